Source: an optimization exercise on an open RTL-to-GDS flow (aim: small area and a short achievable clock period). Production flows keep margins and buffers that such runs may drop.
Where RTL was checked, it was by simulation tests only, not by an equivalence proof against the original.
The runs stand in the order in which they began. Some may have run side by side, so a run need not build on the results above it, and the first need not be the original design.
The series may have gaps, and a smaller design here may also do less where the tests do not look.
For runs 1, 4 and 6, only the layout was checked, not whether the RTL still works.

==> flow/config.mk <==
export PLATFORM = sky130hd
export DESIGN_NAME = fir_parallel
export DESIGN_NICKNAME = fir_parallel
export VERILOG_FILES = /design/flow/design.v
export SDC_FILE = /design/flow/constraint.sdc
export NUM_CORES = 4
export LEC_CHECK = 0
export CAP_MARGIN = 20
export CORE_MARGIN = 2
export CORE_UTILIZATION = 40
export SLEW_MARGIN = 20
==> flow/constraint.sdc <==
create_clock -name core_clock -period 14.0 [get_ports {i_clock}]
set_input_delay 2.8000 -clock core_clock [delete_from_list [all_inputs] [get_ports {i_clock}]]
set_output_delay 2.8000 -clock core_clock [all_outputs]
set_load 0.01 [all_outputs]
==> flow/design.v <==
module fir_instance #(
  NB_IN = 8,
  NB_COEFFS = 8,
  N_COEFFS = 8,
  NB_OUT = NB_IN + NB_COEFFS + $clog2(N_COEFFS)
)
( 
  input [NB_IN*N_COEFFS -1 : 0] i_data,
  input [NB_COEFFS*N_COEFFS -1 : 0] i_coeffs,
  output signed [NB_OUT-1 : 0] o_data
);
  localparam NB_PROD = NB_IN + NB_COEFFS;
  reg signed [NB_OUT  -1 : 0] data_sum; 
  reg signed [NB_PROD -1 : 0] prod;
  reg signed [NB_IN -1 : 0] i_data_array [N_COEFFS -1 : 0];
  integer j;
  always@(*)
  begin
    data_sum = {NB_OUT {1'b0}};
    for(j=0; j<N_COEFFS; j=j+1)
    begin: data_accum
      i_data_array[j] = $signed(i_data[(j+1)*NB_IN-1 -: NB_IN]);
      prod = i_data_array[j]*$signed(i_coeffs[(j+1)*NB_COEFFS-1 -: NB_COEFFS]);
      data_sum = data_sum + prod;
    end
  end
  assign o_data = data_sum;
endmodule
module fir_parallel #(
  NB_IN = 8,
  NB_COEFFS = 8,
  N_COEFFS = 8,
  PARALLELISM = 2,
  NB_OUT = NB_IN + NB_COEFFS + $clog2(N_COEFFS)
)
( 
  input [NB_IN*PARALLELISM -1 : 0] i_data,
  input [NB_COEFFS*N_COEFFS -1 : 0] i_coeffs,
  input i_clock,
  output [NB_OUT*PARALLELISM -1 : 0] o_data
);
  reg signed [NB_IN -1 : 0] shift_reg [N_COEFFS-1 -1 : 0];
  reg signed [NB_IN -1 : 0] fir_input_full [N_COEFFS-1+PARALLELISM -1 : 0];
  reg signed [NB_IN -1 : 0] data_in_reg [PARALLELISM -1 : 0];
  wire signed [NB_OUT-1 : 0] data_out [PARALLELISM -1 : 0];
  reg signed [NB_OUT-1 : 0] data_out_reg [PARALLELISM -1 : 0];
  integer ii, kk;
  always @(*)
  begin: fir_input_gen
    for(kk = 0; kk < PARALLELISM; kk = kk+1)
    begin: fir_input_loop_p    
      fir_input_full[kk] = data_in_reg[kk];
    end
    for(ii = PARALLELISM; ii < N_COEFFS+PARALLELISM-1; ii = ii+1)
    begin: fir_input_loop
      fir_input_full[ii] = shift_reg[ii-PARALLELISM];
    end
  end
  integer i, ll, mm, pp;
  always @(posedge i_clock)
  begin
    for(pp = 0; pp < PARALLELISM; pp = pp+1)
    begin: Data_in_reg
      data_in_reg[pp] <= i_data[(pp+1)*NB_IN -1 -: NB_IN];
    end
    for(ll = 0; ll < PARALLELISM; ll = ll+1)
    begin: Shift_reg_input
      shift_reg[ll] <= data_in_reg[ll];
    end
    for(i=PARALLELISM; i<N_COEFFS-1; i=i+PARALLELISM)
    begin: shift_reg_for
      for(mm = 0; mm < PARALLELISM; mm = mm+1)
      begin: Shift_reg_input
        if(i+mm < N_COEFFS-1)
        begin
          shift_reg[i+mm] <= shift_reg[i-PARALLELISM+mm];
        end
      end
    end
    for(pp = 0; pp < PARALLELISM; pp = pp+1)
    begin: Data_out_reg
      data_out_reg[pp] <= data_out[pp];
    end
  end
  genvar l,s;
  generate
    wire [NB_IN*N_COEFFS -1 : 0] fir_input[PARALLELISM -1 : 0];
    for(l = 0; l < PARALLELISM; l = l+1)
    begin
      for(s = 0; s < N_COEFFS; s = s+1)
      begin
        assign fir_input[l][(s+1)*NB_IN -1 -: NB_IN] = fir_input_full[N_COEFFS+PARALLELISM-1 -s-l -1];
      end
      fir_instance u_fir(
        .i_data(fir_input[l]),
        .i_coeffs(i_coeffs),
        .o_data(data_out[l])
      );
      assign o_data[(l+1)*NB_OUT -1 -: NB_OUT] = data_out_reg[l]; 
    end
  endgenerate
endmodule
==> flow/run.sh <==
#!/bin/bash
# synth_recipe.tcl (not shown) runs the flow's synth.tcl, then flattens the netlist and writes it again
# the make line also repeats each setting of config.mk as NAME=value (left out here)
make -C /OpenROAD-flow-scripts/flow DESIGN_CONFIG=/design/flow/config.mk WORK_HOME=/design/flow/orfs CLKGATE_MAP_FILE= SYNTH_SCRIPT=/design/flow/synth_recipe.tcl finish
==> flow_metrics.py, run 1 <==
metrics = {
    "status": {
        "run_status": "no timing/DRC/antenna violations",
    },
    "critical_path": {
        "endpoint_kind": "flop",
        "worstSetupStartpoint": "i_coeffs[9]",
        "startpoint_type": "primary input",
        "rrSetupSlack_ns": 2.02,
        "cpMostUsedCell": "fa_1",
        "ff2ff_path_depth": 37,
        "crit_type": "in -> reg",
        "crit_fanout": 6,
        "worstSetupEndpoint": "data_out_reg[0][17]$_DFF_P_",
        "cp_slowest_cell": "fa_1",
        "cp.required_ns": 14.32,
        "r2r_end": "data_out_reg[0][17]$_DFF_P_",
        "slowest_delay_ns": 0.58,
        "arrival_ns": 13.95,
        "r2r_start": "shift_reg[5][2]$_DFF_P_",
    },
    "min_path": {
        "min_path_type": "reg -> reg",
    },
    "synth": {
        "synthDominantCellAreaShare_pct": 57.0,
        "ys_ff_latch": 110,
        "synth_most_common_cell": "inv_1",
        "netlist_area_um2": 46900,
        "synth_area_leaders": "fa_1 (57%), inv_1 (12%), ha_1 (9.7%)",
        "yosys_warnings": 11,
        "synth_edf_count": 0,
        "synth_area_per_cell_um2": 9.89,
        "yosysUniqueCellTypes": 51,
        "async_reset_ff_share_pct": 0,
        "ys.flop_type": "dfxtp_1",
        "synthCells": 4742,
        "synth_top_area_cell": "fa_1",
        "ys_seq_area_share_pct": 4.70,
        "synth.cells.most_frequent": "inv_1 (1467), fa_1 (1336), nand2_1 (457)",
    },
    "drt": {
        "vias": 31077,
        "ant_nets": 0,
        "routed_wl_mm": 129,
        "drc": 0,
        "drt_first_pass_iters": 7,
        "wire_per_inst_um": 19.6,
        "viasPerCell": 4.74,
        "drtIter0Drc": 1762,
    },
    "sta": {
        "min_period_over_period_pct": 97.4,
        "timing.fmax_mhz": 73.4,
        "fin_setup_tns_ns": 0,
        "worst_pin_slew_ns": 1.20,
        "slew_headroom_pct": 20.0,
        "slew_viol_final": 0,
        "setup_violations": 0,
        "hold_viol": 0,
        "skew_ns": 0.0239,
        "setup_ws_ns": 0.368,
        "period_needed_ns": 13.63,
    },
    "layout": {
        "multi_input_comb_area_um2": 39100,
        "drive_above_1_share_pct": 7.33,
        "register_area_um2": 2200,
        "final_cells": 6561,
        "utilization_pct": 45.1,
        "largest_register_ffs": 56,
        "fillers": 11068,
        "synthToLayoutAreaGrowth_pct": 11.8,
        "nNetsFinal": 6810,
    },
    "floorplanning": {
        "dieHeight_um": 346,
        "num_io_pins": 119,
        "rows": 125,
        "coreArea_um2": 116000,
        "die_w_um": 346,
        "die_area_um2": 120000,
        "start_util_pct": 40.4,
    },
    "run": {
        "max_cap_violations": 0,
    },
    "global_route": {
        "grt_pass1_wl_mm": 205,
        "grt_pass1_vias": 35089,
        "grt_max_degree": 18,
        "antenna_found_initial": 12,
        "grt-ovfl-total": 0,
        "grt_use_total_pct": 22.8,
    },
    "cts": {
        "clk_latency_ns": 0.44,
        "clk_pin_slew_ns": 0.10,
        "clockBufferDepth": 2,
        "htreeDepth": 3,
        "clockRootBuffer": "clkbuf_16",
        "clock-sinks": 110,
        "cts_tree": "yes",
        "cts_hold_buf": 0,
        "cts_buffers": 9,
    },
    "placement": {
        "gp_congestion": 0.878,
        "placedCellCount": 6534,
        "dp_hpwl_mm": 107,
        "io_buffer_count": 118,
        "pre_cts_slack_ns": -0.608,
    },
}
[worst max-delay path: cells and delay by family]
kind                     cells  cell delay (ns)
AND/OR/NAND/NOR              4             0.97
XOR/XNOR                     1             0.18
adder cells (fa/ha/maj)     16             7.49
buffers and inverters       12             1.26
AO/OA/AOI/OAI                6             1.28
[routing by layer]
metal  global-route usage (%)  part of all wire (%)  vias to the layer above
met5                        0                 0.030                        -
met1                     30.8                    42                    16230
li1                         -                     -                    13821
met4                     6.06                   2.9                        6
met3                     5.05                   7.5                      135
met2                     37.1                    48                      885
[layout by cell type, fill, tap and decap left out, types with 3 or more instances in the layout]
cell type,Yosys,routed
o21ai_0,26,18
dlymetal6s2s_1,0,11
nor3_1,7,6
fa_2,0,7
fa_1,1336,1329
nor2_1,53,50
a21o_1,16,16
nand4_1,5,5
nand3_1,4,4
o21a_1,10,10
a211oi_1,4,3
a21oi_1,34,23
inv_2,0,7
nor2b_1,44,44
buf_12,0,6
buf_6,0,8
diode_2,0,4
nand2b_1,73,73
a21oi_2,1,10
ha_4,0,7
inv_1,1467,1459
clkbuf_16,0,9
buf_4,0,266
ha_1,365,357
xnor2_2,0,3
o21ai_1,0,4
clkinvlp_4,0,3
xnor2_1,90,85
dfxtp_1,110,109
and2_1,454,452
clkdlybuf4s50_1,0,104
xor2_1,18,17
nand2_1,457,455
o21ai_2,0,3
[worst min path at each step]
stage | from | slack (ns) | cells past startpoint | endpoint
after floorplan | data_in_reg[0][4]$_DFF_P_ | 0.33 | 0 | shift_reg[0][4]$_DFF_P_
after global placement | data_in_reg[0][7]$_DFF_P_ | 0.54 | 0 | shift_reg[0][7]$_DFF_P_
after detailed placement | data_in_reg[0][7]$_DFF_P_ | 0.54 | 0 | shift_reg[0][7]$_DFF_P_
after CTS | data_in_reg[0][7]$_DFF_P_ | 0.55 | 0 | shift_reg[0][7]$_DFF_P_
after global routing | data_in_reg[0][7]$_DFF_P_ | 0.57 | 0 | shift_reg[0][7]$_DFF_P_
final | data_in_reg[0][7]$_DFF_P_ | 0.56 | 0 | shift_reg[0][7]$_DFF_P_
[cell families (layout without fill, tap and decap cells)]
logic type	count (synthesis)	count (layout)	synth area share [%]
AO/OA/AOI/OAI	118	118	1.64
XOR/XNOR	108	108	2.02
adder cells (fa/ha/maj)	1701	1701	66.8
buffers and inverters	1592	1883	12.7
flip-flops	110	110	4.70
other	0	4	0
AND/OR/NAND/NOR	1113	1113	12.1
[layout make-up]
type	instances	share of cell area [%]
inverter	1467	10.5
clock buffer	12	0.470
sequential	110	4.20
timing repair inverter	1	0.0143
clock inverter	4	0.0573
tap	1524	3.64
multi-input combinational	3040	74.6
timing repair buffer	399	6.51
antenna	4	0.0191
[metrics by stage]
stage	hold WS [ns]	cell area, um^2
finish	0.559	52400
global route	0.566	52400
CTS	0.552	51900
detailed placement	0.539	51600
global placement	0.540	51600
floorplan	0.329	46900
[what timing repair did]
item                                    CTS  global route
pin swaps                                 0            57
setup buffers                             0             5
cloned                                    0             2
gates resized for setup                   8           104
endpoints found under the setup margin    5            13
Power of run 1 is not shown: default switching activity piles up to over one toggle a cycle in this logic, so the estimate is an artifact.
## Run 2: large edit since run 1, in outline
flow/design.v: 102 -> 2449 lines; modules unchanged: 0
  fir_fa: new, 10 lines
  fir_ha: new, 9 lines
  fir_hac: new, 9 lines
  fir_lut: new, 12 lines
  fir_parallel: edited, 74 -> 2409 lines, shown in part
  removed: fir_instance
==> module fir_fa as of run 2 <==
module fir_fa (
  input a,
  input b,
  input c,
  output s,
  output co
);
  assign s = a ^ b ^ c;
  assign co = (a & b) | (a & c) | (b & c);
endmodule
==> module fir_ha as of run 2 <==
module fir_ha (
  input a,
  input b,
  output s,
  output co
);
  assign s = a ^ b;
  assign co = a & b;
endmodule
==> module fir_hac as of run 2 <==
module fir_hac (
  input a,
  input b,
  output s,
  output co
);
  assign s = ~(a ^ b);
  assign co = a | b;
endmodule
==> module fir_lut as of run 2 <==
module fir_lut (
  input s1,
  input s2,
  input s3n,
  input a,
  input b,
  input abn,
  output yn
);
  wire t = ~(s3n | abn);
  assign yn = ~((s1 & a) | (s2 & b) | t);
endmodule
==> module fir_parallel, changes in run 2, first 57 of 2481 lines <==
@@ -1,74 +1,2409 @@
-module fir_parallel #(
-  NB_IN = 8,
-  NB_COEFFS = 8,
-  N_COEFFS = 8,
-  PARALLELISM = 2,
-  NB_OUT = NB_IN + NB_COEFFS + $clog2(N_COEFFS)
-)
-( 
-  input [NB_IN*PARALLELISM -1 : 0] i_data,
-  input [NB_COEFFS*N_COEFFS -1 : 0] i_coeffs,
+module fir_parallel (
+  input [15:0] i_data,
+  input [63:0] i_coeffs,
   input i_clock,
-  output [NB_OUT*PARALLELISM -1 : 0] o_data
+  output [37:0] o_data
 );
-  reg signed [NB_IN -1 : 0] shift_reg [N_COEFFS-1 -1 : 0];
-  reg signed [NB_IN -1 : 0] fir_input_full [N_COEFFS-1+PARALLELISM -1 : 0];
-  reg signed [NB_IN -1 : 0] data_in_reg [PARALLELISM -1 : 0];
-  wire signed [NB_OUT-1 : 0] data_out [PARALLELISM -1 : 0];
-  reg signed [NB_OUT-1 : 0] data_out_reg [PARALLELISM -1 : 0];
-  integer ii, kk;
-  always @(*)
-  begin: fir_input_gen
-    for(kk = 0; kk < PARALLELISM; kk = kk+1)
-    begin: fir_input_loop_p    
-      fir_input_full[kk] = data_in_reg[kk];
-    end
-    for(ii = PARALLELISM; ii < N_COEFFS+PARALLELISM-1; ii = ii+1)
-    begin: fir_input_loop
-      fir_input_full[ii] = shift_reg[ii-PARALLELISM];
-    end
-  end
-  integer i, ll, mm, pp;
-  always @(posedge i_clock)
-  begin
-    for(pp = 0; pp < PARALLELISM; pp = pp+1)
-    begin: Data_in_reg
-      data_in_reg[pp] <= i_data[(pp+1)*NB_IN -1 -: NB_IN];
-    end
-    for(ll = 0; ll < PARALLELISM; ll = ll+1)
-    begin: Shift_reg_input
-      shift_reg[ll] <= data_in_reg[ll];
-    end
-    for(i=PARALLELISM; i<N_COEFFS-1; i=i+PARALLELISM)
-    begin: shift_reg_for
-      for(mm = 0; mm < PARALLELISM; mm = mm+1)
-      begin: Shift_reg_input
-        if(i+mm < N_COEFFS-1)
-        begin
-          shift_reg[i+mm] <= shift_reg[i-PARALLELISM+mm];
-        end
-      end
-    end
-    for(pp = 0; pp < PARALLELISM; pp = pp+1)
--- a/flow/config.mk
+++ b/flow/config.mk
@@ -10,2 +10,4 @@
 export CORE_UTILIZATION = 40
 export SLEW_MARGIN = 20
+export SYNTH_HIERARCHICAL = 1
+export SYNTH_MINIMUM_KEEP_SIZE = 0
==> run 2 against run 1 <==
  * Via count is 18% lower
  * Global-route usage up 5.5 points
  * Area after synthesis is 29% lower
  * Die area shrank 28%
  * First-iteration DRC count is 42% higher
  * Non-clock buffer count is 170 lower
  * Synthesized cell count fell by 42%
  * Cell area fell by 26%
  * Flip-flop and latch count increased by 252
  * Routed wire length down 5.6%
==> flow_metrics.py, run 2 <==
metrics = {
    "global_route": {
        "antenna_found_initial": 6,
        "grt_use_total_pct": 28.3,
        "grt_pass1_wl_mm": 181,
        "grt_max_degree": 34,
        "grt-ovfl-total": 0,
        "grt_pass1_vias": 27362,
    },
    "cts": {
        "cts_buffers": 48,
        "cts_hold_buf": 0,
        "htreeDepth": 2,
        "clock-sinks": 362,
        "clk_pin_slew_ns": 0.07,
        "cts_tree": "yes",
        "clk_latency_ns": 0.63,
        "postCtsResizedCells": 0,
        "clockRootBuffer": "clkbuf_16",
        "post_cts_buffers": 0,
        "clockBufferDepth": 3,
    },
    "layout": {
        "most-common-layout-cells": "nor2_1 (582), a221oi_2 (576), fa_1 (526), dfxtp_1 (340), inv_1 (205)",
        "final_common_cell": "nor2_1",
        "finalInstanceArea_um2": 38900,
        "final_cells": 4136,
        "nNetsFinal": 3774,
        "antenna_cells": 0,
        "drive_above_1_share_pct": 28.3,
        "synthToLayoutAreaGrowth_pct": 16.2,
    },
    "synth": {
        "ys_seq_area_share_pct": 21.7,
        "netlist_area_um2": 33500,
        "synth_top_area_cell": "fa_1",
        "synthDominantCellAreaShare_pct": 31.5,
        "yosysUniqueCellTypes": 31,
        "ys.flop_type": "dfxtp_1",
        "synth_area_leaders": "fa_1 (31%), a221oi_2 (26%), dfxtp_1 (22%)",
        "async_reset_ff_share_pct": 0,
        "ys_ff_latch": 362,
        "synth_area_per_cell_um2": 12.3,
        "synth_edf_count": 0,
        "synth_most_common_cell": "nor2_1",
        "synth.cells.most_frequent": "nor2_1 (582), a221oi_2 (576), fa_1 (526)",
        "synthCells": 2731,
        "yosys_warnings": 7,
    },
    "drt": {
        "drc": 0,
        "wl_met3_mm": 9.59,
        "vias": 25620,
        "drtIter0Drc": 2506,
        "ant_nets": 0,
        "viasPerCell": 6.19,
        "routed_wl_mm": 122,
        "met1_length_mm": 47.9,
        "drt_first_pass_iters": 6,
        "wire_per_inst_um": 29.4,
        "dr.max_layer_used": "met5",
        "dr_wl_met2_mm": 58.3,
    },
    "floorplanning": {
        "die_w_um": 293,
        "die_area_um2": 86000,
        "num_io_pins": 119,
        "coreArea_um2": 83300,
        "start_util_pct": 40.2,
        "dieHeight_um": 293,
        "rows": 106,
    },
    "critical_path": {
        "crit_fanout": 6,
        "endpoint_kind": "output pin",
        "worstSetupStartpoint": "q0_0_s0[4]$_DFF_P_",
        "cp.required_ns": 11.20,
        "r2r_start": "s2[4]$_DFF_P_",
        "crit_type": "reg -> out",
        "startpoint_type": "flop",
        "arrival_ns": 2.81,
    },
    "sta": {
        "worst_pin_slew_ns": 1.21,
        "fin_setup_tns_ns": 0,
        "grt_setup_unrepaired": "false",
        "setup_violations": 0,
        "timing.fmax_mhz": 178,
        "period_needed_ns": 5.61,
        "setup_ws_ns": 8.39,
        "slew_headroom_pct": 19.5,
        "slew_viol_final": 0,
        "skew_ns": 0.0400,
        "min_period_over_period_pct": 40.1,
        "hold_viol": 0,
    },
    "min_path": {
        "min_path_type": "reg -> reg",
        "hp-start": "s0[2]$_DFF_P_",
    },
    "placement": {
        "placedCellCount": 4047,
        "dp_hpwl_mm": 83.8,
        "gp_congestion": 0.919,
        "pre_cts_slack_ns": 8.71,
        "io_buffer_count": 118,
        "placed_area_um2": 37100,
    },
    "status": {
        "run_status": "no timing/DRC/antenna violations",
    },
    "run": {
        "max_cap_violations": 0,
    },
}
==> run 2: per-stage QoR <==
step | hold slack [ns] | util, %
finish | 0.415 | 46.7
global route | 0.430 | 46.7
CTS | 0.413 | 46.7
detailed placement | 0.411 | 44.6
global placement | 0.407 | 44.6
floorplan | 0.360 | -
==> run 2: per-layer routing <==
layer / vias up / global-route usage, %
met3: 418 / 5.40
li1: 10769 / -
met5: - / 0
met1: 13016 / 35.2
met2: 1411 / 47.7
met4: 6 / 12.6
==> run 2: cells by family after synthesis <==
group           synth area share [%]
compound gates                  27.7
xor+xnor                        1.58
simple gates                    8.82
flops                           21.7
fa+ha+maj                       37.1
other cells                   0.0112
mux                            0.875
buf+inv                         2.30
==> run 2: layout make-up <==
type                       count  area, um^2
fill                        7501       44400
multi-input combinational   2171       25700
sequential                   362        7270
timing repair buffer         229        2010
tap                         1080        1350
clock buffer                  60        1340
inverter                     205         769
clock inverter                29         405
==> run 2: Yosys stat by module, one instance, submodules excluded <==
module	area (um^2)	flops+latches
fir_parallel	11300	362
fir_fa	20.0	0
fir_ha	12.5	0
fir_lut	18.8	0
==> run 2: worst max-delay path, stage by stage, from the launching register on <==
cell and delay, ns:
dfxtp_1 0.37, a21o_1 0.30, a21o_1 0.27, a21oi_2 0.37
mux2_2 0.39, clkdlybuf4s50_1 0.48
==> run 2: path summary, 6_finish.rpt <==
check	to	slack [ns]	cells past startpoint
setup reg to reg	q0_2_s1[4]$_DFF_P_	8.67	15
hold reg to reg	s2[2]$_DFF_P_	0.42	0
setup / recovery	o_data[18]	8.39	5
hold / removal	s2[2]$_DFF_P_	0.42	0
Power of run 2 is not shown: the default activity estimate is doubtful for this run.
==> run 3: too many edits to list; what changed since run 2 <==
flow/design.v: 2449 -> 2063 lines; modules unchanged: 3
  fir_add19: new, 7 lines
  fir_pfx19: new, 46 lines
  fir_lutn: new, 13 lines
  fir_lutp: new, 13 lines
  fir_aoi22: new, 9 lines
  fir_parallel: edited, 2409 -> 1947 lines, shown in part
  removed: fir_lut
==> module fir_add19 as of run 3 <==
module fir_add19 (
  input [18:0] a,
  input [18:0] b,
  output [18:0] s
);
  assign s = a + b;
endmodule
==> module fir_pfx19 as of run 3 <==
module fir_pfx19 (
  input [18:0] p,
  input [18:0] g,
  output [18:0] s
);
  wire [18:0] g1, p1, g2, p2, g3, p3, g4, p4, g5;
  genvar i;
  generate
    for (i = 0; i < 19; i = i + 1) begin : lv
      if (i % 2 == 1) begin : a1
        assign g1[i] = g[i] | (p[i] & g[i - 1]);
        assign p1[i] = p[i] & p[i - 1];
      end else begin : b1
        assign g1[i] = g[i];
        assign p1[i] = p[i];
      end
      if (i % 4 >= 2) begin : a2
        assign g2[i] = g1[i] | (p1[i] & g1[i - i % 4 + 1]);
        assign p2[i] = p1[i] & p1[i - i % 4 + 1];
      end else begin : b2
        assign g2[i] = g1[i];
        assign p2[i] = p1[i];
      end
      if (i % 8 >= 4) begin : a3
        assign g3[i] = g2[i] | (p2[i] & g2[i - i % 8 + 3]);
        assign p3[i] = p2[i] & p2[i - i % 8 + 3];
      end else begin : b3
        assign g3[i] = g2[i];
        assign p3[i] = p2[i];
      end
      if (i % 16 >= 8) begin : a4
        assign g4[i] = g3[i] | (p3[i] & g3[i - i % 16 + 7]);
        assign p4[i] = p3[i] & p3[i - i % 16 + 7];
      end else begin : b4
        assign g4[i] = g3[i];
        assign p4[i] = p3[i];
      end
      if (i >= 16) begin : a5
        assign g5[i] = g4[i] | (p4[i] & g4[15]);
      end else begin : b5
        assign g5[i] = g4[i];
      end
    end
  endgenerate
  assign s = p ^ {g5[17:0], 1'b0};
endmodule
==> module fir_lutn as of run 3 <==
module fir_lutn (
  input s1,
  input s2,
  input s3,
  input a,
  input b,
  input ab,
  output y
);
  wire n1;
  fir_aoi22 u_n1 (.a1(s1), .a2(a), .b1(s2), .b2(b), .y(n1));
  assign y = n1 & ~(s3 & ab);
endmodule
==> module fir_lutp as of run 3 <==
module fir_lutp (
  input s1,
  input s2,
  input s3,
  input a,
  input b,
  input ab,
  output y
);
  wire n1;
  fir_aoi22 u_n1 (.a1(s1), .a2(a), .b1(s2), .b2(b), .y(n1));
  assign y = ~n1 | (s3 & ab);
endmodule
==> module fir_aoi22 as of run 3 <==
module fir_aoi22 (
  input a1,
  input a2,
  input b1,
  input b2,
  output y
);
  assign y = ~((a1 & a2) | (b1 & b2));
endmodule
==> module fir_parallel, changes in run 3, first 50 of 4270 lines <==
@@ -10,4 +10,8 @@
   reg [7:0] s3;
   reg [7:0] s4;
+  reg [7:0] s5;
+  reg [7:0] s6;
+  reg [7:0] s7;
+  reg [7:0] s8;
   reg [7:0] cr0;
   reg [7:0] cr1;
@@ -18,8 +22,8 @@
   reg [7:0] cr6;
   reg [7:0] cr7;
-  reg [8:0] csn0;
-  reg [8:0] csn1;
-  reg [8:0] csn2;
-  reg [8:0] csn3;
+  reg [8:0] cs0;
+  reg [8:0] cs1;
+  reg [8:0] cs2;
+  reg [8:0] cs3;
   always @(posedge i_clock) begin
     s0 <= i_data[7:0];
@@ -28,4 +32,8 @@
     s3 <= s1;
     s4 <= s2;
+    s5 <= s3;
+    s6 <= s4;
+    s7 <= s5;
+    s8 <= s6;
     cr0 <= i_coeffs[7:0];
     cr1 <= i_coeffs[15:8];
@@ -36,2374 +44,1904 @@
     cr6 <= i_coeffs[55:48];
     cr7 <= i_coeffs[63:56];
-    csn0 <= ~({cr7[7], cr7} + {cr6[7], cr6});
-    csn1 <= ~({cr5[7], cr5} + {cr4[7], cr4});
-    csn2 <= ~({cr3[7], cr3} + {cr2[7], cr2});
-    csn3 <= ~({cr1[7], cr1} + {cr0[7], cr0});
+    cs0 <= {cr7[7], cr7} + {cr6[7], cr6};
+    cs1 <= {cr5[7], cr5} + {cr4[7], cr4};
+    cs2 <= {cr3[7], cr3} + {cr2[7], cr2};
+    cs3 <= {cr1[7], cr1} + {cr0[7], cr0};
   end
   wire dt1_0_s0_s1_0_1 = s0[0] & ~s1[0];
   wire dt1_0_s0_s1_0_2 = ~s0[0] & s1[0];
-  wire dt1_0_s0_s1_0_3n = ~(s0[0] & s1[0]);
-  wire [8:0] t1_0_g0_b0_n;
-  fir_lut u_t1_0_g0_b0_0 (.s1(dt1_0_s0_s1_0_1), .s2(dt1_0_s0_s1_0_2), .s3n(dt1_0_s0_s1_0_3n), .a(cr7[0]), .b(cr6[0]), .abn(csn0[0]), .yn(t1_0_g0_b0_n[0]));
-  fir_lut u_t1_0_g0_b0_1 (.s1(dt1_0_s0_s1_0_1), .s2(dt1_0_s0_s1_0_2), .s3n(dt1_0_s0_s1_0_3n), .a(cr7[1]), .b(cr6[1]), .abn(csn0[1]), .yn(t1_0_g0_b0_n[1]));
-  fir_lut u_t1_0_g0_b0_2 (.s1(dt1_0_s0_s1_0_1), .s2(dt1_0_s0_s1_0_2), .s3n(dt1_0_s0_s1_0_3n), .a(cr7[2]), .b(cr6[2]), .abn(csn0[2]), .yn(t1_0_g0_b0_n[2]));
removed: flow/run.sh
==> flow/flow/run.sh (new file) <==
#!/bin/bash
# Layout flow: the standard ORFS flow (standard.sh, unchanged synthesis),
# with these changes after synthesis:
#  - after floorplan, every combinational cell gets the smallest drive
#    strength of its family (flow/downsize.tcl);
#  - timing repair aims at a setup slack of SETUP_MARGIN ns instead of 0, so the
#    resizer speeds up the paths that set the achieved period;
#  - the port buffers are plain buf_1 cells instead of the delay cell that
#    buffer_ports picks by default (repair may upsize them).
# Each step's full output goes to its own log file in this folder.
set -euo pipefail
SETUP_MARGIN=8.5
HERE=$(pwd)
bash standard.sh synth > log_1_synth.txt 2>&1
bash standard.sh \
  "POST_FLOORPLAN_TCL=${HERE}/flow/downsize.tcl" \
  "SETUP_SLACK_MARGIN=${SETUP_MARGIN}" \
  "BUFFER_PORTS_ARGS=-buffer_cell sky130_fd_sc_hd__buf_1" \
  finish > log_2_layout.txt 2>&1
==> flow/flow/downsize.tcl (new file) <==
# Run after floorplan: give every combinational cell the smallest-area drive
# strength of its family (synthesis sizes each small module for speed against a
# default load); the later timing repair upsizes the cells on critical paths.
set block [ord::get_db_block]
set db [ord::get_db]
set swapped 0
foreach inst [$block getInsts] {
  set cur [$inst getMaster]
  set name [$cur getName]
  if {![regexp {^sky130_fd_sc_hd__([a-z0-9]+)_(\d+)$} $name -> fam sz]} { continue }
  if {[string match "df*" $fam] || [string match "*clk*" $fam] || [string match "*dly*" $fam]
      || $fam eq "conb" || [string match "tap*" $fam] || [string match "fill*" $fam]
      || [string match "decap*" $fam]} { continue }
  set best ""
  set barea 0
  foreach s {1 0 2 4} {
    set m [$db findMaster "sky130_fd_sc_hd__${fam}_$s"]
    if {$m eq "NULL" || $m eq ""} { continue }
    set a [expr {[$m getWidth] * [$m getHeight]}]
    if {$best eq "" || $a < $barea} {
      set best $m
      set barea $a
    }
  }
  if {$best ne "" && [$best getName] ne $name} {
    if {[$inst swapMaster $best]} { incr swapped }
  }
}
puts "downsize: swapped $swapped instances to their smallest drive strength"
==> flow/standard.sh (new file) <==
#!/bin/bash
# synth_recipe.tcl (not shown) runs the flow's synth.tcl, then flattens the netlist and writes it again
# the make line also repeats each setting of config.mk as NAME=value (left out here)
make -C /OpenROAD-flow-scripts/flow DESIGN_CONFIG=/design/flow/config.mk WORK_HOME=/design/flow/orfs CLKGATE_MAP_FILE= SYNTH_SCRIPT=/design/flow/synth_recipe.tcl "${@:-finish}"
--- a/flow/config.mk
+++ b/flow/config.mk
@@ -9,4 +9,7 @@
 export CORE_MARGIN = 2
 export CORE_UTILIZATION = 40
+export CTS_BUF_LIST = sky130_fd_sc_hd__clkbuf_16
+export CTS_CLUSTER_DIAMETER = 100
+export CTS_CLUSTER_SIZE = 30
 export SLEW_MARGIN = 20
 export SYNTH_HIERARCHICAL = 1
==> run 3 against run 2 <==
  * Final cell count is 8.1% lower
  * First-iteration DRC count is 31% higher
  * Non-clock buffer count fell by 8
  * Global-route usage increased by 0.082 points
  * Critical path depth up 8
  * Fmax is 3.7% higher
  * Area after synthesis is 2.5% lower
  * Register-to-register slack lost 0.08 ns
==> flow_metrics.py, run 3 <==
metrics = {
    "synth": {
        "synth_most_common_cell": "a22oi_2",
        "synthDominantCellAreaShare_pct": 32.2,
        "synth_area_per_cell_um2": 13.2,
        "yosys_warnings": 7,
        "netlist_area_um2": 32600,
        "synth.cells.most_frequent": "a22oi_2 (576), fa_1 (524), a21boi_2 (456)",
        "yosysUniqueCellTypes": 40,
        "synthCells": 2464,
        "ys.flop_type": "dfxtp_1",
        "synth_area_leaders": "fa_1 (32%), a22oi_2 (22%), a21boi_2 (16%)",
        "ys_ff_latch": 234,
        "synth_top_area_cell": "fa_1",
        "ys_seq_area_share_pct": 14.4,
        "async_reset_ff_share_pct": 0,
        "synth_edf_count": 0,
    },
    "sta": {
        "holdWs_ns": 0.412,
        "timing.fmax_mhz": 185,
        "slew_viol_final": 0,
        "fin_setup_tns_ns": 0,
        "skew_ns": 0.0383,
        "period_needed_ns": 5.41,
        "hold_viol": 0,
        "setup_violations": 0,
        "min_period_over_period_pct": 38.7,
        "worst_pin_slew_ns": 0.979,
        "slew_headroom_pct": 34.6,
        "grt_setup_unrepaired": "true",
    },
    "critical_path": {
        "cpMostUsedCell": "fa_1",
        "startpoint_type": "flop",
        "r2r_start": "s5[4]$_DFF_P_",
        "slowest_delay_ns": 0.55,
        "cp.required_ns": 14.45,
        "arrival_ns": 5.86,
        "rrSetupSlack_ns": 8.59,
        "cp_slowest_cell": "fa_1",
        "crit_fanout": 9,
        "crit_type": "reg -> reg",
        "path_buf_inv": 1,
        "ff2ff_path_depth": 13,
        "r2r_end": "rp0[11]$_DFF_P_",
        "crit_family": "adder cells",
        "worstPathCellList": "nor2b_4 -> a22oi_1 -> a21boi_1 -> fa_1 -> fa_1 -> fa_1 -> fa_1 -> fa_1 -> fa_1 -> fa_1 -> fa_1 -> inv_1 -> ha_1",
        "endpoint_kind": "flop",
    },
    "drt": {
        "drc": 0,
        "ant_nets": 0,
        "drtIter0Drc": 3278,
        "drt_first_pass_iters": 6,
        "vias": 24562,
        "routed_wl_mm": 121,
        "viasPerCell": 6.46,
        "wire_per_inst_um": 31.9,
    },
    "layout": {
        "nNetsFinal": 3407,
        "most-common-layout-cells": "a22oi_1 (576), fa_1 (524), a21boi_1 (453), dfxtp_1 (133), a21bo_1 (120)",
        "utilization_pct": 40.2,
        "final_common_cell": "a22oi_1",
        "antenna_cells": 0,
        "drive_above_1_share_pct": 14.4,
        "synthToLayoutAreaGrowth_pct": -0.698,
    },
    "floorplanning": {
        "num_io_pins": 119,
        "die_w_um": 290,
        "start_util_pct": 40.4,
        "dieHeight_um": 290,
        "rows": 104,
        "coreArea_um2": 80700,
        "die_area_um2": 83900,
    },
    "cts": {
        "clock-sinks": 234,
        "htreeDepth": 1,
        "cts_buffers": 19,
        "clockRootBuffer": "clkbuf_16",
        "cts_hold_buf": 0,
        "cts_tree": "yes",
        "clk_pin_slew_ns": 0.11,
        "clockBufferDepth": 3,
        "clk_latency_ns": 0.58,
    },
    "placement": {
        "gp_congestion": 0.965,
        "dp_hpwl_mm": 90.9,
        "io_buffer_count": 118,
    },
    "global_route": {
        "antenna_found_initial": 0,
        "grt-ovfl-total": 0,
        "grt_max_degree": 34,
        "grt_use_total_pct": 28.3,
        "grt_pass1_wl_mm": 173,
        "grt_pass1_vias": 24891,
    },
    "status": {
        "run_status": "no timing/DRC/antenna violations",
    },
    "run": {
        "max_cap_violations": 0,
    },
    "min_path": {
        "holdPathStages": 0,
        "hold_path_end": "s2[1]$_DFF_P_",
        "hp-start": "s0[1]$_DFF_P_",
        "min_path_type": "reg -> reg",
    },
}
run 3: cell count changes in the layout (fill, tap and decap cells not counted), moves of 80 or more:
cell	change
inv_1	-133
a221oi_2	-576
a21bo_1	+120
dfxtp_1	-207
a21boi_1	+453
ha_1	-80
a22oi_1	+576
clkdlybuf4s50_1	-118
nor2_1	-561
buf_1	+110
nor2b_4	+85
run 3: area by class of cell:
cell class	instances	area (um^2)
Sequential cell	234	4840
Fill cell	7829	48300
Inverter	70	263
Timing Repair Buffer	221	1230
Clock buffer	19	475
Multi-Input combinational cell	2184	24100
Tap cell	1060	1330
Clock inverter	14	183
run 3: per-stage QoR:
step                setup WS (ns)  std cells  instance area [um^2]
floorplan                    8.51       2488                 32700
global placement             8.18       3702                 30000
detailed placement           8.14       3702                 30000
CTS                          8.43       3736                 31300
global route                 8.46       3802                 32400
finish                       8.59       3802                 32400
run 3: modules after synthesis (local to each module, per instance):
| module | copies in the design | area, um^2 | flops+latches | cells inside |
|---|---|---|---|---|
| fir_parallel | 1 | 7660 | 234 | 656 |
| fir_pfx19 | 2 | 480 | 0 | 66 |
| fir_fa | 520 | 20.0 | 0 | 1 |
| fir_aoi22 | 576 | 12.5 | 0 | 1 |
| fir_ha | 4 | 12.5 | 0 | 1 |
| fir_lutn | 456 | 11.3 | 0 | 1 |
| fir_lutp | 120 | 10.0 | 0 | 1 |
run 3: kinds of logic after synthesis:
kind of cell | after synthesis | synth area share, %
AO/OA/AOI/OAI | 1254 | 43.8
XOR/XNOR | 48 | 1.29
adder cells (fa/ha/maj) | 596 | 34.9
buffers and inverters | 72 | 0.851
flip-flops | 234 | 14.4
other | 2 | 0.0230
AND/OR/NAND/NOR | 258 | 4.74
run 3: per-layer routing:
layer	wire, um	up-vias	global-route usage (%)	part of all wire (%)
met5	0	-	0	0
met4	10500	0	19.3	8.7
met3	10300	435	4.20	8.5
met2	54400	1746	44.5	45
met1	45900	12516	36.2	38
li1	-	9865	-	-
run 3: repair_timing:
action | in CTS | in global routing
endpoints found under the setup margin | 27 | 26
resized for setup | 186 | 207
pin swaps | 1 | 18
gates cloned | 0 | 2
setup buffers | 1 | 64
run 3: how the worst max path moves through the flow:
| stage | from | end | slack (ns) | cells past startpoint |
|---|---|---|---|---|
| after floorplan | cr6[7]$_DFF_P_ | rp0[11]$_DFF_P_ | 8.51 | 12 |
| after global placement | s3[5]$_DFF_P_ | rp0[11]$_DFF_P_ | 8.18 | 13 |
| after detailed placement | s4[1]$_DFF_P_ | rp1[11]$_DFF_P_ | 8.14 | 13 |
| after CTS | cr2[4]$_DFF_P_ | rp1[11]$_DFF_P_ | 8.43 | 12 |
| after global routing | rg1[0]$_DFF_P_ | o_data[37] | 8.46 | 9 |
| final | s5[4]$_DFF_P_ | rp0[11]$_DFF_P_ | 8.59 | 13 |
Power of run 3 is not shown: the default activity estimate is doubtful for this run.
## Run 4: large edit since run 3, in outline
flow/design.v: 2063 -> 2249 lines; modules unchanged: 8
  fir_parallel: edited, 1947 -> 2133 lines, shown in part
==> module fir_parallel as of run 4, first 54 of 2133 lines <==
module fir_parallel (
  input [15:0] i_data,
  input [63:0] i_coeffs,
  input i_clock,
  output [37:0] o_data
);
  reg [7:0] s0;
  reg [7:0] s1;
  reg [7:0] s2;
  reg [7:0] s3;
  reg [7:0] s4;
  reg [7:0] s5;
  reg [7:0] s6;
  reg [7:0] cr0;
  reg [7:0] cr1;
  reg [7:0] cr2;
  reg [7:0] cr3;
  reg [7:0] cr4;
  reg [7:0] cr5;
  reg [7:0] cr6;
  reg [7:0] cr7;
  reg [8:0] cs0;
  reg [8:0] cs1;
  reg [8:0] cs2;
  reg [8:0] cs3;
  always @(posedge i_clock) begin
    s0 <= i_data[7:0];
    s1 <= i_data[15:8];
    s2 <= s0;
    s3 <= s1;
    s4 <= s2;
    s5 <= s3;
    s6 <= s4;
    cr0 <= i_coeffs[7:0];
    cr1 <= i_coeffs[15:8];
    cr2 <= i_coeffs[23:16];
    cr3 <= i_coeffs[31:24];
    cr4 <= i_coeffs[39:32];
    cr5 <= i_coeffs[47:40];
    cr6 <= i_coeffs[55:48];
    cr7 <= i_coeffs[63:56];
    cs0 <= {cr7[7], cr7} + {cr6[7], cr6};
    cs1 <= {cr5[7], cr5} + {cr4[7], cr4};
    cs2 <= {cr3[7], cr3} + {cr2[7], cr2};
    cs3 <= {cr1[7], cr1} + {cr0[7], cr0};
  end
  wire dt1_0_s0_s1_0_1 = s0[0] & ~s1[0];
  wire dt1_0_s0_s1_0_2 = ~s0[0] & s1[0];
  wire dt1_0_s0_s1_0_3 = s0[0] & s1[0];
  wire [8:0] t1_0_g0_b0_q;
  fir_lutn u_t1_0_g0_b0_0 (.s1(dt1_0_s0_s1_0_1), .s2(dt1_0_s0_s1_0_2), .s3(dt1_0_s0_s1_0_3), .a(cr7[0]), .b(cr6[0]), .ab(cs0[0]), .y(t1_0_g0_b0_q[0]));
  fir_lutn u_t1_0_g0_b0_1 (.s1(dt1_0_s0_s1_0_1), .s2(dt1_0_s0_s1_0_2), .s3(dt1_0_s0_s1_0_3), .a(cr7[1]), .b(cr6[1]), .ab(cs0[1]), .y(t1_0_g0_b0_q[1]));
  fir_lutn u_t1_0_g0_b0_2 (.s1(dt1_0_s0_s1_0_1), .s2(dt1_0_s0_s1_0_2), .s3(dt1_0_s0_s1_0_3), .a(cr7[2]), .b(cr6[2]), .ab(cs0[2]), .y(t1_0_g0_b0_q[2]));
  fir_lutn u_t1_0_g0_b0_3 (.s1(dt1_0_s0_s1_0_1), .s2(dt1_0_s0_s1_0_2), .s3(dt1_0_s0_s1_0_3), .a(cr7[3]), .b(cr6[3]), .ab(cs0[3]), .y(t1_0_g0_b0_q[3]));
--- a/flow/flow/run.sh
+++ b/flow/flow/run.sh
@@ -10,5 +10,5 @@
 # Each step's full output goes to its own log file in this folder.
 set -euo pipefail
-SETUP_MARGIN=8.5
+SETUP_MARGIN=9.2
 HERE=$(pwd)
 bash standard.sh synth > log_1_synth.txt 2>&1
==> run 4 against run 3 <==
  * Still clean
  * Flip-flop and latch count is 70 higher
  * Non-clock buffer count rose by 69
  * Global-route usage down 3.1 points
  * Critical path depth up 2
  * First-iteration DRC count is 4.6% lower
  * Register-to-register slack better by 0.40 ns
  * Die area up 5.5%
  * Fmax increased by 8.0%
  * Clock skew rose by 0.0098 ns
  * Area after synthesis up 5.6%
  * Highest routed layer is now met5
==> flow_metrics.py, run 4 <==
metrics = {
    "status": {
        "run_status": "no timing/DRC/antenna violations",
    },
    "drt": {
        "drc": 0,
        "vias": 24644,
        "wire_per_inst_um": 28.3,
        "routed_wl_mm": 114,
        "viasPerCell": 6.11,
        "drt_first_pass_iters": 7,
        "ant_nets": 0,
        "drtIter0Drc": 3127,
    },
    "synth": {
        "synth_edf_count": 0,
        "netlist_area_um2": 34400,
        "synth.cells.most_frequent": "a22oi_2 (576), fa_1 (528), a21boi_2 (456)",
        "synth_area_leaders": "fa_1 (31%), a22oi_2 (21%), dfxtp_1 (18%)",
        "synth_area_per_cell_um2": 13.5,
        "yosysUniqueCellTypes": 29,
        "synthDominantCellAreaShare_pct": 30.7,
        "yosys_warnings": 7,
        "synth_xor_area_share_pct": 1.57,
        "ys.flop_type": "dfxtp_1",
        "ys_ff_latch": 304,
        "synthAdderAreaFrac_pct": 34.6,
        "synth_top_area_cell": "fa_1",
        "synth_top_family_by_area": "compound AO/OA/AOI/OAI gates",
        "ys_seq_area_share_pct": 17.7,
        "synthCells": 2555,
        "synth_mux_area_share_pct": 0.843,
        "synth_compound_area_share_pct": 40.9,
        "async_reset_ff_share_pct": 0,
        "synth_most_common_cell": "a22oi_2",
        "synth-simple-area-share_pct": 3.62,
    },
    "cts": {
        "clk_pin_slew_ns": 0.11,
        "htreeDepth": 1,
        "clk_latency_ns": 0.61,
        "cts_hold_buf": 0,
        "cts_tree": "yes",
        "clockRootBuffer": "clkbuf_16",
        "cts_buffers": 20,
        "clockBufferDepth": 3,
        "clock-sinks": 304,
    },
    "floorplanning": {
        "num_io_pins": 119,
        "die_w_um": 297,
        "dieHeight_um": 297,
        "coreArea_um2": 85300,
        "die_area_um2": 88500,
        "rows": 107,
        "start_util_pct": 40.4,
    },
    "critical_path": {
        "crit_type": "reg -> reg",
        "r2r_start": "s1[2]$_DFF_P_",
        "crit_fanout": 18,
        "startpoint_type": "flop",
        "worstSetupEndpoint": "q1_3_s1[4]$_DFF_P_",
        "rrSetupSlack_ns": 8.99,
        "worstSetupStartpoint": "s1[2]$_DFF_P_",
        "ff2ff_path_depth": 15,
        "r2r_end": "q1_3_s1[4]$_DFF_P_",
        "cp.required_ns": 14.51,
        "arrival_ns": 5.52,
        "endpoint_kind": "flop",
    },
    "global_route": {
        "grt_max_degree": 34,
        "grt_use_total_pct": 25.2,
        "use_met3_pct": 6.97,
        "use_met2_pct": 39.7,
        "met1_usage_pct": 33.7,
        "grt-ovfl-total": 0,
        "antenna_found_initial": 8,
        "grt_pass1_wl_mm": 170,
        "top_usage_layer": "met2",
        "grt_pass1_vias": 25189,
    },
    "sta": {
        "slew_viol_final": 0,
        "fin_setup_tns_ns": 0,
        "setup_violations": 0,
        "skew_ns": 0.0482,
        "slew_headroom_pct": 29.8,
        "worst_pin_slew_ns": 1.05,
        "min_period_over_period_pct": 35.8,
        "timing.fmax_mhz": 200,
        "grt_setup_unrepaired": "true",
        "hold_viol": 0,
        "period_needed_ns": 5.01,
    },
    "placement": {
        "dp_hpwl_mm": 80.9,
        "gp_congestion": 0.909,
        "io_buffer_count": 118,
    },
    "layout": {
        "synthToLayoutAreaGrowth_pct": 1.33,
        "most-common-layout-cells": "a22oi_1 (572), fa_1 (476), a21boi_1 (434), dfxtp_1 (245), buf_4 (126)",
        "final_common_cell": "a22oi_1",
        "fillers": 8177,
        "drive_above_1_share_pct": 15.0,
        "nNetsFinal": 3591,
    },
    "run": {
        "max_cap_violations": 0,
    },
    "min_path": {
        "min_path_type": "reg -> reg",
    },
}
run 4: cell count changes after synthesis, moves of 6 or more:
cell / change
a211oi_1: -8
a31oi_1: +6
and2_1: -16
dfxtp_1: +70
ha_1: +36
mux2_2: +24
nand2_1: +20
nand2b_1: +6
nand3_1: +6
nor2_1: -14
nor2b_1: -34
o21bai_1: -6
xnor2_1: -14
xor2_1: +24
run 4: cell families (layout without fill, tap and decap cells):
group,count (synthesis),in the layout
AOI/OAI and AO/OA,1238,1238
adders and majority gates,636,636
DFF,304,304
and+or+nand+nor,218,218
buffers and inverters,72,396
xor gates and xnor gates,60,60
muxes,26,26
other,1,10
run 4: how the worst min path moves through the flow:
stage | start | endpoint | slack [ns] | cells past startpoint
6_report | s0[3]$_DFF_P_ | s2[3]$_DFF_P_ | 0.36 | 0
3_5_place_dp | s0[4]$_DFF_P_ | s2[4]$_DFF_P_ | 0.35 | 0
4_1_cts | s0[3]$_DFF_P_ | s2[3]$_DFF_P_ | 0.36 | 0
2_1_floorplan | s0[5]$_DFF_P_ | s2[5]$_DFF_P_ | 0.36 | 0
3_3_place_gp | s0[4]$_DFF_P_ | s2[4]$_DFF_P_ | 0.35 | 0
5_1_grt | s0[4]$_DFF_P_ | s2[4]$_DFF_P_ | 0.38 | 0
run 4: Yosys stat by module, one instance, submodules excluded:
| module | cells | copies in the design |
|---|---|---|
| fir_fa | 1 | 518 |
| fir_lutn | 1 | 456 |
| fir_parallel | 847 | 1 |
| fir_lutp | 1 | 120 |
| fir_aoi22 | 1 | 576 |
| fir_ha | 1 | 38 |
run 4: per-layer routing:
metal | up-vias | routed length (um)
met5 | - | 39
met2 | 1623 | 51300
met1 | 12447 | 46200
li1 | 10269 | -
met3 | 299 | 12700
met4 | 6 | 4100
run 4: metrics by stage:
stage               setup slack [ns]  util, %  instance area (um^2)  hold slack [ns]  std cells
CTS                             9.03     40.2                 34300            0.359       4001
detailed placement              8.51     37.9                 32300            0.351       3896
global route                    8.88     40.9                 34900            0.379       4031
global placement                8.57     37.9                 32300            0.350       3896
finish                          8.99     40.9                 34900            0.364       4032
floorplan                       9.11        -                 34900            0.355       2562
run 4: final cells by class:
| class | instances | area, um^2 | area share, % |
|---|---|---|---|
| Timing Repair Buffer | 290 | 2040 | 5.84 |
| Clock buffer | 20 | 500 | 1.43 |
| Sequential cell | 304 | 6220 | 17.8 |
| Tap cell | 1144 | 1430 | 4.10 |
| Clock inverter | 14 | 260 | 0.746 |
| Inverter | 72 | 270 | 0.774 |
| Antenna cell | 2 | 5.00 | 0.0143 |
| Multi-Input combinational cell | 2186 | 24200 | 69.3 |
run 4: critical path, stage by stage (launching register included):
cell	delay [ns]
dfxtp_4	0.42
and2_1	0.16
buf_4	0.22
a21bo_1	0.25
fa_2	0.59
fa_2	0.47
fa_2	0.40
fa_2	0.37
fa_1	0.57
inv_2	0.06
ha_4	0.16
fa_2	0.55
ha_2	0.20
nand3b_1	0.08
mux2_4	0.28
xnor2_1	0.12
run 4: what timing repair did:
action | in CTS | in global routing
gates cloned | 1 | 0
endpoints found under the setup margin | 45 | 42
buffers inserted | 70 | 29
resized for setup | 216 | 103
pin swaps | 56 | 36
Power of run 4 is left out: the tool's default activity adds up to more than one toggle a clock period on the data nets, which glitch-free logic cannot reach.
--- run 5: outline of the changes from run 4 ---
flow/design.v: 2249 -> 2239 lines; modules unchanged: 8
  fir_parallel: edited, 2133 -> 2123 lines, shown in part
==> module fir_parallel as of run 5, first 54 of 2123 lines <==
module fir_parallel (
  input [15:0] i_data,
  input [63:0] i_coeffs,
  input i_clock,
  output [37:0] o_data
);
  reg [7:0] s0;
  reg [7:0] s1;
  reg [7:0] s2;
  reg [7:0] s3;
  reg [7:0] s4;
  reg [7:0] s5;
  reg [7:0] s6;
  reg [7:0] cr0;
  reg [7:0] cr1;
  reg [7:0] cr2;
  reg [7:0] cr3;
  reg [7:0] cr4;
  reg [7:0] cr5;
  reg [7:0] cr6;
  reg [7:0] cr7;
  reg [8:0] cs0;
  reg [8:0] cs1;
  reg [8:0] cs2;
  reg [8:0] cs3;
  always @(posedge i_clock) begin
    s0 <= i_data[7:0];
    s1 <= i_data[15:8];
    s2 <= s0;
    s3 <= s1;
    s4 <= s2;
    s5 <= s3;
    s6 <= s4;
    cr0 <= i_coeffs[7:0];
    cr1 <= i_coeffs[15:8];
    cr2 <= i_coeffs[23:16];
    cr3 <= i_coeffs[31:24];
    cr4 <= i_coeffs[39:32];
    cr5 <= i_coeffs[47:40];
    cr6 <= i_coeffs[55:48];
    cr7 <= i_coeffs[63:56];
    cs0 <= {cr7[7], cr7} + {cr6[7], cr6};
    cs1 <= {cr5[7], cr5} + {cr4[7], cr4};
    cs2 <= {cr3[7], cr3} + {cr2[7], cr2};
    cs3 <= {cr1[7], cr1} + {cr0[7], cr0};
  end
  wire dt1_0_s0_s1_0_1 = s0[0] & ~s1[0];
  wire dt1_0_s0_s1_0_2 = ~s0[0] & s1[0];
  wire dt1_0_s0_s1_0_3 = s0[0] & s1[0];
  wire [8:0] t1_0_g0_b0_q;
  fir_lutn u_t1_0_g0_b0_0 (.s1(dt1_0_s0_s1_0_1), .s2(dt1_0_s0_s1_0_2), .s3(dt1_0_s0_s1_0_3), .a(cr7[0]), .b(cr6[0]), .ab(cs0[0]), .y(t1_0_g0_b0_q[0]));
  fir_lutn u_t1_0_g0_b0_1 (.s1(dt1_0_s0_s1_0_1), .s2(dt1_0_s0_s1_0_2), .s3(dt1_0_s0_s1_0_3), .a(cr7[1]), .b(cr6[1]), .ab(cs0[1]), .y(t1_0_g0_b0_q[1]));
  fir_lutn u_t1_0_g0_b0_2 (.s1(dt1_0_s0_s1_0_1), .s2(dt1_0_s0_s1_0_2), .s3(dt1_0_s0_s1_0_3), .a(cr7[2]), .b(cr6[2]), .ab(cs0[2]), .y(t1_0_g0_b0_q[2]));
  fir_lutn u_t1_0_g0_b0_3 (.s1(dt1_0_s0_s1_0_1), .s2(dt1_0_s0_s1_0_2), .s3(dt1_0_s0_s1_0_3), .a(cr7[3]), .b(cr6[3]), .ab(cs0[3]), .y(t1_0_g0_b0_q[3]));
==> run 5 against run 4 <==
  * First-iteration DRC count grew 4.5%
  * Area after synthesis shrank 0.27%
  * Clock skew shrank 0.014 ns
  * Flip-flop and latch count shrank 6
  * Critical path type is now reg -> out
==> flow_metrics.py, run 5 <==
metrics = {
    "cts": {
        "clk_pin_slew_ns": 0.10,
        "clock-sinks": 298,
        "cts_buffers": 21,
        "htreeDepth": 1,
        "clk_latency_ns": 0.61,
        "clockRootBuffer": "clkbuf_16",
        "clockBufferDepth": 3,
        "cts_tree": "yes",
    },
    "global_route": {
        "antenna_found_initial": 4,
        "grt-ovfl-total": 0,
        "grt_max_degree": 34,
        "met1_usage_pct": 33.2,
        "grt_pass1_vias": 24683,
        "top_usage_layer": "met2",
        "use_met2_pct": 39.2,
        "grt_pass1_wl_mm": 166,
        "grt_use_total_pct": 24.6,
        "use_met3_pct": 6.03,
    },
    "synth": {
        "yosysUniqueCellTypes": 35,
        "synth_edf_count": 0,
        "synth_area_per_cell_um2": 13.4,
        "ys_ff_latch": 298,
        "ys.flop_type": "dfxtp_1",
        "synth_area_leaders": "fa_1 (31%), a22oi_2 (21%), dfxtp_1 (17%)",
        "async_reset_ff_share_pct": 0,
        "yosys_warnings": 7,
        "synthCells": 2556,
        "synth_top_area_cell": "fa_1",
        "synth_most_common_cell": "a22oi_2",
        "synth.cells.most_frequent": "a22oi_2 (576), fa_1 (528), a21boi_2 (456)",
        "ys_seq_area_share_pct": 17.4,
        "synthDominantCellAreaShare_pct": 30.8,
        "netlist_area_um2": 34300,
    },
    "sta": {
        "fin_setup_tns_ns": 0,
        "worst_pin_slew_ns": 1.03,
        "grt_setup_unrepaired": "true",
        "holdWs_ns": 0.377,
        "timing.fmax_mhz": 205,
        "skew_ns": 0.0340,
        "setup_violations": 0,
        "slew_viol_final": 0,
        "min_period_over_period_pct": 34.8,
        "slew_headroom_pct": 31.4,
        "period_needed_ns": 4.87,
        "hold_viol": 0,
    },
    "run": {
        "max_cap_violations": 0,
    },
    "critical_path": {
        "crit_type": "reg -> out",
        "cp.required_ns": 11.20,
        "worstPathCellList": "a21o_4 -> a21oi_4 -> inv_2 -> a21oi_4 -> mux2_4 -> buf_6",
        "ff2ff_path_depth": 10,
        "r2r_start": "s4[1]$_DFF_P_",
        "endpoint_kind": "output pin",
        "slowest_delay_ns": 0.36,
        "arrival_ns": 2.07,
        "path_buf_inv": 2,
        "cp_slowest_cell": "dfxtp_4",
        "crit_fanout": 3,
        "startpoint_type": "flop",
        "cpMostUsedCell": "a21oi_4",
        "crit_family": "compound AO/OA/AOI/OAI gates",
        "r2r_end": "p1_1_b[11]$_DFF_P_",
        "rrSetupSlack_ns": 9.20,
    },
    "floorplanning": {
        "die_w_um": 297,
        "start_util_pct": 40.3,
        "rows": 107,
        "num_io_pins": 119,
        "die_area_um2": 88200,
        "coreArea_um2": 85100,
        "dieHeight_um": 297,
    },
    "drt": {
        "drc": 0,
        "routed_wl_mm": 112,
        "viasPerCell": 6.08,
        "ant_nets": 0,
        "wire_per_inst_um": 27.9,
        "drt_first_pass_iters": 6,
        "vias": 24484,
        "drtIter0Drc": 3269,
    },
    "placement": {
        "dp_hpwl_mm": 80.3,
        "placedCellCount": 3892,
        "io_buffer_count": 118,
        "gp_congestion": 0.924,
    },
    "layout": {
        "utilization_pct": 40.4,
        "final_cells": 4024,
        "antenna_cells": 0,
        "multi_input_comb_area_um2": 24000,
        "fillers": 8257,
        "register_area_um2": 6110,
        "synthToLayoutAreaGrowth_pct": 0.149,
        "final_common_cell": "a22oi_1",
        "nNetsFinal": 3584,
        "most-common-layout-cells": "a22oi_1 (578), fa_1 (511), a21boi_1 (454), dfxtp_1 (219), buf_4 (121)",
        "drive_above_1_share_pct": 14.0,
    },
    "min_path": {
        "hold_path_end": "s2[3]$_DFF_P_",
        "holdPathStages": 0,
        "hp-start": "s0[3]$_DFF_P_",
        "min_path_type": "reg -> reg",
    },
    "status": {
        "run_status": "no timing/DRC/antenna violations",
    },
}
## run 5: cell count changes in the layout (fill, tap and decap cells not counted), sizes merged, moves of 5 or more
cell	before	now
nand2b	10	4
a21oi	32	27
buf	289	271
xnor2	26	36
xor2	34	26
inv	81	102
nor2b	98	103
dfxtp	304	298
## run 5: area by class of cell
cell class | count | share of cell area, %
Multi-Input combinational cell | 2176 | 69.7
Clock buffer | 21 | 1.53
Inverter | 93 | 1.01
Timing Repair Buffer | 275 | 5.21
Tap cell | 1144 | 4.16
Sequential cell | 298 | 17.8
Clock inverter | 17 | 0.651
## run 5: worst max path at each step
stage / start / to / slack [ns] / depth (start not counted)
after floorplan: s2[0]$_DFF_P_ / q0_2_s1[3]$_DFF_P_ / 9.13 / 14
after global placement: s0[0]$_DFF_P_ / q1_2_s1[4]$_DFF_P_ / 8.73 / 15
after detailed placement: s0[0]$_DFF_P_ / q1_2_s1[4]$_DFF_P_ / 8.62 / 15
after CTS: q0_0_s0[4]$_DFF_P_ / o_data[16] / 9.05 / 6
after global routing: q0_0_s0[4]$_DFF_P_ / o_data[17] / 9.00 / 6
final: q0_0_s0[4]$_DFF_P_ / o_data[16] / 9.13 / 6
## run 5: worst reg2reg max path, cell delays in order, from the launching register on
cell	delay [ns]
dfxtp_1	0.69
nor2b_4	0.37
a22oi_1	0.12
a21boi_1	0.18
fa_1	0.51
fa_1	0.51
fa_1	0.49
fa_1	0.47
fa_1	0.42
fa_1	0.52
fa_1	0.42
## run 5: Yosys stat by module, one instance, submodules excluded
module        area (um^2)  copies in the design  flops+latches
fir_lutp             10.0                   120              0
fir_ha               12.5                    36              0
fir_parallel         9980                     1            298
fir_lutn             11.3                   456              0
fir_aoi22            12.5                   576              0
fir_fa               20.0                   518              0
## run 5: metrics by stage
stage | instance area [um^2] | worst slack [ns]
4_1_cts | 33300 | 9.05
3_5_place_dp | 32100 | 8.62
2_1_floorplan | 34600 | 9.13
3_3_place_gp | 32100 | 8.73
5_1_grt | 34400 | 9.00
6_report | 34400 | 9.13
## run 5: logic make-up after synthesis
group | Yosys count | synth area share, %
muxes | 22 | 0.721
DFF | 298 | 17.4
and+or+nand+nor | 215 | 3.60
adders and majority gates | 638 | 34.8
buffers and inverters | 93 | 1.02
AOI/OAI and AO/OA | 1227 | 40.9
other | 1 | 0.0109
xor gates and xnor gates | 62 | 1.58
## run 5: per-layer routing
metal	routed length, um	part of all wire [%]
met5	61	0.054
met3	12500	11
met1	45600	41
met4	3430	3.1
met2	50700	45
## run 5: what timing repair did
| action | in CTS | in global routing |
|---|---|---|
| buffers inserted | 11 | 76 |
| hold buffers | 0 | 0 |
| resized for setup | 128 | 178 |
| pin swaps | 6 | 8 |
| endpoints found under the hold margin | 0 | 0 |
| cloned | 0 | 7 |
| endpoints found under the setup margin | 69 | 52 |
Power of run 5 is not shown: the default activity estimate is doubtful for this run.
==> run 6: changes to the inputs <==
--- a/flow/design.v
+++ b/flow/design.v
@@ -1166,37 +1166,30 @@
   wire [18:0] t1_a = {~tc554, ~tc552, ~tc548, ~tc540, ~tc530, ~tc518, ~tc504, ~tc488, ~tc470, ~tc452, ~tc432, ~tc414, ~tc400, ~ts399, ~tc378, ~ts375, ~ts367, ~ts365, ~t1_0_g0_b0_q[0]};
   wire [18:0] t1_b = {1'b0, ~ts553, ~ts551, ~ts547, ~ts539, ~ts529, ~ts517, ~ts503, ~ts487, ~ts469, ~ts451, ~ts431, ~ts413, 1'b0, ~ts387, ~ts377, ~ts369, 1'b0, ~p1_1_a[0]};
-  reg [4:0] q1_0_s0, q1_0_s1;
+  reg [7:0] q1_0_s0, q1_0_s1;
   always @(posedge i_clock) begin
-    q1_0_s0 <= {1'b0, t1_a[3:0]} + {1'b0, t1_b[3:0]};
+    q1_0_s0 <= {1'b0, t1_a[6:0]} + {1'b0, t1_b[6:0]};
   end
   reg [4:0] q1_1_s0, q1_1_s1;
   always @(posedge i_clock) begin
-    q1_1_s0 <= {1'b0, t1_a[7:4]} + {1'b0, t1_b[7:4]};
-    q1_1_s1 <= {1'b0, t1_a[7:4]} + {1'b0, t1_b[7:4]} + 5'd1;
+    q1_1_s0 <= {1'b0, t1_a[10:7]} + {1'b0, t1_b[10:7]};
+    q1_1_s1 <= {1'b0, t1_a[10:7]} + {1'b0, t1_b[10:7]} + 5'd1;
   end
   reg [4:0] q1_2_s0, q1_2_s1;
   always @(posedge i_clock) begin
-    q1_2_s0 <= {1'b0, t1_a[11:8]} + {1'b0, t1_b[11:8]};
-    q1_2_s1 <= {1'b0, t1_a[11:8]} + {1'b0, t1_b[11:8]} + 5'd1;
+    q1_2_s0 <= {1'b0, t1_a[14:11]} + {1'b0, t1_b[14:11]};
+    q1_2_s1 <= {1'b0, t1_a[14:11]} + {1'b0, t1_b[14:11]} + 5'd1;
   end
   reg [4:0] q1_3_s0, q1_3_s1;
   always @(posedge i_clock) begin
-    q1_3_s0 <= {1'b0, t1_a[15:12]} + {1'b0, t1_b[15:12]};
-    q1_3_s1 <= {1'b0, t1_a[15:12]} + {1'b0, t1_b[15:12]} + 5'd1;
+    q1_3_s0 <= {1'b0, t1_a[18:15]} + {1'b0, t1_b[18:15]};
+    q1_3_s1 <= {1'b0, t1_a[18:15]} + {1'b0, t1_b[18:15]} + 5'd1;
   end
-  reg [3:0] q1_4_s0, q1_4_s1;
-  always @(posedge i_clock) begin
-    q1_4_s0 <= {1'b0, t1_a[18:16]} + {1'b0, t1_b[18:16]};
-    q1_4_s1 <= {1'b0, t1_a[18:16]} + {1'b0, t1_b[18:16]} + 4'd1;
-  end
-  wire c1_1 = q1_0_s0[4];
+  wire c1_1 = q1_0_s0[7];
   wire c1_2 = q1_1_s0[4] | (q1_1_s1[4] & c1_1);
   wire c1_3 = q1_2_s0[4] | (q1_2_s1[4] & c1_2);
-  wire c1_4 = q1_3_s0[4] | (q1_3_s1[4] & c1_3);
-  assign o_data[22:19] = q1_0_s0[3:0];
-  assign o_data[26:23] = c1_1 ? q1_1_s1[3:0] : q1_1_s0[3:0];
-  assign o_data[30:27] = c1_2 ? q1_2_s1[3:0] : q1_2_s0[3:0];
-  assign o_data[34:31] = c1_3 ? q1_3_s1[3:0] : q1_3_s0[3:0];
-  assign o_data[37:35] = c1_4 ? q1_4_s1[2:0] : q1_4_s0[2:0];
+  assign o_data[25:19] = q1_0_s0[6:0];
+  assign o_data[29:26] = c1_1 ? q1_1_s1[3:0] : q1_1_s0[3:0];
+  assign o_data[33:30] = c1_2 ? q1_2_s1[3:0] : q1_2_s0[3:0];
+  assign o_data[37:34] = c1_3 ? q1_3_s1[3:0] : q1_3_s0[3:0];
   wire dt0_0_s1_s2_0_1 = s1[0] & ~s2[0];
   wire dt0_0_s1_s2_0_2 = ~s1[0] & s2[0];
@@ -2204,36 +2197,29 @@
   wire [18:0] t0_a = {~tc1108, ~tc1106, ~tc1102, ~tc1094, ~tc1084, ~tc1072, ~tc1058, ~tc1042, ~tc1024, ~tc1006, ~tc986, ~tc968, ~tc954, ~ts953, ~tc932, ~ts929, ~ts921, ~ts919, ~t0_0_g0_b0_q[0]};
   wire [18:0] t0_b = {1'b0, ~ts1107, ~ts1105, ~ts1101, ~ts1093, ~ts1083, ~ts1071, ~ts1057, ~ts1041, ~ts1023, ~ts1005, ~ts985, ~ts967, 1'b0, ~ts941, ~ts931, ~ts923, 1'b0, ~p0_1_a[0]};
-  reg [4:0] q0_0_s0, q0_0_s1;
+  reg [7:0] q0_0_s0, q0_0_s1;
   always @(posedge i_clock) begin
-    q0_0_s0 <= {1'b0, t0_a[3:0]} + {1'b0, t0_b[3:0]};
+    q0_0_s0 <= {1'b0, t0_a[6:0]} + {1'b0, t0_b[6:0]};
   end
   reg [4:0] q0_1_s0, q0_1_s1;
   always @(posedge i_clock) begin
-    q0_1_s0 <= {1'b0, t0_a[7:4]} + {1'b0, t0_b[7:4]};
-    q0_1_s1 <= {1'b0, t0_a[7:4]} + {1'b0, t0_b[7:4]} + 5'd1;
+    q0_1_s0 <= {1'b0, t0_a[10:7]} + {1'b0, t0_b[10:7]};
+    q0_1_s1 <= {1'b0, t0_a[10:7]} + {1'b0, t0_b[10:7]} + 5'd1;
   end
   reg [4:0] q0_2_s0, q0_2_s1;
   always @(posedge i_clock) begin
-    q0_2_s0 <= {1'b0, t0_a[11:8]} + {1'b0, t0_b[11:8]};
-    q0_2_s1 <= {1'b0, t0_a[11:8]} + {1'b0, t0_b[11:8]} + 5'd1;
+    q0_2_s0 <= {1'b0, t0_a[14:11]} + {1'b0, t0_b[14:11]};
+    q0_2_s1 <= {1'b0, t0_a[14:11]} + {1'b0, t0_b[14:11]} + 5'd1;
   end
   reg [4:0] q0_3_s0, q0_3_s1;
   always @(posedge i_clock) begin
-    q0_3_s0 <= {1'b0, t0_a[15:12]} + {1'b0, t0_b[15:12]};
-    q0_3_s1 <= {1'b0, t0_a[15:12]} + {1'b0, t0_b[15:12]} + 5'd1;
-  end
-  reg [3:0] q0_4_s0, q0_4_s1;
-  always @(posedge i_clock) begin
-    q0_4_s0 <= {1'b0, t0_a[18:16]} + {1'b0, t0_b[18:16]};
-    q0_4_s1 <= {1'b0, t0_a[18:16]} + {1'b0, t0_b[18:16]} + 4'd1;
+    q0_3_s0 <= {1'b0, t0_a[18:15]} + {1'b0, t0_b[18:15]};
+    q0_3_s1 <= {1'b0, t0_a[18:15]} + {1'b0, t0_b[18:15]} + 5'd1;
   end
-  wire c0_1 = q0_0_s0[4];
+  wire c0_1 = q0_0_s0[7];
   wire c0_2 = q0_1_s0[4] | (q0_1_s1[4] & c0_1);
   wire c0_3 = q0_2_s0[4] | (q0_2_s1[4] & c0_2);
-  wire c0_4 = q0_3_s0[4] | (q0_3_s1[4] & c0_3);
-  assign o_data[3:0] = q0_0_s0[3:0];
-  assign o_data[7:4] = c0_1 ? q0_1_s1[3:0] : q0_1_s0[3:0];
-  assign o_data[11:8] = c0_2 ? q0_2_s1[3:0] : q0_2_s0[3:0];
-  assign o_data[15:12] = c0_3 ? q0_3_s1[3:0] : q0_3_s0[3:0];
-  assign o_data[18:16] = c0_4 ? q0_4_s1[2:0] : q0_4_s0[2:0];
+  assign o_data[6:0] = q0_0_s0[6:0];
+  assign o_data[10:7] = c0_1 ? q0_1_s1[3:0] : q0_1_s0[3:0];
+  assign o_data[14:11] = c0_2 ? q0_2_s1[3:0] : q0_2_s0[3:0];
+  assign o_data[18:15] = c0_3 ? q0_3_s1[3:0] : q0_3_s0[3:0];
 endmodule
==> run 6 against run 5 <==
  * Still clean on timing, DRC and antenna
  * Global-route usage rose by 0.80 points
  * Final cell count rose by 0.22%
  * Flip-flop and latch count fell by 10
  * Setup slack got worse by 0.035 ns
  * Non-clock buffer count rose by 27
  * Hold slack got worse by 0.0070 ns
  * First-iteration DRC count fell by 7.6%
  * Die area fell by 0.27%
  * Via count rose by 0.27%
  * Fmax fell by 0.72%
  * Sequential share of layout area fell by 0.67 points
  * Area after synthesis fell by 0.28%
==> flow_metrics.py, run 6 <==
metrics = {
    "drt": {
        "drt_first_pass_iters": 10,
        "viasPerCell": 6.09,
        "drc": 0,
        "wire_per_inst_um": 27.8,
        "routed_wl_mm": 112,
        "vias": 24549,
        "drtIter0Drc": 3022,
        "ant_nets": 0,
    },
    "layout": {
        "nNetsFinal": 3591,
        "synthToLayoutAreaGrowth_pct": 1.17,
        "final_common_cell": "a22oi_1",
        "most-common-layout-cells": "a22oi_1 (572), fa_1 (482), a21boi_1 (435), dfxtp_1 (208), buf_4 (145)",
        "fillers": 8191,
        "drive_above_1_share_pct": 16.5,
    },
    "cts": {
        "cts_tree": "yes",
        "cts_hold_buf": 0,
        "clk_latency_ns": 0.60,
        "clock-sinks": 288,
        "htreeDepth": 1,
        "clockBufferDepth": 3,
        "cts_buffers": 20,
        "clockRootBuffer": "clkbuf_16",
        "clk_pin_slew_ns": 0.12,
    },
    "sta": {
        "min_period_over_period_pct": 35.0,
        "grt_setup_unrepaired": "true",
        "worst_pin_slew_ns": 1.01,
        "timing.fmax_mhz": 204,
        "hold_viol": 0,
        "setup_violations": 0,
        "skew_ns": 0.0362,
        "period_needed_ns": 4.90,
        "slew_viol_final": 0,
        "fin_setup_tns_ns": 0,
        "slew_headroom_pct": 32.8,
    },
    "global_route": {
        "use_met2_pct": 40.7,
        "use_met3_pct": 6.82,
        "grt-ovfl-total": 0,
        "grt_use_total_pct": 25.4,
        "grt_max_degree": 34,
        "grt_pass1_wl_mm": 167,
        "antenna_found_initial": 3,
        "grt_pass1_vias": 25117,
        "top_usage_layer": "met2",
        "met1_usage_pct": 33.7,
    },
    "floorplanning": {
        "die_w_um": 297,
        "die_area_um2": 88000,
        "rows": 107,
        "start_util_pct": 40.3,
        "dieHeight_um": 297,
        "num_io_pins": 119,
        "coreArea_um2": 85000,
    },
    "synth": {
        "synth_area_leaders": "fa_1 (31%), a22oi_2 (21%), dfxtp_1 (17%)",
        "yosysUniqueCellTypes": 40,
        "synthDominantCellAreaShare_pct": 30.9,
        "yosys_warnings": 7,
        "synth_area_per_cell_um2": 13.5,
        "synthCells": 2539,
        "synth_most_common_cell": "a22oi_2",
        "synth_top_area_cell": "fa_1",
        "netlist_area_um2": 34300,
        "async_reset_ff_share_pct": 0,
        "ys_ff_latch": 288,
        "ys_seq_area_share_pct": 16.8,
        "ys.flop_type": "dfxtp_1",
        "synth.cells.most_frequent": "a22oi_2 (576), fa_1 (528), a21boi_2 (456)",
        "synth_edf_count": 0,
    },
    "min_path": {
        "min_path_type": "reg -> reg",
        "holdPathStages": 0,
    },
    "critical_path": {
        "rrSetupSlack_ns": 9.10,
        "arrival_ns": 5.39,
        "startpoint_type": "flop",
        "cp.required_ns": 14.49,
        "crit_type": "reg -> reg",
        "endpoint_kind": "flop",
        "crit_fanout": 7,
        "ff2ff_path_depth": 16,
    },
    "run": {
        "max_cap_violations": 0,
    },
    "placement": {
        "io_buffer_count": 118,
        "gp_congestion": 0.924,
        "dp_hpwl_mm": 80.5,
    },
    "status": {
        "run_status": "no timing/DRC/antenna violations",
    },
}
[run 6: timing repair]
item                       in CTS  in global routing
gates cloned                    0                  1
setup endpoints to repair      49                 38
pin swaps                      18                 33
resized for setup             165                174
buffers inserted               80                 30
[run 6: critical path, cell delays in order (launching register included)]
cell and delay [ns]:
dfxtp_4 0.40, nor2b_2 0.16, buf_6 0.13, a22oi_1 0.14, a21bo_1 0.24, fa_1 0.42, fa_1 0.49, fa_2 0.39
fa_1 0.48, fa_1 0.53, inv_2 0.05, ha_4 0.16, fa_1 0.53, ha_2 0.21, nand3b_1 0.08, mux2_4 0.28
xnor2_1 0.12
[run 6: path summary, 6_finish.rpt]
check                 from            endpoint
max          s1[1]$_DFF_P_  q1_2_s1[4]$_DFF_P_
min          s0[0]$_DFF_P_       s2[0]$_DFF_P_
min reg2reg  s0[0]$_DFF_P_       s2[0]$_DFF_P_
max reg2reg  s1[1]$_DFF_P_  q1_2_s1[4]$_DFF_P_
[run 6: cell type report]
class | instances | area, um^2 | area share [%]
timing repair buffer | 302 | 2020 | 5.82
tap | 1144 | 1430 | 4.13
sequential | 288 | 5920 | 17.1
clock inverter | 15 | 223 | 0.643
inverter | 91 | 342 | 0.986
multi-input combinational | 2171 | 24200 | 69.8
clock buffer | 21 | 526 | 1.52
antenna | 1 | 2.50 | 0.00722
[run 6: kinds of logic (layout without fill, tap and decap cells)]
group,Yosys count,after routing,synth area share (%)
AO/OA/AOI/OAI,1249,1249,41.5
adder cells (fa/ha/maj),636,636,34.8
flip-flops,288,288,16.8
AND/OR/NAND/NOR,187,187,3.23
buffers and inverters,91,429,0.997
XOR/XNOR,59,59,1.68
multiplexers,28,28,0.964
other,1,13,0.0109
[run 6: per-layer routing]
metal | vias to the layer above | wire length (um)
li1 | 10251 | -
met1 | 12500 | 44700
met2 | 1539 | 51500
met3 | 255 | 12700
met4 | 4 | 3060
met5 | - | 23
[run 6: Yosys stat by module (local to each module, per instance)]
module | cells | flip-flops and latches
fir_aoi22 | 1 | 0
fir_ha | 1 | 0
fir_lutn | 1 | 0
fir_lutp | 1 | 0
fir_parallel | 833 | 288
fir_fa | 1 | 0
[run 6: through the flow]
| stage | instances | util [%] | cell area, um^2 | setup slack [ns] | hold slack, ns |
|---|---|---|---|---|---|
| floorplan | 2550 | - | 34700 | 9.14 | 0.355 |
| global placement | 3885 | 37.7 | 32000 | 8.71 | 0.346 |
| detailed placement | 3885 | 37.7 | 32000 | 8.63 | 0.351 |
| CTS | 4001 | 39.9 | 33900 | 9.15 | 0.370 |
| global route | 4032 | 40.8 | 34600 | 8.95 | 0.386 |
| finish | 4033 | 40.8 | 34700 | 9.10 | 0.370 |
Power of run 6 is not shown: the default activity estimate is doubtful for this run.
==> run 7: changes to the inputs <==
--- a/flow/design.v
+++ b/flow/design.v
@@ -1,2 +1,72 @@
+module fir_csel7 (
+  input [6:0] qa,
+  input [6:0] qb,
+  output [7:0] s0,
+  output [7:0] s1
+);
+  wire [6:0] p = qa ^ qb;
+  wire [6:0] g = ~(qa | qb);
+  wire c0_0 = 1'b0;
+  wire c1_0 = c0_0 | (1'b1);
+  wire c0_1 = (g[0]);
+  wire c1_1 = c0_1 | (p[0]);
+  wire c0_2 = (g[0] & p[1]) | (g[1]);
+  wire c1_2 = c0_2 | (p[0] & p[1]);
+  wire c0_3 = (g[0] & p[1] & p[2]) | (g[1] & p[2]) | (g[2]);
+  wire c1_3 = c0_3 | (p[0] & p[1] & p[2]);
+  wire c0_4 = (g[0] & p[1] & p[2] & p[3]) | (g[1] & p[2] & p[3]) | (g[2] & p[3]) | (g[3]);
+  wire c1_4 = c0_4 | (p[0] & p[1] & p[2] & p[3]);
+  wire c0_5 = (g[0] & p[1] & p[2] & p[3] & p[4]) | (g[1] & p[2] & p[3] & p[4]) | (g[2] & p[3] & p[4]) | (g[3] & p[4]) | (g[4]);
+  wire c1_5 = c0_5 | (p[0] & p[1] & p[2] & p[3] & p[4]);
+  wire c0_6 = (g[0] & p[1] & p[2] & p[3] & p[4] & p[5]) | (g[1] & p[2] & p[3] & p[4] & p[5]) | (g[2] & p[3] & p[4] & p[5]) | (g[3] & p[4] & p[5]) | (g[4] & p[5]) | (g[5]);
+  wire c1_6 = c0_6 | (p[0] & p[1] & p[2] & p[3] & p[4] & p[5]);
+  wire c0_7 = (g[0] & p[1] & p[2] & p[3] & p[4] & p[5] & p[6]) | (g[1] & p[2] & p[3] & p[4] & p[5] & p[6]) | (g[2] & p[3] & p[4] & p[5] & p[6]) | (g[3] & p[4] & p[5] & p[6]) | (g[4] & p[5] & p[6]) | (g[5] & p[6]) | (g[6]);
+  wire c1_7 = c0_7 | (p[0] & p[1] & p[2] & p[3] & p[4] & p[5] & p[6]);
+  assign s0[0] = p[0] ^ c0_0;
+  assign s1[0] = p[0] ^ c1_0;
+  assign s0[1] = p[1] ^ c0_1;
+  assign s1[1] = p[1] ^ c1_1;
+  assign s0[2] = p[2] ^ c0_2;
+  assign s1[2] = p[2] ^ c1_2;
+  assign s0[3] = p[3] ^ c0_3;
+  assign s1[3] = p[3] ^ c1_3;
+  assign s0[4] = p[4] ^ c0_4;
+  assign s1[4] = p[4] ^ c1_4;
+  assign s0[5] = p[5] ^ c0_5;
+  assign s1[5] = p[5] ^ c1_5;
+  assign s0[6] = p[6] ^ c0_6;
+  assign s1[6] = p[6] ^ c1_6;
+  assign s0[7] = c0_7;
+  assign s1[7] = c1_7;
+endmodule
+module fir_csel4 (
+  input [3:0] qa,
+  input [3:0] qb,
+  output [4:0] s0,
+  output [4:0] s1
+);
+  wire [3:0] p = qa ^ qb;
+  wire [3:0] g = ~(qa | qb);
+  wire c0_0 = 1'b0;
+  wire c1_0 = c0_0 | (1'b1);
+  wire c0_1 = (g[0]);
+  wire c1_1 = c0_1 | (p[0]);
+  wire c0_2 = (g[0] & p[1]) | (g[1]);
+  wire c1_2 = c0_2 | (p[0] & p[1]);
+  wire c0_3 = (g[0] & p[1] & p[2]) | (g[1] & p[2]) | (g[2]);
+  wire c1_3 = c0_3 | (p[0] & p[1] & p[2]);
+  wire c0_4 = (g[0] & p[1] & p[2] & p[3]) | (g[1] & p[2] & p[3]) | (g[2] & p[3]) | (g[3]);
+  wire c1_4 = c0_4 | (p[0] & p[1] & p[2] & p[3]);
+  assign s0[0] = p[0] ^ c0_0;
+  assign s1[0] = p[0] ^ c1_0;
+  assign s0[1] = p[1] ^ c0_1;
+  assign s1[1] = p[1] ^ c1_1;
+  assign s0[2] = p[2] ^ c0_2;
+  assign s1[2] = p[2] ^ c1_2;
+  assign s0[3] = p[3] ^ c0_3;
+  assign s1[3] = p[3] ^ c1_3;
+  assign s0[4] = c0_4;
+  assign s1[4] = c1_4;
+endmodule
 module fir_fa (
   input a,
@@ -1164,24 +1234,32 @@
   wire ts553, tc554;
   fir_ha u_ts553 (.a(p1_1_a[17]), .b(tc550), .s(ts553), .co(tc554));
-  wire [18:0] t1_a = {~tc554, ~tc552, ~tc548, ~tc540, ~tc530, ~tc518, ~tc504, ~tc488, ~tc470, ~tc452, ~tc432, ~tc414, ~tc400, ~ts399, ~tc378, ~ts375, ~ts367, ~ts365, ~t1_0_g0_b0_q[0]};
-  wire [18:0] t1_b = {1'b0, ~ts553, ~ts551, ~ts547, ~ts539, ~ts529, ~ts517, ~ts503, ~ts487, ~ts469, ~ts451, ~ts431, ~ts413, 1'b0, ~ts387, ~ts377, ~ts369, 1'b0, ~p1_1_a[0]};
+  wire [18:0] t1_qa = {tc554, tc552, tc548, tc540, tc530, tc518, tc504, tc488, tc470, tc452, tc432, tc414, tc400, ts399, tc378, ts375, ts367, ts365, t1_0_g0_b0_q[0]};
+  wire [18:0] t1_qb = {1'b1, ts553, ts551, ts547, ts539, ts529, ts517, ts503, ts487, ts469, ts451, ts431, ts413, 1'b1, ts387, ts377, ts369, 1'b1, p1_1_a[0]};
+  wire [7:0] b1_0_s0, b1_0_s1;
+  fir_csel7 u_csel1_0 (.qa(t1_qa[6:0]), .qb(t1_qb[6:0]), .s0(b1_0_s0), .s1(b1_0_s1));
   reg [7:0] q1_0_s0, q1_0_s1;
   always @(posedge i_clock) begin
-    q1_0_s0 <= {1'b0, t1_a[6:0]} + {1'b0, t1_b[6:0]};
+    q1_0_s0 <= b1_0_s0;
   end
+  wire [4:0] b1_1_s0, b1_1_s1;
+  fir_csel4 u_csel1_1 (.qa(t1_qa[10:7]), .qb(t1_qb[10:7]), .s0(b1_1_s0), .s1(b1_1_s1));
   reg [4:0] q1_1_s0, q1_1_s1;
   always @(posedge i_clock) begin
-    q1_1_s0 <= {1'b0, t1_a[10:7]} + {1'b0, t1_b[10:7]};
-    q1_1_s1 <= {1'b0, t1_a[10:7]} + {1'b0, t1_b[10:7]} + 5'd1;
+    q1_1_s0 <= b1_1_s0;
+    q1_1_s1 <= b1_1_s1;
   end
+  wire [4:0] b1_2_s0, b1_2_s1;
+  fir_csel4 u_csel1_2 (.qa(t1_qa[14:11]), .qb(t1_qb[14:11]), .s0(b1_2_s0), .s1(b1_2_s1));
   reg [4:0] q1_2_s0, q1_2_s1;
   always @(posedge i_clock) begin
-    q1_2_s0 <= {1'b0, t1_a[14:11]} + {1'b0, t1_b[14:11]};
-    q1_2_s1 <= {1'b0, t1_a[14:11]} + {1'b0, t1_b[14:11]} + 5'd1;
+    q1_2_s0 <= b1_2_s0;
+    q1_2_s1 <= b1_2_s1;
   end
+  wire [4:0] b1_3_s0, b1_3_s1;
+  fir_csel4 u_csel1_3 (.qa(t1_qa[18:15]), .qb(t1_qb[18:15]), .s0(b1_3_s0), .s1(b1_3_s1));
   reg [4:0] q1_3_s0, q1_3_s1;
   always @(posedge i_clock) begin
-    q1_3_s0 <= {1'b0, t1_a[18:15]} + {1'b0, t1_b[18:15]};
-    q1_3_s1 <= {1'b0, t1_a[18:15]} + {1'b0, t1_b[18:15]} + 5'd1;
+    q1_3_s0 <= b1_3_s0;
+    q1_3_s1 <= b1_3_s1;
   end
   wire c1_1 = q1_0_s0[7];
@@ -2195,24 +2273,32 @@
   wire ts1107, tc1108;
   fir_ha u_ts1107 (.a(p0_1_a[17]), .b(tc1104), .s(ts1107), .co(tc1108));
-  wire [18:0] t0_a = {~tc1108, ~tc1106, ~tc1102, ~tc1094, ~tc1084, ~tc1072, ~tc1058, ~tc1042, ~tc1024, ~tc1006, ~tc986, ~tc968, ~tc954, ~ts953, ~tc932, ~ts929, ~ts921, ~ts919, ~t0_0_g0_b0_q[0]};
-  wire [18:0] t0_b = {1'b0, ~ts1107, ~ts1105, ~ts1101, ~ts1093, ~ts1083, ~ts1071, ~ts1057, ~ts1041, ~ts1023, ~ts1005, ~ts985, ~ts967, 1'b0, ~ts941, ~ts931, ~ts923, 1'b0, ~p0_1_a[0]};
+  wire [18:0] t0_qa = {tc1108, tc1106, tc1102, tc1094, tc1084, tc1072, tc1058, tc1042, tc1024, tc1006, tc986, tc968, tc954, ts953, tc932, ts929, ts921, ts919, t0_0_g0_b0_q[0]};
+  wire [18:0] t0_qb = {1'b1, ts1107, ts1105, ts1101, ts1093, ts1083, ts1071, ts1057, ts1041, ts1023, ts1005, ts985, ts967, 1'b1, ts941, ts931, ts923, 1'b1, p0_1_a[0]};
+  wire [7:0] b0_0_s0, b0_0_s1;
+  fir_csel7 u_csel0_0 (.qa(t0_qa[6:0]), .qb(t0_qb[6:0]), .s0(b0_0_s0), .s1(b0_0_s1));
   reg [7:0] q0_0_s0, q0_0_s1;
   always @(posedge i_clock) begin
-    q0_0_s0 <= {1'b0, t0_a[6:0]} + {1'b0, t0_b[6:0]};
+    q0_0_s0 <= b0_0_s0;
   end
+  wire [4:0] b0_1_s0, b0_1_s1;
+  fir_csel4 u_csel0_1 (.qa(t0_qa[10:7]), .qb(t0_qb[10:7]), .s0(b0_1_s0), .s1(b0_1_s1));
   reg [4:0] q0_1_s0, q0_1_s1;
   always @(posedge i_clock) begin
-    q0_1_s0 <= {1'b0, t0_a[10:7]} + {1'b0, t0_b[10:7]};
-    q0_1_s1 <= {1'b0, t0_a[10:7]} + {1'b0, t0_b[10:7]} + 5'd1;
+    q0_1_s0 <= b0_1_s0;
+    q0_1_s1 <= b0_1_s1;
   end
+  wire [4:0] b0_2_s0, b0_2_s1;
+  fir_csel4 u_csel0_2 (.qa(t0_qa[14:11]), .qb(t0_qb[14:11]), .s0(b0_2_s0), .s1(b0_2_s1));
   reg [4:0] q0_2_s0, q0_2_s1;
   always @(posedge i_clock) begin
-    q0_2_s0 <= {1'b0, t0_a[14:11]} + {1'b0, t0_b[14:11]};
-    q0_2_s1 <= {1'b0, t0_a[14:11]} + {1'b0, t0_b[14:11]} + 5'd1;
+    q0_2_s0 <= b0_2_s0;
+    q0_2_s1 <= b0_2_s1;
   end
+  wire [4:0] b0_3_s0, b0_3_s1;
+  fir_csel4 u_csel0_3 (.qa(t0_qa[18:15]), .qb(t0_qb[18:15]), .s0(b0_3_s0), .s1(b0_3_s1));
   reg [4:0] q0_3_s0, q0_3_s1;
   always @(posedge i_clock) begin
-    q0_3_s0 <= {1'b0, t0_a[18:15]} + {1'b0, t0_b[18:15]};
-    q0_3_s1 <= {1'b0, t0_a[18:15]} + {1'b0, t0_b[18:15]} + 5'd1;
+    q0_3_s0 <= b0_3_s0;
+    q0_3_s1 <= b0_3_s1;
   end
   wire c0_1 = q0_0_s0[7];
==> run 7 against run 6 <==
  * Register-to-register slack improved by 0.18 ns
  * Global-route usage fell by 1.1 points
  * Count of clock-buffer cells in the layout rose by 1
  * Still clean
==> flow_metrics.py, run 7 <==
metrics = {
    "global_route": {
        "grt_pass1_vias": 25045,
        "grt_use_total_pct": 24.3,
        "antenna_found_initial": 3,
        "grt_pass1_wl_mm": 165,
        "grt-ovfl-total": 0,
        "grt_max_degree": 34,
    },
    "floorplanning": {
        "die_area_um2": 89200,
        "die_w_um": 299,
        "rows": 108,
        "num_io_pins": 119,
        "start_util_pct": 40.2,
        "dieHeight_um": 299,
        "coreArea_um2": 86300,
    },
    "synth": {
        "netlist_area_um2": 34700,
        "yosys_warnings": 7,
        "synth_area_per_cell_um2": 13.3,
        "synthCells": 2602,
    },
    "critical_path": {
        "startpoint_type": "flop",
        "arrival_ns": 1.98,
        "crit_type": "reg -> out",
        "slowest_delay_ns": 0.38,
        "endpoint_kind": "output pin",
        "cp_slowest_cell": "dfxtp_4",
        "crit_fanout": 5,
        "cpMostUsedCell": "a21oi_4",
        "cp.required_ns": 11.20,
        "worstPathCellList": "a21oi_4 -> inv_2 -> a21oi_4 -> mux2_4 -> buf_6",
    },
    "cts": {
        "cts_tree": "yes",
        "cts_buffers": 22,
        "clk_pin_slew_ns": 0.10,
        "clockRootBuffer": "clkbuf_16",
        "clock-sinks": 288,
        "clk_latency_ns": 0.61,
        "clockBufferDepth": 3,
        "htreeDepth": 1,
    },
    "placement": {
        "dp_hpwl_mm": 79.9,
        "io_buffer_count": 118,
        "gp_congestion": 0.929,
    },
    "sta": {
        "min_period_over_period_pct": 34.1,
        "skew_ns": 0.0378,
        "slew_viol_final": 0,
        "grt_setup_unrepaired": "true",
        "worst_pin_slew_ns": 1.03,
        "hold_viol": 0,
        "setup_violations": 0,
        "period_needed_ns": 4.78,
        "slew_headroom_pct": 31.3,
        "timing.fmax_mhz": 209,
        "fin_setup_tns_ns": 0,
    },
    "layout": {
        "nNetsFinal": 3611,
        "synthToLayoutAreaGrowth_pct": -0.951,
        "fillers": 8344,
        "most-common-layout-cells": "a22oi_1 (576), fa_1 (525), a21boi_1 (456), dfxtp_1 (202), a21bo_1 (120)",
        "drive_above_1_share_pct": 12.2,
        "final_common_cell": "a22oi_1",
    },
    "drt": {
        "drt_first_pass_iters": 7,
        "ant_nets": 0,
        "drtIter0Drc": 3114,
        "viasPerCell": 6.03,
        "wire_per_inst_um": 27.5,
        "routed_wl_mm": 111,
        "vias": 24422,
        "drc": 0,
    },
    "status": {
        "run_status": "no timing/DRC/antenna violations",
    },
    "min_path": {
        "min_path_type": "reg -> reg",
    },
    "run": {
        "max_cap_violations": 0,
    },
}
==> run 7: path summary, 6_finish.rpt <==
kind / start / end / slack (ns) / cells past startpoint
max: q1_0_s0[7]$_DFF_P_ / o_data[37] / 9.22 / 5
min: s1[5]$_DFF_P_ / s3[5]$_DFF_P_ / 0.37 / 0
max reg2reg: cr1[0]$_DFF_P_ / p1_1_b[11]$_DFF_P_ / 9.28 / 9
min reg2reg: s1[5]$_DFF_P_ / s3[5]$_DFF_P_ / 0.37 / 0
==> run 7: final cells by class <==
cell class              instances  area [um^2]  share of cell area [%]
flip-flops and latches        288         5920                    17.2
inverters                     107          402                    1.17
diodes                          1         2.50                 0.00728
well taps                    1155         1450                    4.20
multi-input cells            2212        24300                    70.5
clock inverters                18          238                   0.691
clock buffers                  22          551                    1.60
repair buffers                249         1580                    4.58
==> run 7: per-stage QoR <==
stage / hold slack [ns] / setup slack, ns / instance area [um^2] / util, % / instances
6_report: 0.374 / 9.22 / 34400 / 39.8 / 4052
5_1_grt: 0.387 / 9.13 / 34400 / 39.8 / 4051
4_1_cts: 0.380 / 9.20 / 33400 / 38.7 / 3983
3_5_place_dp: 0.369 / 8.99 / 32400 / 37.5 / 3941
3_3_place_gp: 0.370 / 8.99 / 32400 / 37.5 / 3941
2_1_floorplan: 0.355 / 9.09 / 35000 / - / 2621
==> run 7: per-layer routing <==
metal,vias up,global-route usage (%),routed length (um)
met4,0,7.65,3740
met1,12387,33.0,46700
li1,10309,-,-
met3,261,6.29,11900
met2,1465,37.8,49000
met5,-,0,0
==> run 7: worst max-delay path, delay by kind of cell (launching register included) <==
kind / cells / cell delay, ns
buffers and inverters: 2 / 0.19
multiplexers: 1 / 0.34
AO/OA/AOI/OAI: 2 / 0.48
flip-flops: 1 / 0.38
==> run 7: repair_timing <==
item | CTS | global route
hold buffers | 0 | 0
resized for setup | 107 | 165
gates cloned | 0 | 5
pin swaps | 4 | 6
buffers inserted | 2 | 63
endpoints found under the setup margin | 42 | 48
Power of run 7 is not shown: the default activity estimate is doubtful for this run.
==> run 8: changes to the inputs <==
--- a/flow/flow/run.sh
+++ b/flow/flow/run.sh
@@ -10,5 +10,5 @@
 # Each step's full output goes to its own log file in this folder.
 set -euo pipefail
-SETUP_MARGIN=9.2
+SETUP_MARGIN=9.4
 HERE=$(pwd)
 bash standard.sh synth > log_1_synth.txt 2>&1
==> run 8 against run 7 <==
  * Clock skew increased by 0.0059 ns
  * Die area unchanged
  * Flip-flop and latch count did not move
  * Non-clock buffer count rose by 70
  * First-iteration DRC count rose by 1.6%
  * Setup slack improved by 0.069 ns
  * Critical path depth unchanged
  * Via count grew 2.4%
  * Fmax is 1.5% higher
  * Area after synthesis is the same
  * Hold slack better by 0.015 ns
  * Synthesized cell count unchanged
==> flow_metrics.py, run 8 <==
metrics = {
    "status": {
        "run_status": "no timing/DRC/antenna violations",
    },
    "layout": {
        "final_common_cell": "a22oi_1",
        "nNetsFinal": 3680,
        "register_area_um2": 5990,
        "drive_above_1_share_pct": 19.7,
        "final_cells": 4122,
        "most-common-layout-cells": "a22oi_1 (570), fa_1 (471), a21boi_1 (424), dfxtp_1 (172), buf_4 (152)",
        "fillers": 8225,
        "multi_input_comb_area_um2": 24800,
        "finalInstanceArea_um2": 35700,
        "synthToLayoutAreaGrowth_pct": 2.78,
    },
    "global_route": {
        "met1_usage_pct": 33.9,
        "grt_pass1_wl_mm": 168,
        "grt-ovfl-total": 0,
        "top_usage_layer": "met2",
        "grt_max_degree": 34,
        "antenna_found_initial": 4,
        "grt_use_total_pct": 24.8,
        "use_met2_pct": 38.1,
        "grt_pass1_vias": 25531,
        "use_met3_pct": 6.89,
    },
    "synth": {
        "synthCells": 2602,
        "yosys_warnings": 7,
        "synth_area_per_cell_um2": 13.3,
        "netlist_area_um2": 34700,
    },
    "drt": {
        "drt_first_pass_iters": 7,
        "ant_nets": 0,
        "drtIter0Drc": 3165,
        "vias": 25015,
        "wire_per_inst_um": 27.8,
        "drc": 0,
        "routed_wl_mm": 115,
        "viasPerCell": 6.07,
    },
    "critical_path": {
        "crit_type": "reg -> out",
        "startpoint_type": "flop",
        "crit_fanout": 4,
        "arrival_ns": 1.91,
        "endpoint_kind": "output pin",
        "cp.required_ns": 11.20,
    },
    "sta": {
        "hold_viol": 0,
        "timing.fmax_mhz": 212,
        "skew_ns": 0.0437,
        "grt_setup_unrepaired": "true",
        "min_period_over_period_pct": 33.6,
        "slew_viol_final": 0,
        "period_needed_ns": 4.71,
        "setup_violations": 0,
        "slew_headroom_pct": 30.1,
        "worst_pin_slew_ns": 1.05,
        "holdWs_ns": 0.388,
        "fin_setup_tns_ns": 0,
    },
    "cts": {
        "clk_pin_slew_ns": 0.10,
        "cts_hold_buf": 0,
        "clk_latency_ns": 0.61,
        "cts_tree": "yes",
        "clock-sinks": 288,
        "htreeDepth": 1,
        "clockRootBuffer": "clkbuf_16",
        "clockBufferDepth": 3,
        "cts_buffers": 21,
    },
    "floorplanning": {
        "dieHeight_um": 299,
        "die_area_um2": 89200,
        "die_w_um": 299,
        "start_util_pct": 40.2,
        "num_io_pins": 119,
        "rows": 108,
        "coreArea_um2": 86300,
    },
    "run": {
        "max_cap_violations": 0,
    },
    "placement": {
        "gp_congestion": 0.940,
        "placedCellCount": 3933,
        "placed_area_um2": 32300,
        "dp_hpwl_mm": 80.4,
        "io_buffer_count": 118,
    },
    "min_path": {
        "min_path_type": "reg -> reg",
    },
}
==> run 8: metal layers <==
metal / wire length [um] / vias up
li1: - / 10449
met1: 47100 / 12609
met2: 50300 / 1676
met3: 13300 / 277
met4: 4070 / 4
met5: 27 / -
==> run 8: path summary, 6_finish.rpt <==
| path | start | to | slack [ns] | cells past startpoint |
|---|---|---|---|---|
| setup / recovery | q0_0_s0[7]$_DFF_P_ | o_data[17] | 9.29 | 5 |
| hold / removal | s0[2]$_DFF_P_ | s2[2]$_DFF_P_ | 0.39 | 0 |
| setup reg to reg | s0[5]$_DFF_P_ | q1_2_s1[3]$_DFF_P_ | 9.44 | 16 |
| hold reg to reg | s0[2]$_DFF_P_ | s2[2]$_DFF_P_ | 0.39 | 0 |
==> run 8: critical path, stage by stage (launching register included) <==
cell	delay (ns)
dfxtp_4	0.37
a21oi_4	0.18
inv_2	0.06
a21oi_4	0.23
mux2_4	0.33
buf_6	0.12
==> run 8: cell type report <==
cell class	instances	area share, %
clock inverters	17	0.726
well taps	1155	4.05
repair buffers	319	6.35
clock buffers	21	1.47
inverters	107	1.13
flip-flops and latches	288	16.8
diodes	3	0.0210
multi-input cells	2212	69.5
==> run 8: stage by stage <==
step	utilization, %	setup WS, ns
final	41.3	9.29
after global routing	41.3	9.18
after CTS	40.1	9.19
after detailed placement	37.4	8.92
after global placement	37.4	9.00
after floorplan	-	9.37
==> run 8: repair_timing <==
action,in CTS,in global routing
setup buffers,88,56
cloned,0,4
pin swaps,7,24
gates resized for setup,277,194
setup endpoints to repair,64,58
Power of run 8 is not shown: the default activity estimate is doubtful for this run.
==> run 9: changes to the inputs <==
--- a/flow/flow/run.sh
+++ b/flow/flow/run.sh
@@ -10,5 +10,5 @@
 # Each step's full output goes to its own log file in this folder.
 set -euo pipefail
-SETUP_MARGIN=9.4
+SETUP_MARGIN=9.2
 HERE=$(pwd)
 bash standard.sh synth > log_1_synth.txt 2>&1
--- a/flow/config.mk
+++ b/flow/config.mk
@@ -6,5 +6,5 @@
 export NUM_CORES = 4
 export LEC_CHECK = 0
-export CAP_MARGIN = 20
+export CAP_MARGIN = 10
 export CORE_MARGIN = 2
 export CORE_UTILIZATION = 40
@@ -12,5 +12,5 @@
 export CTS_CLUSTER_DIAMETER = 100
 export CTS_CLUSTER_SIZE = 30
-export SLEW_MARGIN = 20
+export SLEW_MARGIN = 10
 export SYNTH_HIERARCHICAL = 1
 export SYNTH_MINIMUM_KEEP_SIZE = 0
==> run 9 against run 8 <==
  * Still clean
  * Fmax is 1.4% lower
  * Count of clock-buffer cells in the layout is 1 higher
  * Sequential share of layout area is 0.43 points higher
  * Cell area is 3.6% lower
  * First-iteration DRC count is 1.6% lower
==> flow_metrics.py, run 9 <==
metrics = {
    "status": {
        "run_status": "no timing/DRC/antenna violations",
    },
    "cts": {
        "clockRootBuffer": "clkbuf_16",
        "clock-sinks": 288,
        "clockBufferDepth": 3,
        "clk_latency_ns": 0.61,
        "cts_tree": "yes",
        "clk_pin_slew_ns": 0.10,
        "htreeDepth": 1,
        "cts_hold_buf": 0,
        "cts_buffers": 22,
    },
    "sta": {
        "skew_ns": 0.0378,
        "timing.fmax_mhz": 209,
        "setup_violations": 0,
        "period_needed_ns": 4.78,
        "slew_viol_final": 0,
        "slew_headroom_pct": 31.3,
        "worst_pin_slew_ns": 1.03,
        "fin_setup_tns_ns": 0,
        "min_period_over_period_pct": 34.1,
        "grt_setup_unrepaired": "true",
        "hold_viol": 0,
    },
    "global_route": {
        "grt_use_total_pct": 24.3,
        "grt_pass1_vias": 25045,
        "grt_max_degree": 34,
        "grt_pass1_wl_mm": 165,
        "antenna_found_initial": 3,
        "grt-ovfl-total": 0,
    },
    "synth": {
        "yosys_warnings": 7,
        "netlist_area_um2": 34700,
        "synth_area_per_cell_um2": 13.3,
        "synthCells": 2602,
    },
    "floorplanning": {
        "start_util_pct": 40.2,
        "rows": 108,
        "coreArea_um2": 86300,
        "die_area_um2": 89200,
        "die_w_um": 299,
        "num_io_pins": 119,
        "dieHeight_um": 299,
    },
    "critical_path": {
        "arrival_ns": 1.98,
        "cp.required_ns": 11.20,
        "r2r_start": "cr1[0]$_DFF_P_",
        "crit_type": "reg -> out",
        "endpoint_kind": "output pin",
        "rrSetupSlack_ns": 9.28,
        "ff2ff_path_depth": 9,
        "worstSetupStartpoint": "q1_0_s0[7]$_DFF_P_",
        "startpoint_type": "flop",
        "worstSetupEndpoint": "o_data[37]",
        "crit_fanout": 5,
        "r2r_end": "p1_1_b[11]$_DFF_P_",
    },
    "drt": {
        "wire_per_inst_um": 27.5,
        "drtIter0Drc": 3114,
        "viasPerCell": 6.03,
        "routed_wl_mm": 111,
        "ant_nets": 0,
        "vias": 24422,
        "drc": 0,
        "drt_first_pass_iters": 7,
    },
    "layout": {
        "synthToLayoutAreaGrowth_pct": -0.951,
        "most-common-layout-cells": "a22oi_1 (576), fa_1 (525), a21boi_1 (456), dfxtp_1 (202), a21bo_1 (120)",
        "multi_input_comb_area_um2": 24300,
        "drive_above_1_share_pct": 12.2,
        "fillers": 8344,
        "final_common_cell": "a22oi_1",
        "register_area_um2": 5920,
        "nNetsFinal": 3611,
    },
    "placement": {
        "io_buffer_count": 118,
        "dp_hpwl_mm": 79.9,
        "gp_congestion": 0.929,
    },
    "min_path": {
        "min_path_type": "reg -> reg",
    },
    "run": {
        "max_cap_violations": 0,
    },
}
[run 9: layer usage]
metal,wire (um),GRT usage [%],part of all wire (%)
met1,46700,33.0,42
met4,3740,7.65,3.4
met5,0,0,0
met3,11900,6.29,11
met2,49000,37.8,44
[run 9: per-stage QoR]
stage | setup slack (ns) | utilization [%] | hold WS, ns | instances | instance area [um^2]
after floorplan | 9.09 | - | 0.355 | 2621 | 35000
after global placement | 8.99 | 37.5 | 0.370 | 3941 | 32400
after detailed placement | 8.99 | 37.5 | 0.369 | 3941 | 32400
after CTS | 9.20 | 38.7 | 0.380 | 3983 | 33400
after global routing | 9.13 | 39.8 | 0.387 | 4051 | 34400
final | 9.22 | 39.8 | 0.374 | 4052 | 34400
[run 9: worst min-delay path by stage]
stage | start | endpoint | slack (ns) | depth (start not counted)
2_1_floorplan | s0[7]$_DFF_P_ | s2[7]$_DFF_P_ | 0.36 | 0
3_3_place_gp | s0[1]$_DFF_P_ | s2[1]$_DFF_P_ | 0.37 | 0
3_5_place_dp | s0[1]$_DFF_P_ | s2[1]$_DFF_P_ | 0.37 | 0
4_1_cts | s0[1]$_DFF_P_ | s2[1]$_DFF_P_ | 0.38 | 0
5_1_grt | s1[5]$_DFF_P_ | s3[5]$_DFF_P_ | 0.39 | 0
6_report | s1[5]$_DFF_P_ | s3[5]$_DFF_P_ | 0.37 | 0
[run 9: worst max-delay path, cell delays in order, from the launching register on]
cell,delay (ns)
dfxtp_4,0.38
a21oi_4,0.22
inv_2,0.07
a21oi_4,0.26
mux2_4,0.34
buf_6,0.12
[run 9: final cells by class]
| class | count | share of cell area [%] |
|---|---|---|
| clock buffers | 22 | 1.60 |
| repair buffers | 249 | 4.58 |
| diodes | 1 | 0.00728 |
| multi-input cells | 2212 | 70.5 |
| well taps | 1155 | 4.20 |
| inverters | 107 | 1.17 |
| clock inverters | 18 | 0.691 |
| flip-flops and latches | 288 | 17.2 |
[run 9: what timing repair did]
item	4_1_cts	5_1_grt
gates cloned	0	5
setup endpoints to repair	42	48
buffers inserted	2	63
gates resized for setup	107	165
pin swaps	4	6
Power of run 9 is not shown: the default activity estimate is doubtful for this run.
==> run 10: changes to the inputs <==
==> flow/config.mk (replaced) <==
export PLATFORM = sky130hd
export DESIGN_NAME = fir_parallel
export DESIGN_NICKNAME = fir_parallel
export VERILOG_FILES = /design/flow/design.v
export SDC_FILE = /design/flow/constraint.sdc
export NUM_CORES = 4
export LEC_CHECK = 0
export CAP_MARGIN = 20
export CORE_MARGIN = 2
export CORE_UTILIZATION = 50
export CTS_BUF_LIST = sky130_fd_sc_hd__clkbuf_16
export CTS_CLUSTER_DIAMETER = 50
export CTS_CLUSTER_SIZE = 16
export SLEW_MARGIN = 20
export SYNTH_HIERARCHICAL = 1
export SYNTH_MINIMUM_KEEP_SIZE = 0
==> run 10 against run 9 <==
  * Still clean
  * Via count rose by 3.7%
  * Critical path depth increased by 4
  * Global-route usage is 7.2 points higher
  * Hold slack got worse by 0.0028 ns
  * Non-clock buffer count fell by 6
  * Synthesized cell count did not move
  * Final cell count fell by 4.5%
  * Core utilization up 11 points
  * Register-to-register slack got worse by 0.05 ns
  * Die area decreased by 20%
  * Cell area rose by 1.3%
  * First-iteration DRC count up 12%
  * Critical path type is now reg -> reg
==> flow_metrics.py, run 10 <==
metrics = {
    "cts": {
        "clk_latency_ns": 0.61,
        "clockRootBuffer": "clkbuf_16",
        "cts_buffers": 46,
        "htreeDepth": 2,
        "cts_hold_buf": 0,
        "clockBufferDepth": 3,
        "clock-sinks": 288,
        "clk_pin_slew_ns": 0.06,
        "cts_tree": "yes",
    },
    "critical_path": {
        "cpMostUsedCell": "fa_1",
        "arrival_ns": 5.23,
        "crit_type": "reg -> reg",
        "startpoint_type": "flop",
        "crit_fanout": 18,
        "crit_family": "adder cells",
        "path_buf_inv": 0,
        "cp.required_ns": 14.46,
        "worstPathCellList": "a22oi_1 -> a21boi_1 -> fa_1 -> fa_1 -> fa_1 -> fa_1 -> fa_1 -> fa_1 -> fa_1",
        "slowest_delay_ns": 0.98,
        "endpoint_kind": "flop",
        "cp_slowest_cell": "dfxtp_1",
    },
    "sta": {
        "grt_setup_unrepaired": "true",
        "setup_violations": 0,
        "period_needed_ns": 4.77,
        "slew_viol_final": 0,
        "hold_viol": 0,
        "fin_setup_tns_ns": 0,
        "slew_headroom_pct": 30.6,
        "timing.fmax_mhz": 210,
        "skew_ns": 0.0306,
        "worst_pin_slew_ns": 1.04,
        "min_period_over_period_pct": 34.0,
    },
    "global_route": {
        "grt_use_total_pct": 31.5,
        "grt_max_degree": 34,
        "grt_pass1_wl_mm": 168,
        "antenna_found_initial": 1,
        "grt_pass1_vias": 26205,
        "grt-ovfl-total": 0,
    },
    "floorplanning": {
        "die_area_um2": 71600,
        "rows": 96,
        "dieHeight_um": 268,
        "coreArea_um2": 68700,
        "start_util_pct": 50.5,
        "die_w_um": 268,
        "num_io_pins": 119,
    },
    "placement": {
        "gp_congestion": 0.950,
        "io_buffer_count": 118,
        "placedCellCount": 3711,
        "dp_hpwl_mm": 81.8,
    },
    "drt": {
        "drc": 0,
        "viasPerCell": 6.55,
        "wire_per_inst_um": 29.3,
        "routed_wl_mm": 113,
        "vias": 25335,
        "drtIter0Drc": 3493,
        "drt_first_pass_iters": 9,
        "ant_nets": 0,
    },
    "min_path": {
        "min_path_type": "reg -> reg",
    },
    "layout": {
        "nNetsFinal": 3629,
        "most-common-layout-cells": "a22oi_1 (576), fa_1 (524), a21boi_1 (453), dfxtp_1 (212), a21bo_1 (120)",
        "final_common_cell": "a22oi_1",
        "final_cells": 3868,
        "utilization_pct": 50.7,
        "drive_above_1_share_pct": 12.9,
        "synthToLayoutAreaGrowth_pct": 0.371,
    },
    "run": {
        "max_cap_violations": 0,
    },
    "synth": {
        "netlist_area_um2": 34700,
        "synthCells": 2602,
        "yosys_warnings": 7,
        "synth_area_per_cell_um2": 13.3,
    },
    "status": {
        "run_status": "no timing/DRC/antenna violations",
    },
}
## run 10: cell types whose count changed in the layout (fill, tap and decap cells not counted), sizes merged
| cell | delta |
|---|---|
| diode | +1 |
| inv | +8 |
| clkbuf | +25 |
| clkinvlp | +3 |
| clkinv | +4 |
| buf | -6 |
| bufinv | +5 |
## run 10: timing repair
item	CTS	global route
endpoints found under the hold margin	0	0
buffers inserted	5	61
setup endpoints to repair	53	46
cloned	0	4
pin swaps	3	5
resized for setup	103	144
## run 10: metal layers
metal,part of all wire (%),vias up,track usage (%)
li1,-,10371,-
met3,11,340,7.13
met2,46,1755,50.8
met4,3.8,0,10.8
met5,0,-,0
met1,39,12869,41.7
## run 10: worst reg2reg max path, cell delays in order, from the launching register on
cell	delay, ns
dfxtp_1	0.98
a22oi_1	0.14
a21boi_1	0.23
fa_1	0.59
fa_1	0.49
fa_1	0.41
fa_1	0.46
fa_1	0.41
fa_1	0.43
fa_1	0.48
## run 10: metrics by stage
step	cell area, um^2	worst slack [ns]	hold slack, ns
6_report	34800	9.23	0.371
5_1_grt	34800	9.16	0.381
4_1_cts	33900	9.17	0.359
3_5_place_dp	32000	8.80	0.369
3_3_place_gp	32000	8.92	0.362
2_1_floorplan	35000	9.09	0.355
## run 10: layout make-up
cell class / count / area [um^2]
Clock buffer: 47 / 1180
Multi-Input combinational cell: 2212 / 24300
Tap cell: 931 / 1160
Inverter: 107 / 402
Timing Repair Buffer: 243 / 1470
Clock inverter: 38 / 428
Antenna cell: 2 / 5.00
Sequential cell: 288 / 5890
Fill cell: 6111 / 33900
## run 10: path summary, 6_finish.rpt
path                                     start                end  slack [ns]  depth (start not counted)
worst min-delay path             s0[6]$_DFF_P_      s2[6]$_DFF_P_        0.37                          0
worst max-delay path            cr0[1]$_DFF_P_  p0_1_a[6]$_DFF_P_        9.23                          9
worst max register to register  cr0[1]$_DFF_P_  p0_1_a[6]$_DFF_P_        9.23                          9
worst min register to register   s0[6]$_DFF_P_      s2[6]$_DFF_P_        0.37                          0
Power of run 10 is not shown: the default activity estimate is doubtful for this run.
==> run 11: changes to the inputs <==
--- a/flow/config.mk
+++ b/flow/config.mk
@@ -10,6 +10,6 @@
 export CORE_UTILIZATION = 50
 export CTS_BUF_LIST = sky130_fd_sc_hd__clkbuf_16
-export CTS_CLUSTER_DIAMETER = 50
-export CTS_CLUSTER_SIZE = 16
+export CTS_CLUSTER_DIAMETER = 100
+export CTS_CLUSTER_SIZE = 30
 export SLEW_MARGIN = 20
 export SYNTH_HIERARCHICAL = 1
==> run 11 against run 10 <==
  * Sequential share of layout area rose by 0.55 points
  * Area after synthesis unchanged
  * Clock skew grew 0.013 ns
  * Critical path type is now reg -> out
  * Critical endpoint is now o_data[16]
  * Highest routed layer unchanged
==> flow_metrics.py, run 11 <==
metrics = {
    "synth": {
        "netlist_area_um2": 34700,
        "synth_area_per_cell_um2": 13.3,
        "synthCells": 2602,
        "yosys_warnings": 7,
    },
    "sta": {
        "fin_setup_tns_ns": 0,
        "hold_viol": 0,
        "setup_violations": 0,
        "min_period_over_period_pct": 33.9,
        "worst_pin_slew_ns": 1.05,
        "grt_setup_unrepaired": "true",
        "slew_viol_final": 0,
        "slew_headroom_pct": 30.1,
        "period_needed_ns": 4.74,
        "timing.fmax_mhz": 211,
        "skew_ns": 0.0438,
    },
    "layout": {
        "most-common-layout-cells": "a22oi_1 (575), fa_1 (526), a21boi_1 (456), dfxtp_1 (206)",
        "antenna_cells": 0,
        "final_common_cell": "a22oi_1",
        "synthToLayoutAreaGrowth_pct": -2.49,
        "drive_above_1_share_pct": 11.1,
        "nNetsFinal": 3594,
        "finalInstanceArea_um2": 33900,
        "fillers": 6189,
        "utilization_pct": 49.3,
    },
    "cts": {
        "clockRootBuffer": "clkbuf_16",
        "clk_latency_ns": 0.60,
        "clk_pin_slew_ns": 0.11,
        "htreeDepth": 1,
        "clockBufferDepth": 3,
        "cts_buffers": 20,
        "clock-sinks": 288,
        "cts_tree": "yes",
    },
    "critical_path": {
        "crit_type": "reg -> out",
        "startpoint_type": "flop",
        "cp.required_ns": 11.20,
        "crit_fanout": 5,
        "arrival_ns": 1.94,
        "rrSetupSlack_ns": 9.27,
        "endpoint_kind": "output pin",
        "ff2ff_path_depth": 10,
    },
    "drt": {
        "vias": 25019,
        "wire_per_inst_um": 29.6,
        "drtIter0Drc": 3292,
        "viasPerCell": 6.57,
        "drc": 0,
        "routed_wl_mm": 113,
        "drt_first_pass_iters": 10,
        "ant_nets": 0,
    },
    "floorplanning": {
        "die_area_um2": 71600,
        "rows": 96,
        "coreArea_um2": 68700,
        "start_util_pct": 50.5,
        "num_io_pins": 119,
        "dieHeight_um": 268,
        "die_w_um": 268,
    },
    "global_route": {
        "grt_pass1_wl_mm": 167,
        "grt-ovfl-total": 0,
        "grt_use_total_pct": 31.1,
        "antenna_found_initial": 0,
        "grt_max_degree": 34,
        "grt_pass1_vias": 25733,
    },
    "placement": {
        "dp_hpwl_mm": 81.8,
        "gp_congestion": 0.950,
        "io_buffer_count": 118,
        "placed_area_um2": 32000,
    },
    "run": {
        "max_cap_violations": 0,
    },
    "min_path": {
        "holdPathStages": 0,
        "min_path_type": "reg -> reg",
    },
    "status": {
        "run_status": "no timing/DRC/antenna violations",
    },
}
## run 11: worst paths after layout
check	startpoint	end
setup / recovery	q0_0_s0[7]$_DFF_P_	o_data[16]
hold / removal	s0[6]$_DFF_P_	s2[6]$_DFF_P_
setup reg to reg	s4[1]$_DFF_P_	p1_1_b[11]$_DFF_P_
hold reg to reg	s0[6]$_DFF_P_	s2[6]$_DFF_P_
## run 11: critical path, stage by stage (launching register included)
cell     delay (ns)
dfxtp_4        0.39
a21oi_4        0.18
inv_2          0.07
a21oi_4        0.22
mux2_1         0.35
buf_1          0.13
## run 11: stage by stage
step	instances	setup slack [ns]	hold slack [ns]
2_1_floorplan	2621	9.09	0.355
3_3_place_gp	3711	8.92	0.362
3_5_place_dp	3711	8.80	0.369
4_1_cts	3751	9.15	0.326
5_1_grt	3808	9.15	0.347
6_report	3808	9.26	0.341
## run 11: final cells by class
cell class / instances / area [um^2] / area share (%)
Multi-Input combinational cell: 2212 / 24200 / 71.6
Sequential cell: 288 / 5910 / 17.5
Timing Repair Buffer: 234 / 1410 / 4.16
Tap cell: 931 / 1160 / 3.44
Clock buffer: 21 / 526 / 1.55
Inverter: 107 / 402 / 1.19
Clock inverter: 15 / 215 / 0.636
## run 11: repair_timing
item / 4_1_cts / 5_1_grt
pin swaps: 3 / 4
hold buffers: 0 / 0
gates resized for setup: 91 / 148
gates cloned: 0 / 3
buffers inserted: 4 / 54
endpoints found under the setup margin: 52 / 48
## run 11: layer usage
metal  share of wire (%)  GRT usage [%]
met4                 3.5           10.2
met5                   0              0
met3                  11           6.45
met1                  40           41.8
met2                  46           50.3
Power of run 11 is not shown: the default activity estimate is doubtful for this run.
--- run 12: outline of the changes from run 11 ---
flow/design.v: 2311 -> 2321 lines; modules unchanged: 10
  fir_parallel: edited, 2125 -> 2135 lines, shown in part
==> module fir_parallel, changes in run 12, first 15 of 1630 lines <==
@@ -240,17 +240,17 @@
   fir_lutn u_t1_1_g1_b6_7 (.s1(dt1_1_s0_s1_6_1), .s2(dt1_1_s0_s1_6_2), .s3(dt1_1_s0_s1_6_3), .a(cr5[7]), .b(cr4[7]), .ab(cs1[7]), .y(t1_1_g1_b6_q[7]));
   fir_lutp u_t1_1_g1_b6_8 (.s1(dt1_1_s0_s1_6_1), .s2(dt1_1_s0_s1_6_2), .s3(dt1_1_s0_s1_6_3), .a(cr5[7]), .b(cr4[7]), .ab(cs1[8]), .y(t1_1_g1_b6_q[8]));
-  wire dt1_0_s2_s3_7_1 = s2[7] & ~s3[7];
-  wire dt1_0_s2_s3_7_2 = ~s2[7] & s3[7];
-  wire dt1_0_s2_s3_7_3 = s2[7] & s3[7];
-  wire [8:0] t1_0_g1_b7_q;
-  fir_lutp u_t1_0_g1_b7_0 (.s1(dt1_0_s2_s3_7_1), .s2(dt1_0_s2_s3_7_2), .s3(dt1_0_s2_s3_7_3), .a(cr5[0]), .b(cr4[0]), .ab(cs1[0]), .y(t1_0_g1_b7_q[0]));
-  fir_lutp u_t1_0_g1_b7_1 (.s1(dt1_0_s2_s3_7_1), .s2(dt1_0_s2_s3_7_2), .s3(dt1_0_s2_s3_7_3), .a(cr5[1]), .b(cr4[1]), .ab(cs1[1]), .y(t1_0_g1_b7_q[1]));
-  fir_lutp u_t1_0_g1_b7_2 (.s1(dt1_0_s2_s3_7_1), .s2(dt1_0_s2_s3_7_2), .s3(dt1_0_s2_s3_7_3), .a(cr5[2]), .b(cr4[2]), .ab(cs1[2]), .y(t1_0_g1_b7_q[2]));
-  fir_lutp u_t1_0_g1_b7_3 (.s1(dt1_0_s2_s3_7_1), .s2(dt1_0_s2_s3_7_2), .s3(dt1_0_s2_s3_7_3), .a(cr5[3]), .b(cr4[3]), .ab(cs1[3]), .y(t1_0_g1_b7_q[3]));
-  fir_lutp u_t1_0_g1_b7_4 (.s1(dt1_0_s2_s3_7_1), .s2(dt1_0_s2_s3_7_2), .s3(dt1_0_s2_s3_7_3), .a(cr5[4]), .b(cr4[4]), .ab(cs1[4]), .y(t1_0_g1_b7_q[4]));
-  fir_lutp u_t1_0_g1_b7_5 (.s1(dt1_0_s2_s3_7_1), .s2(dt1_0_s2_s3_7_2), .s3(dt1_0_s2_s3_7_3), .a(cr5[5]), .b(cr4[5]), .ab(cs1[5]), .y(t1_0_g1_b7_q[5]));
-  fir_lutp u_t1_0_g1_b7_6 (.s1(dt1_0_s2_s3_7_1), .s2(dt1_0_s2_s3_7_2), .s3(dt1_0_s2_s3_7_3), .a(cr5[6]), .b(cr4[6]), .ab(cs1[6]), .y(t1_0_g1_b7_q[6]));
-  fir_lutp u_t1_0_g1_b7_7 (.s1(dt1_0_s2_s3_7_1), .s2(dt1_0_s2_s3_7_2), .s3(dt1_0_s2_s3_7_3), .a(cr5[7]), .b(cr4[7]), .ab(cs1[7]), .y(t1_0_g1_b7_q[7]));
==> run 12 against run 11 <==
  * Area after synthesis is 0.20% higher
  * Routed wire length is 0.79% higher
  * Critical path depth is 7 higher
  * Fmax hardly changed
  * Non-clock buffer count is 44 lower
  * Sequential share of layout area is 0.24 points higher
  * Register-to-register slack hardly changed
  * Count of clock-buffer cells in the layout stayed put
  * Cell area is 0.13% lower
  * Critical path type is now reg -> reg
  * Critical endpoint is now p0_1_b[10]$_DFF_P_
==> flow_metrics.py, run 12 <==
metrics = {
    "layout": {
        "nNetsFinal": 3554,
        "utilization_pct": 49.2,
        "drive_above_1_share_pct": 10.6,
        "most-common-layout-cells": "a22oi_1 (576), fa_1 (525), a21boi_1 (457), dfxtp_1 (200), a21bo_1 (120)",
        "final_common_cell": "a22oi_1",
        "synthToLayoutAreaGrowth_pct": -2.81,
        "fillers": 6289,
    },
    "global_route": {
        "grt_max_degree": 34,
        "grt_use_total_pct": 31.4,
        "top_usage_layer": "met2",
        "grt_pass1_vias": 25501,
        "use_met3_pct": 8.49,
        "grt-ovfl-total": 0,
        "antenna_found_initial": 3,
        "met1_usage_pct": 41.5,
        "use_met2_pct": 49.9,
        "grt_pass1_wl_mm": 169,
    },
    "cts": {
        "cts_tree": "yes",
        "clockBufferDepth": 3,
        "clk_latency_ns": 0.60,
        "htreeDepth": 1,
        "clock-sinks": 292,
        "cts_buffers": 21,
        "clockRootBuffer": "clkbuf_16",
        "cts_hold_buf": 0,
        "clk_pin_slew_ns": 0.10,
    },
    "min_path": {
        "hp-start": "s0[3]$_DFF_P_",
        "hold_path_end": "s2[3]$_DFF_P_",
        "holdPathStages": 0,
        "min_path_type": "reg -> reg",
    },
    "sta": {
        "timing.fmax_mhz": 211,
        "hold_viol": 0,
        "fin_setup_tns_ns": 0,
        "min_period_over_period_pct": 33.9,
        "grt_setup_unrepaired": "true",
        "setup_violations": 0,
        "slew_viol_final": 0,
        "slew_headroom_pct": 27.7,
        "worst_pin_slew_ns": 1.08,
        "period_needed_ns": 4.74,
        "skew_ns": 0.0255,
    },
    "drt": {
        "vias": 24929,
        "viasPerCell": 6.61,
        "routed_wl_mm": 114,
        "drc": 0,
        "drt_first_pass_iters": 8,
        "wire_per_inst_um": 30.1,
        "ant_nets": 0,
        "drtIter0Drc": 3042,
    },
    "synth": {
        "synthCells": 2604,
        "netlist_area_um2": 34800,
        "yosys_warnings": 7,
        "synth_area_per_cell_um2": 13.4,
    },
    "placement": {
        "dp_hpwl_mm": 83.3,
        "gp_congestion": 0.956,
        "io_buffer_count": 118,
    },
    "critical_path": {
        "endpoint_kind": "flop",
        "cp.required_ns": 14.45,
        "startpoint_type": "flop",
        "arrival_ns": 5.19,
        "rrSetupSlack_ns": 9.26,
        "r2r_end": "p0_1_b[10]$_DFF_P_",
        "crit_type": "reg -> reg",
        "r2r_start": "s2[3]$_DFF_P_",
        "ff2ff_path_depth": 12,
        "crit_fanout": 11,
    },
    "floorplanning": {
        "start_util_pct": 50.6,
        "num_io_pins": 119,
        "die_area_um2": 71700,
        "dieHeight_um": 268,
        "rows": 96,
        "coreArea_um2": 68700,
        "die_w_um": 268,
    },
    "run": {
        "max_cap_violations": 0,
    },
    "status": {
        "run_status": "no timing/DRC/antenna violations",
    },
}
## run 12: final cells by class
type                       count  area, um^2  share of cell area (%)
timing repair buffer         190        1140                    3.37
inverter                     105         394                    1.17
multi-input combinational   2213       24400                    72.0
tap                          931        1160                    3.45
clock inverter                17         243                   0.718
antenna                        1        2.50                 0.00740
sequential                   292        5990                    17.7
clock buffer                  21         526                    1.55
## run 12: per-layer routing
| layer | up-vias | wire length [um] | part of all wire (%) |
|---|---|---|---|
| met5 | - | 0 | 0 |
| met4 | 0 | 4660 | 4.1 |
| met3 | 345 | 13300 | 12 |
| met2 | 1718 | 50600 | 45 |
| met1 | 12668 | 45000 | 40 |
| li1 | 10198 | - | - |
## run 12: critical path, stage by stage, from the launching register on
cell and delay, ns:
dfxtp_2 0.44, nor2b_1 0.18, buf_6 0.19, buf_4 0.21, a22oi_1 0.08, a21boi_1 0.19, fa_2 0.65, fa_1 0.44
fa_1 0.45, fa_1 0.42, fa_1 0.40, fa_1 0.51, fa_1 0.43
## run 12: metrics by stage
| stage | instances | instance area (um^2) | worst slack (ns) | hold slack [ns] |
|---|---|---|---|---|
| after floorplan | 2623 | 35100 | 9.16 | 0.366 |
| after global placement | 3702 | 32000 | 8.86 | 0.372 |
| after detailed placement | 3702 | 32000 | 8.88 | 0.377 |
| after CTS | 3744 | 33100 | 9.20 | 0.401 |
| after global routing | 3769 | 33800 | 9.18 | 0.397 |
| final | 3770 | 33800 | 9.26 | 0.390 |
## run 12: worst max path at each step
stage                             start            endpoint  slack, ns
after floorplan           s2[6]$_DFF_P_  q0_2_s1[4]$_DFF_P_       9.16
after global placement    s1[4]$_DFF_P_  q1_2_s1[3]$_DFF_P_       8.86
after detailed placement  s1[3]$_DFF_P_  q1_2_s1[3]$_DFF_P_       8.88
after CTS                 s2[5]$_DFF_P_  q0_2_s1[3]$_DFF_P_       9.20
after global routing      s0[0]$_DFF_P_        k1_2$_DFF_P_       9.18
final                     s2[3]$_DFF_P_  p0_1_b[10]$_DFF_P_       9.26
## run 12: what timing repair did
item                       CTS  global route
resized for setup          111           157
pin swaps                    0             5
cloned                       0             3
setup buffers                4            22
setup endpoints to repair   47            39
Power of run 12 is not shown: the default activity estimate is doubtful for this run.
==> run 13: changes to the inputs <==
--- a/flow/config.mk
+++ b/flow/config.mk
@@ -8,5 +8,5 @@
 export CAP_MARGIN = 20
 export CORE_MARGIN = 2
-export CORE_UTILIZATION = 50
+export CORE_UTILIZATION = 55
 export CTS_BUF_LIST = sky130_fd_sc_hd__clkbuf_16
 export CTS_CLUSTER_DIAMETER = 100
==> run 13 against run 12 <==
  * Still clean on timing, DRC and antenna
  * Clock skew increased by 0.0013 ns
  * Final cell count decreased by 2.2%
  * Routed wire length decreased by 5.3%
  * First-iteration DRC count increased by 12%
  * Hold slack got worse by 0.011 ns
  * Critical path type unchanged
  * Largest cell class unchanged
  * Highest routed layer unchanged
==> flow_metrics.py, run 13 <==
metrics = {
    "drt": {
        "routed_wl_mm": 108,
        "drt_first_pass_iters": 11,
        "wire_per_inst_um": 29.2,
        "drc": 0,
        "ant_nets": 0,
        "drtIter0Drc": 3416,
        "vias": 24511,
        "viasPerCell": 6.65,
    },
    "sta": {
        "setup_violations": 0,
        "worst_pin_slew_ns": 1.04,
        "skew_ns": 0.0268,
        "slew_headroom_pct": 30.6,
        "hold_viol": 0,
        "period_needed_ns": 4.75,
        "timing.fmax_mhz": 210,
        "min_period_over_period_pct": 34.0,
        "grt_setup_unrepaired": "true",
        "fin_setup_tns_ns": 0,
        "slew_viol_final": 0,
    },
    "layout": {
        "finalInstanceArea_um2": 33400,
        "drive_above_1_share_pct": 9.33,
        "antenna_cells": 0,
        "nNetsFinal": 3560,
        "synthToLayoutAreaGrowth_pct": -4.04,
        "most-common-layout-cells": "a22oi_1 (576), fa_1 (525), a21boi_1 (457), dfxtp_1 (221), a21bo_1 (120)",
        "final_common_cell": "a22oi_1",
    },
    "cts": {
        "clk_latency_ns": 0.57,
        "clockBufferDepth": 3,
        "htreeDepth": 1,
        "cts_hold_buf": 0,
        "cts_tree": "yes",
        "clock-sinks": 292,
        "cts_buffers": 18,
        "clk_pin_slew_ns": 0.12,
        "clockRootBuffer": "clkbuf_16",
    },
    "synth": {
        "netlist_area_um2": 34800,
        "synthCells": 2604,
        "synth_area_per_cell_um2": 13.4,
        "yosys_warnings": 7,
    },
    "critical_path": {
        "crit_family": "adder cells",
        "crit_type": "reg -> reg",
        "crit_fanout": 9,
        "startpoint_type": "flop",
        "path_buf_inv": 0,
        "cpMostUsedCell": "fa_1",
        "cp_slowest_cell": "nor2b_1",
        "slowest_delay_ns": 0.56,
        "endpoint_kind": "flop",
        "arrival_ns": 5.20,
        "cp.required_ns": 14.45,
        "worstPathCellList": "nor2b_1 -> a22oi_1 -> a21bo_1 -> fa_1 -> fa_1 -> fa_1 -> fa_1 -> fa_1 -> fa_1 -> fa_1",
    },
    "run": {
        "max_cap_violations": 0,
    },
    "placement": {
        "placed_area_um2": 32000,
        "io_buffer_count": 118,
        "dp_hpwl_mm": 79.4,
        "gp_congestion": 0.913,
    },
    "global_route": {
        "grt_use_total_pct": 32.4,
        "antenna_found_initial": 1,
        "grt-ovfl-total": 0,
        "grt_max_degree": 34,
        "grt_pass1_vias": 25452,
        "grt_pass1_wl_mm": 162,
    },
    "floorplanning": {
        "rows": 92,
        "coreArea_um2": 62900,
        "die_area_um2": 65300,
        "die_w_um": 256,
        "num_io_pins": 119,
        "start_util_pct": 55.4,
        "dieHeight_um": 256,
    },
    "status": {
        "run_status": "no timing/DRC/antenna violations",
    },
    "min_path": {
        "min_path_type": "reg -> reg",
    },
}
## run 13: what timing repair did
action | 4_1_cts | 5_1_grt
buffers inserted | 1 | 29
pin swaps | 0 | 4
endpoints found under the setup margin | 42 | 39
resized for setup | 87 | 115
## run 13: layout make-up
class / count / area [um^2]
Inverter: 105 / 394
Timing Repair Buffer: 200 / 1140
Fill cell: 5570 / 29500
Clock inverter: 12 / 153
Multi-Input combinational cell: 2212 / 24200
Clock buffer: 19 / 475
Tap cell: 846 / 1060
Sequential cell: 292 / 5960
## run 13: routing by layer
layer  GRT usage (%)  up-vias  routed length [um]
met4            11.5        0                3810
met2            49.9     1660               47600
met1            45.2    12366               44200
met5               0        -                   0
li1                -    10208                   -
met3            7.27      277               11900
## run 13: path summary, 6_finish.rpt
kind	to	cells past startpoint	slack (ns)	from
setup / recovery	p1_1_b[11]$_DFF_P_	10	9.25	s3[7]$_DFF_P_
hold / removal	s2[1]$_DFF_P_	0	0.38	s0[1]$_DFF_P_
setup reg to reg	p1_1_b[11]$_DFF_P_	10	9.25	s3[7]$_DFF_P_
hold reg to reg	s2[1]$_DFF_P_	0	0.38	s0[1]$_DFF_P_
## run 13: per-stage QoR
step                      hold WS, ns  worst slack (ns)  instances  util [%]
after global placement          0.362              8.96       3625      50.9
final                           0.379              9.25       3686      53.1
after floorplan                 0.366              9.16       2623         -
after global routing            0.398              9.13       3686      53.1
after detailed placement        0.366              8.84       3625      50.9
after CTS                       0.377              9.18       3657      52.2
Power of run 13 is not shown: the default activity estimate is doubtful for this run.
==> run 14: changes to the inputs <==
--- a/flow/flow/run.sh
+++ b/flow/flow/run.sh
@@ -10,5 +10,5 @@
 # Each step's full output goes to its own log file in this folder.
 set -euo pipefail
-SETUP_MARGIN=9.2
+SETUP_MARGIN=9.3
 HERE=$(pwd)
 bash standard.sh synth > log_1_synth.txt 2>&1
--- a/flow/config.mk
+++ b/flow/config.mk
@@ -8,5 +8,5 @@
 export CAP_MARGIN = 20
 export CORE_MARGIN = 2
-export CORE_UTILIZATION = 55
+export CORE_UTILIZATION = 50
 export CTS_BUF_LIST = sky130_fd_sc_hd__clkbuf_16
 export CTS_CLUSTER_DIAMETER = 100
==> run 14 against run 13 <==
  * Area after synthesis unchanged
  * First-iteration DRC count down 9.1%
  * Die area rose by 9.8%
  * Sequential share of layout area shrank 0.18 points
  * Register-to-register slack gained 0.08 ns
  * Cell area is 2.2% higher
==> flow_metrics.py, run 14 <==
metrics = {
    "status": {
        "run_status": "no timing/DRC/antenna violations",
    },
    "global_route": {
        "grt-ovfl-total": 0,
        "grt_pass1_vias": 25937,
        "grt_max_degree": 34,
        "grt_use_total_pct": 32.1,
        "antenna_found_initial": 1,
        "grt_pass1_wl_mm": 171,
    },
    "critical_path": {
        "r2r_start": "cs1[4]$_DFF_P_",
        "arrival_ns": 5.14,
        "crit_type": "reg -> reg",
        "startpoint_type": "flop",
        "worstSetupStartpoint": "cs1[4]$_DFF_P_",
        "endpoint_kind": "flop",
        "r2r_end": "p1_1_b[10]$_DFF_P_",
        "worstSetupEndpoint": "p1_1_b[10]$_DFF_P_",
        "crit_fanout": 16,
        "rrSetupSlack_ns": 9.33,
        "cp.required_ns": 14.47,
        "ff2ff_path_depth": 8,
    },
    "placement": {
        "gp_congestion": 0.982,
        "pre_cts_slack_ns": 8.88,
        "dp_hpwl_mm": 83.7,
        "placedCellCount": 3718,
        "io_buffer_count": 118,
        "placed_area_um2": 32200,
    },
    "sta": {
        "setup_ws_ns": 9.33,
        "period_needed_ns": 4.67,
        "timing.fmax_mhz": 214,
        "setup_violations": 0,
        "skew_ns": 0.0315,
        "fin_setup_tns_ns": 0,
        "slew_viol_final": 0,
        "worst_pin_slew_ns": 1.05,
        "grt_setup_unrepaired": "true",
        "hold_viol": 0,
        "slew_headroom_pct": 29.8,
        "min_period_over_period_pct": 33.4,
    },
    "drt": {
        "vias": 25126,
        "drtIter0Drc": 3106,
        "wire_per_inst_um": 30.6,
        "routed_wl_mm": 116,
        "drc": 0,
        "ant_nets": 0,
        "viasPerCell": 6.61,
        "drt_first_pass_iters": 8,
    },
    "cts": {
        "cts_tree": "yes",
        "cts_hold_buf": 0,
        "clockRootBuffer": "clkbuf_16",
        "cts_buffers": 20,
        "clock-sinks": 292,
        "clockBufferDepth": 3,
        "clk_latency_ns": 0.60,
        "htreeDepth": 1,
        "clk_pin_slew_ns": 0.12,
    },
    "layout": {
        "final_cells": 3800,
        "nNetsFinal": 3585,
        "drive_above_1_share_pct": 12.0,
        "finalInstanceArea_um2": 34100,
        "most-common-layout-cells": "a22oi_1 (576), fa_1 (520), a21boi_1 (455), dfxtp_1 (190), a21bo_1 (120)",
        "final_common_cell": "a22oi_1",
        "synthToLayoutAreaGrowth_pct": -1.93,
    },
    "synth": {
        "yosys_warnings": 7,
        "synthCells": 2604,
        "netlist_area_um2": 34800,
        "synth_area_per_cell_um2": 13.4,
    },
    "run": {
        "max_cap_violations": 0,
    },
    "floorplanning": {
        "dieHeight_um": 268,
        "die_w_um": 268,
        "rows": 96,
        "die_area_um2": 71700,
        "num_io_pins": 119,
        "coreArea_um2": 68700,
        "start_util_pct": 50.6,
    },
    "min_path": {
        "min_path_type": "reg -> reg",
        "hp-start": "s0[1]$_DFF_P_",
    },
}
run 14: cell type report:
class	count	area [um^2]
tap	931	1160
inverter	105	394
fill	6235	34600
sequential	292	6030
clock buffer	21	526
multi-input combinational	2212	24400
clock inverter	15	259
antenna	1	2.50
timing repair buffer	223	1330
run 14: per-stage QoR:
step / hold WS, ns / utilization (%)
2_1_floorplan: 0.366 / -
3_3_place_gp: 0.368 / 46.8
3_5_place_dp: 0.372 / 46.8
4_1_cts: 0.385 / 48.4
5_1_grt: 0.392 / 49.7
6_report: 0.389 / 49.7
run 14: worst min path at each step:
stage	end	cells after the start	slack, ns
after floorplan	s2[7]$_DFF_P_	0	0.37
after global placement	s2[2]$_DFF_P_	0	0.37
after detailed placement	s2[3]$_DFF_P_	0	0.37
after CTS	s2[1]$_DFF_P_	0	0.38
after global routing	s2[2]$_DFF_P_	0	0.39
final	s2[1]$_DFF_P_	0	0.39
run 14: critical path, cell delays in order (launching register included):
cell      delay [ns]
dfxtp_1         0.97
a21boi_1        0.22
fa_2            0.70
fa_1            0.46
fa_1            0.45
fa_1            0.39
fa_1            0.39
fa_1            0.53
fa_1            0.44
run 14: timing repair:
| action | in CTS | in global routing |
|---|---|---|
| gates resized for setup | 135 | 170 |
| cloned | 0 | 6 |
| setup buffers | 1 | 38 |
| pin swaps | 1 | 4 |
| setup endpoints to repair | 52 | 42 |
| hold endpoints to repair | 0 | 0 |
run 14: per-layer routing:
layer	part of all wire, %	track usage, %	vias to the layer above
li1	-	-	10256
met1	40	42.9	12716
met2	45	51.0	1774
met3	11	7.53	378
met4	4.6	11.7	2
met5	0.0095	0	-
Power of run 14 is not shown: the default activity estimate is doubtful for this run.

port drivers added, routing unchanged:
How much do the figures lean on ideal ports? The routed layouts below were timed once more, with nothing changed but the port constraints.
Step 1, drivers: a clkbuf_16 drives i_clock and a buf_2 each remaining input, both assumed.
Step 2 also shifts input and output timing later by t, the mid clock arrival at the registers, as if the neighbouring blocks saw the same clock.
Three values: ideal ports, drivers, drivers and shift; two values: the first two.
run | t (ns) | setup slack, ns | worst setup path after step 2 | clock arrival spread, ns
run 1 | 0.490 | 0.368 / 0.406 / -0.084 | input to register | 0.027 / 0.026
run 2 | 0.674 | 8.389 / 8.325 / 8.670 | register to register | 0.040 / 0.040
run 3 | 0.633 | 8.589 / 8.537 / 8.589 | register to register | 0.041 / 0.041
run 4 | 0.657 | 8.990 / 8.990 / 8.990 | register to register | 0.049 / 0.048
run 5 | 0.663 | 9.133 / 9.063 / 9.197 | register to register | 0.036 / 0.037
run 6 | 0.649 | 9.098 / 9.098 / 9.098 | register to register | 0.039 / 0.040
run 7 | 0.657 | 9.221 / 9.152 / 9.279 | register to register | 0.039 / 0.039
run 8 | 0.650 | 9.290 / 9.227 / 9.440 | register to register | 0.044 / 0.044
run 9 | 0.657 | 9.221 / 9.152 / 9.279 | register to register | 0.039 / 0.039
run 10 | 0.653 | 9.234 / 9.187 / 9.234 | register to register | 0.030 / 0.031
run 11 | 0.639 | 9.261 / 9.201 / 9.270 | register to register | 0.044 / 0.044
run 12 | 0.642 | 9.260 / 9.253 / 9.260 | register to register | 0.026 / 0.026
run 13 | 0.623 | 9.246 / 9.246 / 9.246 | register to register | 0.027 / 0.027
run 14 | 0.641 | 9.326 / 9.318 / 9.326 | register to register | 0.033 / 0.034
With both steps, setup timing fails in run 1, where it was met with ideal ports. The setup slack of run 1, which loses most, moves by +0.038 ns with the drivers and by -0.452 ns with both steps.
